This design comes from an exercise in tuning for small area on the open sky130 flow, not from production work.
The RTL was checked by simulation tests, not by an equivalence proof against the original design.
Runs are listed by start time; runs that overlapped did not see each other's results, and the first one shown may already differ from the original design.
Some runs may be left out. An edit can pass the tests and still lose a function that they never use.
Power is estimated from default activity; no workload was simulated.

**flow/config.mk**
```make
export PLATFORM = sky130hd
export DESIGN_NAME = Final
export DESIGN_NICKNAME = Final
export VERILOG_FILES = /design/flow/design.v
export SDC_FILE = /design/flow/constraint.sdc
export NUM_CORES = 4
export LEC_CHECK = 0
export CAP_MARGIN = 20
export CORE_MARGIN = 2
export CORE_UTILIZATION = 40
export SLEW_MARGIN = 20
```
**flow/constraint.sdc**
```tcl
create_clock -name core_clock -period 10.0 [get_ports {CLK}]
set_input_delay 2.0000 -clock core_clock [delete_from_list [all_inputs] [get_ports {CLK}]]
set_output_delay 2.0000 -clock core_clock [all_outputs]
set_load 0.01 [all_outputs]
```
**flow/design.v**
```verilog
module fredivider1(clk,rst,CLK);
input clk;
input rst;
output CLK;
integer a;
assign CLK=(a==125);
always@(posedge clk)
begin
	if(rst)
		a<=0;
	else if(a==249)
		a<=1;
	else
		a<=a+1;
end
endmodule
module fredivider2(clk,rst,CLK);
input clk;
input rst;
output CLK;
integer a;
assign CLK=(a==51);
always@(posedge clk)
begin
	if(rst)
		a<=0;
	else if(a==99)
		a<=1;
	else
		a<=a+1;
end
endmodule
module sweepkeyboard
(
	input	clk,rst,en,A,
	output reg[3:0] out
);
	reg		[1:0]state;
	parameter S0 = 0, S1 = 1, S2 = 2, S3 = 3;
	always @ (posedge clk ) 
	begin
		if (rst)
			state <= S0;
		else if (en)
			case (state)
				S0:
						state <=A?S0:S1;
				S1:
						state <=A?S1:S2;
				S2:
						state <=A?S2:S3;
				S3:
						state <=A?S3:S0;
			endcase
	end
	always @ (*)
	begin
			case (state)
				S0:
						out = 4'b1000;
				S1:
						out = 4'b0100;
				S2:
						out = 4'b0010;
				S3:
						out = 4'b0001;
			endcase
	end
endmodule
module acceptsignal(clk,rst,en,In,A,B);
input clk;
input rst;
input en;
input[3:0] In;
output reg A;
output B;
assign B=|In;
integer a;
reg b;
always@(posedge clk)
begin
if(rst)
begin
A<=0;
a=0;
end
else if(en)
begin
b=|In;
if(b!=0)
begin
a=a+1;
if (a<=1)
A<=0;
else
A<=1;
end
else
begin
A<=0;
a=0;
end
end
end
endmodule
module judgewhichkey(clk,rst,CLK,keyCols,keyRows,Key);
	input clk;
	input rst;
	input CLK;
	output[3:0] keyCols;
	input[3:0] keyRows;
	output reg[4:0] Key;
wire A;
wire B;
wire[0:7] X;
wire[3:0] keycols;
sweepkeyboard skb(clk,rst,CLK,B,keycols);
assign keyCols=keycols;
acceptsignal asg(clk,rst,CLK,keyRows,A,B);
 assign X[0:3]=keycols;
 assign X[4:7]=keyRows;
always@(*)
	begin
		if(A==1)
			begin
				case(X)
					8'b1000_1000:
					begin
						 Key=5'H1;
					end
					8'b0100_1000:
					begin
						 Key=5'H2;
					end
					8'b0010_1000:
					begin
						 Key=5'H3;
					end
					8'b1000_0100:
					begin
						 Key=5'H4;
					end
					8'b0100_0100:
					begin
						 Key=5'H5;
					end
					8'b0010_0100:
					begin
						 Key=5'H6;
					end
					8'b1000_0010:
					begin
						 Key=5'H7;
					end
					8'b0100_0010:
					begin
						 Key=5'H8;
					end
					8'b0010_0010:
					begin
						 Key=5'H9;
					end
					8'b1000_0001:
					begin
						 Key=5'H0;
					end 
					8'b0100_0001:
					begin
						 Key=5'b11100;
					end
					8'b0010_0001:
					begin
						 Key=5'b11110;
					end
					8'b0001_0001:
					begin
						 Key=5'b11000;
					end
					default:
					begin
						 Key=5'b11111;
					end
				endcase			
			end
		else 
			 Key=5'b11111;		
	end
endmodule
module mul2(in,out);
input[7:0] in;
output[7:0] out;
wire m;
assign m=&in;
wire step;
assign step=in[3]|(in[2]&(in[1]|in[0]));
assign out[7]=m;
assign out[6]=in[5]|m;
assign out[5]=in[4]|m;
assign out[4]=step|m;
assign out[3]=(in[3]&in[0])|(in[2]&(~in[1])&(~in[0]))|m;
assign out[2]=((~in[3])&(~in[2])&in[1])|((~in[3])&in[2]&in[1]&in[0])|(in[3]&(~(in[2]|in[1]|in[0])))|m;
assign out[1]=((~in[3])&(~in[2])&in[0])|((~in[3])&in[2]&in[1]&(~in[0]))|(in[3]&(~(in[2]|in[1]|in[0])))|m;
assign out[0]=m;
endmodule
module minus1
(
	input[7:0] in,
	output[7:0] out
);
wire zero;
assign zero=in[3]|in[2]|in[1]|in[0];
assign out[0]=~in[0];
assign out[1]=(~(in[0]^in[1]))&zero;
assign out[2]=((~in[3])&in[2]&(~in[1])&in[0])|((~in[3])&in[2]&in[1]&(~in[0]))|((~in[3])&in[2]&in[1]&in[0])|(in[3]&(~in[2])&(~in[1])&(~in[0]));
assign out[3]=(in[3]&(~in[2])&(~in[1])&in[0])|(~zero);
assign out[4]=in[6]|(in[5]&in[4]&zero)|(in[5]&(~in[4])&(~zero))|((~in[5])&in[4]&zero);
assign out[5]=in[6]|(in[5]&in[4])|(in[5]&(~in[4])&zero);
assign out[6]=0;
assign out[7]=0;
endmodule
module Move
(
	input	clk,
	input	rst,
	input	en,
	input[4:0] in,
	output reg[15:0] out
);
	wire In;
	wire Reset;
	wire Start;
	wire timing;
	wire zero;
	assign In=~(&in);
	assign Reset=in[4]&in[3]&in[2]&in[1]&(~in[0]);
	assign Start=in[4]&in[3]&in[2]&(~in[1])&(~in[0]);
	assign timing=in[4]&in[3]&(~in[2])&(~in[1])&(~in[0]);
	assign zero=|out[15:8];
	wire[7:0] buffer1;
	wire[7:0] temp1;
	assign temp1[3:0]=in[3:0];
	assign temp1[7:4]=out[3:0];
	mul2 MUL2(temp1,buffer1);
	wire[7:0] buffer2;
	minus1 MINUS1(out[15:8],buffer2);
	reg taketime;
	reg	[2:0]state;
	parameter S0 = 0, S1 = 1, S2 = 2, S3 = 3,S4 = 4;
	reg[15:0] buffer;
	reg judge;
	integer a;
	integer b;
always @ (posedge clk) 
if (rst)
begin
	state <= S2;
	taketime<=0;
	judge<=1;
	a<=0;
	b<=0;
end
else if (en)
begin
	   if(In==0&&taketime==0&&state[1]==0&&state[0]==0)
			begin
			if (b<500)
				begin
				b<=b+1;
				end
			else
			begin
				b<=0;
				state <= S2;
			end
			judge<=1;
			end
		else if(In==0&&taketime==0&&(~(state[1]==1&&state[0]==0)))
			begin
			b<=0;
			judge<=1;
			end
		else if(In==1&&judge==1&&timing==0&&Start==0&&Reset==0&&taketime==0)
			begin
			b<=0;
			case (state)
				S0:
					begin
						state <= S1;
						judge<=0;
						buffer[3:0]<=in[3:0];
						buffer[7:4]<=out[3:0];
						buffer[15:8]<=buffer1;
					end
				S1:
					begin
						state <= S1;
						judge<=0;
						if (out[3]==1||out[2]==1||out[1]==1)
							begin
							buffer<=16'b0100000000100000;
							state <= S4;
							end
						else
							begin
							buffer[3:0]<=in[3:0];
							buffer[7:4]<=temp1[7:4];
							buffer[15:8]<=buffer1;
							end
					end
				S2:
					begin
						state <= S2;
					end
			endcase
			end
		else if(In==1&&judge==1&&timing==1&&(~(state[1]==1&&state[0]==0)))
			begin
			b<=0;
			taketime<=1;
			state <= S3;
			end
		else if(In==0&&taketime==1)
			begin
			b<=0;
			if (zero==1)
				begin
				if (a<50)
					begin
					a<=a+1;
					end
				else
					begin
					buffer[15:8]<=buffer2;
					a<=0;
					end
				end
			else
				begin
				taketime<=0;
				state <= S0;
				end
			end
		else if(In==1&&judge==1&&Start==1&&taketime==0)
			begin
			b<=0;
			buffer<=0;
			state <= S0;
			end
		else if(In==1&&judge==1&&Reset==1&&taketime==0&&(~(state[1]==1&&state[0]==0)))
			begin
			b<=0;
			buffer<=0;
			state <= S0;
			end
		else if(In==1&&judge==0)
			begin
			b<=0;
			a<=0;
			case (state)
				S0:
					begin
						state <= S0;
					end
				S1:
					begin
						state <= S1;
					end
				S2:
					begin
						state <= S2;
					end
				S3:
					begin
						state <= S3;
					end
				S4:
					begin
						state <= S4;
					end
			endcase
			end
end
always@(*)	
begin
	case (state)
		S0:
			begin
				out=0;
			end				
		S1:
			begin
				out=buffer;
			end
		S2:
			begin
				out=16'b1111111111111111;
			end
		S3:
			begin
				out=buffer;
			end
		S4:
			begin
				out=16'b0100000000100000;
			end
		default:
			begin
				out=16'b1111111111111111;
			end
	endcase
end
endmodule
module twobitcounter(clk,rst,en,out);
input clk;
input rst;
input en;
output reg[1:0] out;
reg	[1:0]state;
parameter S0 = 0, S1 = 1, S2 = 2, S3 = 3;
always@(posedge clk)
	begin
		if(rst)
			state<=S0;
		else if(en)
		case(state)
			S0: state<=S1;
			S1: state<=S2;
			S2: state<=S3;
			S3: state<=S0;
		endcase
	end
always@(*)
	begin
		case(state)
			S0: out=2'b00;
			S1: out=2'b01;
			S2: out=2'b10;
			S3: out=2'b11;
		endcase
	end
endmodule
module Mux4bit41(D0,D1,D2,D3,sel,Y);
input[3:0] D0;
input[3:0] D1;
input[3:0] D2;
input[3:0] D3;
input[1:0] sel;
output reg[3:0] Y;
always@(sel or D0 or D1 or D2 or D3)
	begin
		case(sel)
			2'b00:  Y=D0;
			2'b01:  Y=D1;
			2'b10:  Y=D2;
			2'b11:  Y=D3;
		endcase
	end
endmodule
module displaydecoder(data,display8);
input[3:0] data;
output reg[7:0] display8;
always@(*)
	begin
		case(data)
		4'H0: display8=8'b11000000;
		4'H1: display8=8'b11111001;
		4'H2: display8=8'b10100100;
		4'H3: display8=8'b10110000;
		4'H4: display8=8'b10011001;
		4'H5: display8=8'b10010010;
		4'H6: display8=8'b10000010;
		4'H7: display8=8'b11111000;
		4'H8: display8=8'b10000000;
		4'H9: display8=8'b10011000;
		default: display8=8'b11111111;
		endcase
	end
endmodule
module twofourdecoder(in,out);
input[1:0] in;
output[3:0] out;
		assign out[0]=(!in[1])&(!in[0]);
		assign out[1]=(!in[1])&(in[0]);
		assign out[2]=(in[1])&(!in[0]);
		assign out[3]=(in[1])&(in[0]);
endmodule
module sweepdisplay(clk,rst,CLK,displaydata,display8,choosebit);
input clk;
input rst;
input CLK;
input[15:0] displaydata;
output[7:0] display8;
output[3:0] choosebit;
wire[1:0] sel;
wire[3:0] out1;
wire[3:0] out2;
wire[3:0] out3;
wire[3:0] out4;
wire[3:0] chosennum;
assign out4=displaydata[11:8];
assign out3=displaydata[15:12];
assign out2=displaydata[3:0];
assign out1=displaydata[7:4];
twobitcounter tbc(clk,rst,CLK,sel);
Mux4bit41 mux4b41(out1,out2,out3,out4,sel,chosennum);
displaydecoder dspd(chosennum,display8);
twofourdecoder tfd(sel,choosebit);
endmodule
module Final(CLK,rst,keyRows,keyCols,display8,bitchoose);
input CLK;
input rst;
input[3:0] keyRows;
output[3:0] keyCols;
output[7:0] display8;
output[3:0] bitchoose;
wire[15:0] out;
wire[4:0] Key;
wire CLK1;
wire CLK2;
fredivider1 fred1(CLK,rst,CLK1);
fredivider2 fred2(CLK,rst,CLK2);
judgewhichkey jwk(CLK,rst,CLK1,keyCols,keyRows,Key);
Move mb(CLK,rst,CLK1,Key,out);
sweepdisplay sd(CLK,rst,CLK2,out,display8,bitchoose);
endmodule
```
**flow/run.sh**
```bash
#!/bin/bash
# synth_recipe.tcl (not shown) runs the flow's synth.tcl, then flattens the netlist and writes it again
# the make line also repeats each setting of config.mk as NAME=value (left out here)
make -C /OpenROAD-flow-scripts/flow DESIGN_CONFIG=/design/flow/config.mk WORK_HOME=/design/flow/orfs CLKGATE_MAP_FILE= SYNTH_SCRIPT=/design/flow/synth_recipe.tcl finish
```
==> out/metrics.csv, run 1 <==
metric,value,unit
place.gp.congestion,0.862,
final_layout_size_suffix_gt1_share,5.71,%
wl_per_cell,14.9,µm
clock-root-buffer,clkbuf_16,
rsz0062_at_grt,false,
n_antenna_cell,0,
r2r-end,mb.a[4]$_SDFFE_PP0P_,
r2r-start,mb.state[2]$_SDFFE_PP0P_,
grt_pass1_vias,8704,
die_area,27800,µm²
drtAntennaViolNets,0,
fp.coreArea,26100,µm²
drt-initial-drc-count,783,
cts_resized,0,
viasPerCell,5.69,
final-hold-violation-count,0,
maxSlewViolCount,0,
cellLeakagePower,0.00359,µW
worst-endpoint-arrival,3.71,ns
slew_headroom,33.6,%
maxCapViolCount,0,
power.density,125,nW/µm²
grt_max_degree,57,
areaGrowthSynthToFinish,9.19,%
port_buffers,20,
rows,59,
start_util,40.7,%
dpl.hpwl,16.6,mm
synth_nets,1384,
outcome,no timing/DRC/antenna violations,
finalCritPeriodShare,57.1,%
min_period,5.71,ns
cts_tree,done,
drc,0,
track_usage,17.9,%
sw_frac_of_total,23.5,%
crit_path_start,mb.state[2]$_SDFFE_PP0P_,
die_h,167,µm
switching_power,341,µW
pwr-share-comb,2.3,%
fin_nets,1359,
regArea,3880,µm²
ys_seq_elements,186,
antenna_found_initial,0,
clkPwrFrac,45.7,%
htreeDepth,4,
syn_area_per_cell,7.79,µm²
pwr-share-seq,52.0,%
ys.warnings.count,9,
cts_hold_buf,0,
cts_buffers,17,
ioPinCount,22,
critPathCaptureType,primary output,
via_count,9582,
cts_sinks,186,
crit_fanout,23,
synth_edf_count,16,
setup_viol,0,
grt_pass1_wl,42.5,mm
clk_latency,0.44,ns
r2r_slack,6.39,ns
path_class,reg -> out,
multi_input_area,6340,µm²
required,8.00,ns
worst_clock_skew,0.0187,ns
intPower,1110,µW
fill_cells,2601,
post_cts_buffers,0,
drt_wl_total,25.1,mm
synth_flop_cell,dfxtp_1,
netlist_instances,1361,
dpl-instance-area,11000,µm²
die_x,167,µm
max_freq,175,MHz
tightestPinTransition,0.997,ns
crit_path_start_kind,flip-flop,
netlist_area,10600,µm²
clock_path_buffers,2,
path_clk_slew,0.07,ns
yosysUniqueCellTypes,83,
r2r_cells,8,
vdd_drop_max,0.115,mV
overflow,0,
async_reset_ff_share,0,%
hold_path.class,reg -> reg,
setup_tns,0,ns
fin_area,11600,µm²
synth_seq_area_share,36.6,%
dr.pass1.iters,6,
crit_end,display8[3],
power by group through the flow:
| stage | Sequential, µW | Combinational (µW) | Clock [µW] |
|---|---|---|---|
| floorplan | 770 | 24.9 | 0 |
| CTS | 753 | 33.2 | 680 |
| finish | 753 | 32.9 | 661 |
| global placement | 770 | 32.8 | 0 |
| global route | 753 | 37.1 | 712 |
| detailed placement | 770 | 33.2 | 0 |
through the flow:
step	cells	worst slack, ns	power [µW]	hold WS [ns]	utilization, %
2_1_floorplan	1361	5.29	795	0.427	-
3_3_place_gp	1652	3.98	803	0.444	42.2
3_5_place_dp	1652	3.75	803	0.460	42.2
4_1_cts	1684	4.20	1470	0.470	44.4
5_1_grt	1684	3.93	1500	0.498	44.4
6_report	1684	4.29	1450	0.466	44.4
cells in the final DEF, fill, tap and decap left out, types with 19 or more instances in the layout:
master,instances
nor2_1,186
nor4_1,37
nand4_1,41
dfxtp_1,170
nor3_1,46
inv_1,28
xnor2_1,46
nand3_1,74
o21ai_0,91
a31oi_1,25
a21oi_1,116
nand2_1,119
and2_1,19
xor2_1,47
clkdlybuf4s50_1,19
or3_1,37
cell usage after synthesis, drive strengths merged (17+ instances only):
cell	instances	area [µm²]
nor2	186	698
dfxtp	170	3400
nand2	119	447
a21oi	117	589
o21ai	92	460
nand3	74	370
clkbuf	58	218
nor3	48	257
xor2	47	412
xnor2	46	403
nand4	41	257
nor4	39	250
or3	37	231
inv	28	105
a31oi	25	156
and2	20	125
ha	17	213
sequential cells by signal, summed over array words and instances (netlist names):
name and cells:
fred2.a 32, mb.buffer 16, mb.b 32, jwk.asg.a 32
sd.tbc.state 2, mb.state 3, mb.taketime 1, jwk.skb.state 2
fred1.a 32, mb.a 32, mb.judge 1, jwk.asg.A 1
area by class of cell:
type,count,area share [%]
Clock inverter,12,0.897
Sequential cell,186,33.5
Timing Repair Buffer,28,2.20
Multi-Input combinational cell,1075,54.8
Tap cell,335,3.62
Clock buffer,20,4.03
Inverter,28,0.908
how the worst min path moves through the flow:
stage	to	cells past startpoint	slack (ns)	from
finish	fred2.a[0]$_SDFF_PP0_	1	0.47	fred2.a[0]$_SDFF_PP0_
global route	mb.b[31]$_SDFFE_PP0P_	2	0.50	mb.b[31]$_SDFFE_PP0P_
CTS	fred2.a[0]$_SDFF_PP0_	1	0.47	fred2.a[0]$_SDFF_PP0_
detailed placement	fred2.a[0]$_SDFF_PP0_	1	0.46	fred2.a[0]$_SDFF_PP0_
global placement	fred2.a[0]$_SDFF_PP0_	1	0.44	fred2.a[0]$_SDFF_PP0_
floorplan	mb.b[31]$_SDFFE_PP0P_	2	0.43	mb.b[31]$_SDFFE_PP0P_
cells by family (layout without fill, tap and decap cells):
logic type | count (synthesis) | count (layout) | synth area share (%)
simple gates | 664 | 664 | 32.3
compound gates | 290 | 290 | 16.7
flops | 186 | 186 | 36.6
buf+inv | 100 | 88 | 3.75
xor+xnor | 93 | 93 | 7.68
fa+ha+maj | 17 | 17 | 2.01
mux | 9 | 9 | 0.861
other cells | 2 | 2 | 0.0708
critical path, stage by stage, from the launching register on:
cell             delay, ns
dfxtp_1               0.50
nand2b_1              0.59
o21ai_0               0.34
a31oi_1               0.11
o22ai_1               0.49
inv_1                 0.13
ha_1                  0.34
mux2i_1               0.08
a21oi_1               0.17
clkdlybuf4s50_1       0.54
metal layers:
metal | routed length [µm] | vias up | share of wire (%) | track usage, %
met4 | 212 | 0 | 0.84 | 3.41
met3 | 958 | 16 | 3.8 | 3.56
met2 | 11000 | 194 | 44 | 28.4
met5 | 0 | - | 0 | 0
met1 | 12900 | 4501 | 51 | 25.5
li1 | - | 4871 | - | -
==> inputs of run 2 (changes only) <==
==> flow/design.v (replaced) <==
module Final(CLK,rst,keyRows,keyCols,display8,bitchoose);
input CLK;
input rst;
input[3:0] keyRows;
output[3:0] keyCols;
output[7:0] display8;
output[3:0] bitchoose;
reg [7:0] c1;
wire en1 = &c1;
always @(posedge CLK)
	if (rst) c1 <= 8'd130;
	else c1 <= (c1 + 8'd1) | {5'b0, {3{en1}}};
reg [6:0] c2;
wire en2 = &c2;
always @(posedge CLK)
	if (rst) c2 <= 7'd76;
	else c2 <= (c2 + 7'd1) | {2'b0, en2, en2, en2, 1'b0, en2};
reg [1:0] ks;
wire B = |keyRows;
always @(posedge CLK)
	if (rst) ks <= 2'b00;
	else if (en1 && !B) ks <= {ks[0], ~ks[1]};
assign keyCols = {~ks[1]&~ks[0], ~ks[1]&ks[0], ks[1]&ks[0], ks[1]&~ks[0]};
reg p, A;
always @(posedge CLK)
	if (rst) begin p <= 1'b0; A <= 1'b0; end
	else if (en1) begin p <= B; A <= B & p; end
wire r3 = keyRows==4'b1000, r2 = keyRows==4'b0100, r1 = keyRows==4'b0010, r0 = keyRows==4'b0001;
wire c3 = keyCols[3], cc2 = keyCols[2], cc1 = keyCols[1], c0 = keyCols[0];
wire kStart  = A & cc2 & r0;
wire kReset  = A & cc1 & r0;
wire kTiming = A & c0 & r0;
wire kDigit  = A & (r3|r2|r1|(r0&c3)) & ~c0;
reg [3:0] dig;
always @(*)
	case ({ks, keyRows})
		6'b00_1000: dig = 4'd1;
		6'b01_1000: dig = 4'd2;
		6'b11_1000: dig = 4'd3;
		6'b00_0100: dig = 4'd4;
		6'b01_0100: dig = 4'd5;
		6'b11_0100: dig = 4'd6;
		6'b00_0010: dig = 4'd7;
		6'b01_0010: dig = 4'd8;
		6'b11_0010: dig = 4'd9;
		default:    dig = 4'd0;
	endcase
wire kAny = kStart | kReset | kTiming | kDigit;
localparam S0 = 3'd0, S1 = 3'd1, S2 = 3'd2, S3 = 3'd3, S4 = 3'd4;
reg [2:0] st;
reg judge;
reg [8:0] M;       
reg [5:0] a;       
reg [1:0] Lh;      
reg [3:0] Ll;      
wire [3:0] mu = {dig[2:0], 1'b0} - (dig >= 4'd5 ? 4'd10 : 4'd0);
wire [2:0] mt = {1'b0, Ll[0], 1'b0} + (dig >= 4'd5);
wire [2:0] mt0 = {2'b0, dig >= 4'd5};
wire mnz = |M[6:0];
wire [3:0] du = (M[3:0] == 4'd0) ? 4'd9 : M[3:0] - 4'd1;
wire [2:0] dt = (M[3:0] == 4'd0) ? M[6:4] - 3'd1 : M[6:4];
wire bend = (M == 9'd500);
always @(posedge CLK)
	if (rst) begin
		st <= S2; judge <= 1'b1; M <= 9'd0; a <= 6'd0;
	end else if (en1) begin
		case (st)
		S0: begin
			if (!kAny) begin
				if (bend) begin M <= 9'd0; st <= S2; end
				else M <= M + 9'd1;
			end else if (kDigit) begin
				st <= S1; judge <= 1'b0; Lh <= 2'd0; Ll <= dig; M <= {2'b0, mt0, mu};
			end else if (kTiming) begin
				st <= S3; M <= 9'd0;
			end else begin
				st <= S0; M <= 9'd0; Lh <= 2'd0; Ll <= 4'd0;
			end
		end
		S1: begin
			if (!kAny) judge <= 1'b1;
			else if (!judge) a <= 6'd0;
			else if (kDigit) begin
				judge <= 1'b0;
				if (Ll[3:1] != 3'd0) begin
					st <= S4; M <= 9'd0; Lh <= 2'd2; Ll <= 4'd0;
				end else begin
					Lh <= {1'b0, Ll[0]}; Ll <= dig; M <= {2'b0, mt, mu};
				end
			end else if (kTiming) st <= S3;
			else begin
				st <= S0; M <= 9'd0; Lh <= 2'd0; Ll <= 4'd0;
			end
		end
		S2: begin
			if (kStart) begin
				st <= S0; M <= 9'd0; Lh <= 2'd0; Ll <= 4'd0;
			end
		end
		S3: begin
			if (!kAny) begin
				if (mnz) begin
					if (a == 6'd50) begin a <= 6'd0; M <= {2'b0, dt, du}; end
					else a <= a + 6'd1;
				end else st <= S0;
			end
		end
		default: begin  
			if (!kAny) begin
				judge <= 1'b1;
				if (bend) begin M <= 9'd0; st <= S2; end
				else M <= M + 9'd1;
			end else if (!judge) begin
				a <= 6'd0; M <= 9'd0;
			end else if (kDigit) M <= 9'd0;
			else if (kTiming) begin
				st <= S3; M <= {2'b0, 3'd4, 4'd0};
			end else begin
				st <= S0; M <= 9'd0; Lh <= 2'd0; Ll <= 4'd0;
			end
		end
		endcase
	end
reg [1:0] ds;
always @(posedge CLK)
	if (rst) ds <= 2'b00;
	else if (en2) ds <= {ds[0], ~ds[1]};
assign bitchoose = {ds[1]&~ds[0], ds[1]&ds[0], ~ds[1]&ds[0], ~ds[1]&~ds[0]};
reg [3:0] code;
always @(*)
	if (st == S2) code = 4'd15;
	else if (st == S0) code = 4'd0;
	else if (st == S4) code = (ds == 2'b11) ? 4'd4 : (ds == 2'b00) ? 4'd2 : 4'd0;
	else case (ds)
		2'b00: code = {2'b0, Lh};
		2'b01: code = Ll;
		2'b11: code = {1'b0, M[6:4]};
		default: code = M[3:0];
	endcase
reg [7:0] seg;
always @(*)
	case (code)
		4'd0: seg = 8'b11000000;
		4'd1: seg = 8'b11111001;
		4'd2: seg = 8'b10100100;
		4'd3: seg = 8'b10110000;
		4'd4: seg = 8'b10011001;
		4'd5: seg = 8'b10010010;
		4'd6: seg = 8'b10000010;
		4'd7: seg = 8'b11111000;
		4'd8: seg = 8'b10000000;
		4'd9: seg = 8'b10011000;
		default: seg = 8'b11111111;
	endcase
assign display8 = seg;
endmodule
==> run 2 against run 1 <==
Effect of this change:
- clock power fell by about 80%
- maximum frequency rose by 13%
- setup slack improved by 0.67 ns
- still clean on timing, DRC and antenna
- highest routed layer unchanged
- first-iteration DRC count fell by 73%
- combinational power fell by 36%
- critical path depth fell by 2
- hold slack improved by 0.010 ns
- utilization fell by 0.97 points
- synthesized cell count fell by 68%
- cell area fell by 68%
==> out/metrics.csv, run 2 <==
metric,value,unit
setup_viol,0,
finalCritPeriodShare,50.5,%
min_period,5.05,ns
synthTopCellsByArea,"dfxtp_1, ha_1, edfxtp_1, a21oi_1, o21ai_0",
track_usage,18.0,%
final_cell_mix,"dfxtp_1, nor2_1, a21oi_1, nand2_1, o21ai_0",
grt_pass1_vias,2995,
worst_clock_skew,0.0145,ns
pwr-share-comb,6.1,%
vdd_drop_max,0.0559,mV
fill_cells,866,
rows,34,
htreeDepth,2,
critPathCaptureType,primary output,
power.density,92.7,nW/µm²
synth_top_area_share,23.0,%
dr.pass1.iters,5,
ys.warnings.count,1,
outcome,no timing/DRC/antenna violations,
async_reset_ff_share,0,%
required,8.00,ns
crit_path_start_kind,flip-flop,
tightestPinTransition,0.910,ns
largest_reg_flops,9,
path_clk_slew,0.10,ns
fin_nets,453,
max_freq,198,MHz
netlist_area,3480,µm²
final_common_cell,dfxtp_1,
grt_max_degree,38,
cts_buffers,5,
viasPerCell,6.00,
r2r-end,M[0]$_SDFFE_PP0P_,
crit_fanout,8,
hold_path.class,reg -> reg,
maxCapViolCount,0,
maxSlewViolCount,0,
ys_top_cells_by_count,"dfxtp_1, nor2_1, a21oi_1, nand2_1, o21ai_0",
top_register,M,
rsz0062_at_grt,false,
r2r_cells,7,
final_layout_size_suffix_gt1_share,8.14,%
drt-initial-drc-count,208,
post_cts_buffers,0,
cts_resized,0,
final-hold-violation-count,0,
dp_slack,5.03,ns
clk_latency,0.31,ns
wl_per_cell,16.0,µm
clock_path_buffers,2,
synth_area_leader_cell,dfxtp_1,
r2r_slack,7.13,ns
via_count,3228,
synth_edf_count,6,
ioPinCount,22,
fp.coreArea,8590,µm²
synth_seq_area_share,28.2,%
synthMostInstantiatedCell,dfxtp_1,
die_x,97.3,µm
path_class,reg -> out,
drtAntennaViolNets,0,
grt_pass1_wl,14.4,mm
setup_tns,0,ns
setup_ws,4.95,ns
clock-root-buffer,clkbuf_8,
synth_flop_cell,dfxtp_1,
netlist_instances,429,
clkPwrFrac,38.4,%
r2r-start,ks[0]$_SDFFE_PP0P_,
die_area,9470,µm²
n_antenna_cell,0,
cts_sinks,46,
hp-start,p$_SDFFE_PP0P_,
slew_headroom,39.3,%
dpl.hpwl,6.33,mm
hold_path_depth,2,
start_util,40.6,%
drc,0,
antenna_found_initial,0,
intPower,263,µW
areaGrowthSynthToFinish,7.18,%
drt_wl_total,8.62,mm
syn_area_per_cell,8.12,µm²
worst-endpoint-arrival,3.05,ns
sw_frac_of_total,24.0,%
cellLeakagePower,0.00120,µW
port_buffers,20,
ys_seq_elements,46,
switching_power,83.1,µW
cts_hold_buf,0,
min_to,A$_SDFFE_PP0P_,
pwr-share-seq,55.5,%
largest_registers,"M: 9 flops, c1: 8 flops, c2: 7 flops",
place.gp.congestion,0.912,
yosysUniqueCellTypes,74,
synth_nets,453,
cts_tree,done,
die_h,97.3,µm
overflow,0,
==> run 2: cell count changes after synthesis, sizes merged, moves of 37 or more <==
cell	previous run	this run
nand2	119	27
nand3	74	17
o21ai	92	26
nor2	186	34
a21oi	117	30
xor2	47	4
clkbuf	58	21
dfxtp	170	40
==> run 2: layout make-up <==
type,instances,area (µm²),area share (%)
clock inverters,1,7.51,0.201
repair buffers,23,220,5.90
well taps,108,135,3.62
inverters,18,67.6,1.81
multi-input cells,335,2230,59.6
clock buffers,7,97.6,2.61
flip-flops and latches,46,981,26.3
==> run 2: worst max-delay path, stage by stage (launching register included) <==
cell and delay (ns):
dfxtp_1 0.53, mux4_2 0.56, o2bb2ai_1 0.37, inv_1 0.15, ha_1 0.20, mux2_2 0.26
a21oi_1 0.14, clkdlybuf4s50_1 0.54
==> run 2: worst max path at each step <==
stage,slack (ns),from,endpoint
global placement,5.11,keyRows[3],M[0]$_SDFFE_PP0P_
global route,4.75,st[2]$_SDFFE_PP0P_,display8[4]
floorplan,5.84,ds[0]$_SDFFE_PP0P_,display8[4]
finish,4.95,ds[0]$_SDFFE_PP0P_,display8[4]
CTS,4.92,ds[0]$_SDFFE_PP0P_,display8[4]
detailed placement,5.03,keyRows[2],M[0]$_SDFFE_PP0P_
==> run 2: cell families (layout without fill, tap and decap cells) <==
logic type	after synthesis	after routing	share of synthesized area, %
AOI/OAI and AO/OA	128	128	24.7
adders and majority gates	19	19	6.75
buffers and inverters	48	49	7.97
xor gates and xnor gates	14	14	3.52
muxes	11	11	3.95
and+or+nand+nor	162	162	24.8
other	1	1	0.108
DFF	46	46	28.2
==> run 2: routing by layer <==
layer  share of wire, %  vias to the layer above  GRT usage (%)
met5                  0                        -              0
met4                1.1                        0           4.38
met3                5.4                        7           2.52
met2                 45                       97           28.4
met1                 49                     1521           26.1
li1                   -                     1603              -
==> run 2: per-stage QoR <==
| step | util, % | instance area [µm²] | instances | hold slack, ns | power, µW |
|---|---|---|---|---|---|
| finish | 43.5 | 3730 | 538 | 0.476 | 346 |
| global route | 43.5 | 3730 | 538 | 0.510 | 360 |
| CTS | 43.4 | 3730 | 537 | 0.477 | 348 |
| detailed placement | 42.2 | 3620 | 529 | 0.457 | 218 |
| global placement | 42.2 | 3620 | 529 | 0.452 | 217 |
| floorplan | - | 3480 | 429 | 0.445 | 213 |
==> run 2: power by group through the flow <==
| stage | clock, µW | combinational [µW] | sequential (µW) |
|---|---|---|---|
| floorplan | 0 | 17.0 | 196 |
| global placement | 0 | 20.7 | 196 |
| detailed placement | 0 | 21.2 | 196 |
| CTS | 135 | 21.3 | 192 |
| global route | 144 | 24.0 | 193 |
| finish | 133 | 21.2 | 192 |
==> inputs of run 3 (changes only) <==
==> flow/design.v (replaced) <==
module Final(CLK,rst,keyRows,keyCols,display8,bitchoose);
input CLK;
input rst;
input[3:0] keyRows;
output[3:0] keyCols;
output[7:0] display8;
output[3:0] bitchoose;
reg [7:0] c1;
wire en1 = (~c1[1] & ~c1[2] & ~c1[3] & ~c1[4] & ~c1[5] & ~c1[6] & ~c1[7]);
always @(posedge CLK)
	if (rst) c1 <= 8'd176;
	else c1 <= {c1[6:0], c1[7] ^ c1[0] ^ (c1[1] & c1[3])};
reg [6:0] c2;
wire en2 = (~c2[1] & ~c2[2] & ~c2[4] & ~c2[5] & ~c2[6]);
always @(posedge CLK)
	if (rst) c2 <= 7'd95;
	else c2 <= {c2[5:0], c2[6] ^ (c2[0] & c2[3])};
reg [1:0] ks;
wire B = |keyRows;
always @(posedge CLK)
	if (rst) ks <= 2'b00;
	else if (en1 && !B) ks <= {ks[0], ~ks[1]};
assign keyCols = {~ks[1]&~ks[0], ~ks[1]&ks[0], ks[1]&ks[0], ks[1]&~ks[0]};
reg p, A;
always @(posedge CLK)
	if (rst) begin p <= 1'b0; A <= 1'b0; end
	else if (en1) begin p <= B; A <= B & p; end
wire r3 = keyRows==4'b1000, r2 = keyRows==4'b0100, r1 = keyRows==4'b0010, r0 = keyRows==4'b0001;
wire kStart  = A & keyCols[2] & r0;
wire kReset  = A & keyCols[1] & r0;
wire kTiming = A & keyCols[0] & r0;
wire kDigit  = A & (r3|r2|r1|(r0&keyCols[3])) & ~keyCols[0];
wire kSR = kStart | kReset;
wire kAny = kSR | kTiming | kDigit;
reg [3:0] dig;
always @(*)
	case ({ks, keyRows})
		6'b00_1000: dig = 4'd1;
		6'b01_1000: dig = 4'd2;
		6'b11_1000: dig = 4'd3;
		6'b00_0100: dig = 4'd4;
		6'b01_0100: dig = 4'd5;
		6'b11_0100: dig = 4'd6;
		6'b00_0010: dig = 4'd7;
		6'b01_0010: dig = 4'd8;
		6'b11_0010: dig = 4'd9;
		default:    dig = 4'd0;
	endcase
wire ge5 = (dig >= 4'd5);
wire [3:0] mu = {dig[2:0], 1'b0} - (ge5 ? 4'd10 : 4'd0);
localparam S0 = 3'd0, S1 = 3'd1, S2 = 3'd2, S3 = 3'd3, S4 = 3'd4;
reg [2:0] st;
reg judge;         
reg [8:0] M;       
reg [5:0] a;       
reg [1:0] Lh;      
reg [3:0] Ll;      
wire isS0 = st == S0, isS1 = st == S1, isS2 = st == S2, isS3 = st == S3, isS4 = st == S4;
wire bend = (M[0] & M[1] & ~M[2] & ~M[3] & ~M[4] & ~M[5] & M[6] & ~M[7] & ~M[8]);
wire aend = (a[0] & a[1] & a[2] & a[5]);
wire [8:0] bstep = {M[7:0], ~(M[8] ^ M[4])};
wire [5:0] astep = {a[4:0], ~(a[5] ^ a[0])};
wire mnz = |M[6:0];
wire [3:0] du = (M[3:0] == 4'd0) ? 4'd9 : M[3:0] - 4'd1;
wire [2:0] dt = (M[3:0] == 4'd0) ? M[6:4] - 3'd1 : M[6:4];
wire lp = isS1 & Ll[0];
always @(posedge CLK)
	if (rst) begin
		st <= S2; a <= 6'd0;
	end else if (en1) begin
		case (st)
		S0: begin
			if (!kAny) begin
				if (bend) st <= S2;
				M <= bstep;
			end else if (kDigit) begin
				st <= S1; judge <= 1'b0; Lh <= 2'd0; Ll <= dig; M <= {2'b0, 2'b0, ge5, mu};
			end else if (kTiming) begin
				st <= S3; M <= 9'd0;
			end else begin
				M <= 9'd0; Lh <= 2'd0; Ll <= 4'd0;
			end
		end
		S1: begin
			if (!kAny) judge <= 1'b1;
			else if (!judge) a <= 6'd0;
			else if (kDigit) begin
				judge <= 1'b0;
				if (Ll[3:1] != 3'd0) begin
					st <= S4; M <= 9'd0; Lh <= 2'd2; Ll <= 4'd0;
				end else begin
					Lh <= {1'b0, Ll[0]}; Ll <= dig; M <= {2'b0, 1'b0, Ll[0], ge5, mu};
				end
			end else if (kTiming) st <= S3;
			else begin
				st <= S0; M <= 9'd0; Lh <= 2'd0; Ll <= 4'd0;
			end
		end
		S2: begin
			if (kStart) begin
				st <= S0; M <= 9'd0; Lh <= 2'd0; Ll <= 4'd0;
			end
		end
		S3: begin
			if (!kAny) begin
				if (mnz) begin
					if (aend) begin a <= 6'd0; M <= {2'b0, dt, du}; end
					else a <= astep;
				end else st <= S0;
			end
		end
		default: begin  
			if (!kAny) begin
				judge <= 1'b1;
				if (bend) st <= S2;
				M <= bstep;
			end else if (!judge) begin
				a <= 6'd0; M <= 9'd0;
			end else if (kDigit) M <= 9'd0;
			else if (kTiming) begin
				st <= S3; M <= {2'b0, 3'd4, 4'd0};
			end else begin
				st <= S0; M <= 9'd0; Lh <= 2'd0; Ll <= 4'd0;
			end
		end
		endcase
	end
reg [1:0] ds;
always @(posedge CLK)
	if (rst) ds <= 2'b00;
	else if (en2) ds <= {ds[0], ~ds[1]};
assign bitchoose = {ds[1]&~ds[0], ds[1]&ds[0], ~ds[1]&ds[0], ~ds[1]&~ds[0]};
wire [3:0] dsel = ds[1] ? (ds[0] ? {1'b0, M[6:4]} : M[3:0]) : (ds[0] ? Ll : {2'b0, Lh});
wire [3:0] code = isS0 ? 4'd0 : (isS4 & ds[1]) ? {1'b0, ds[0], 2'b0} : dsel;
reg [7:0] seg;
always @(*)
	case (code)
		4'd0: seg = 8'b11000000;
		4'd1: seg = 8'b11111001;
		4'd2: seg = 8'b10100100;
		4'd3: seg = 8'b10110000;
		4'd4: seg = 8'b10011001;
		4'd5: seg = 8'b10010010;
		4'd6: seg = 8'b10000010;
		4'd7: seg = 8'b11111000;
		4'd8: seg = 8'b10000000;
		4'd9: seg = 8'b10011000;
		default: seg = 8'b11111111;
	endcase
assign display8 = seg | {8{isS2}};
endmodule
--- a/flow/config.mk
+++ b/flow/config.mk
@@ -6,6 +6,7 @@
 export NUM_CORES = 4
 export LEC_CHECK = 0
+export ABC_AREA = 1
 export CAP_MARGIN = 20
 export CORE_MARGIN = 2
-export CORE_UTILIZATION = 40
+export CORE_UTILIZATION = 60
 export SLEW_MARGIN = 20
==> run 3 against run 2 <==
Effect of this change:
- sequential share of layout area up 7.4 points
- cell count shrank 7.8%
- register-to-register slack improved by 0.33 ns
==> out/metrics.csv, run 3 <==
metric,value,unit
maxCapViolCount,0,
clk_latency,0.30,ns
viasPerCell,5.53,
crit_slowest_cell,clkdlybuf4s50_1,
via_count,2743,
maxSlewViolCount,0,
cts_resized,0,
antenna_found_initial,0,
rows,25,
hold_path.class,reg -> reg,
worst_clock_skew,0.0108,ns
synth_seq_area_share,37.3,%
crit_buf_inv,5,
pwr-share-seq,61.4,%
yosysUniqueCellTypes,41,
die_area,5410,µm²
switching_power,70.3,µW
rsz0062_at_grt,false,
cts_sinks,46,
grt_pass1_wl,11.2,mm
max_freq,198,MHz
wl_per_cell,13.4,µm
whs,0.421,ns
path_common_cell,inv_1,
fp.coreArea,4690,µm²
syn_area_per_cell,6.91,µm²
min_period,5.06,ns
die_h,73.5,µm
finalCritPeriodShare,50.6,%
cts_tree,done,
crit_fanout,13,
port_buffers,20,
intPower,251,µW
final_cell_mix,"nand2_1, inv_1, nor2_1, dfxtp_1, o21ai_0",
drt_wl_total,6.63,mm
grt_pass1_vias,2507,
r2r_slack,7.46,ns
final-hold-violation-count,0,
dp_slack,5.30,ns
cts_buffers,5,
place.gp.congestion,0.959,
netlist_instances,420,
dr.pass1.iters,5,
n_antenna_cell,0,
slew_headroom,37.3,%
htreeDepth,2,
regArea,1080,µm²
cellLeakagePower,0.00148,µW
synth_flop_cell,dfxtp_1,
required,8.00,ns
crit_chain,nor2_1 -> inv_1 -> nor2_2 -> inv_2 -> nand2_1 -> inv_1 -> nand2_1 -> inv_1 -> ha_1 -> or2_2 -> o21ai_0 -> o21ai_1 -> clkdlybuf4s50_1,
async_reset_ff_share,0,%
drtAntennaViolNets,0,
overflow,0,
drt-initial-drc-count,196,
grt_max_degree,21,
areaGrowthSynthToFinish,10.9,%
synth_nets,435,
final_common_cell,nand2_1,
start_util,61.8,%
critPathCaptureType,primary output,
path_clk_slew,0.08,ns
tightestPinTransition,0.940,ns
pwr-share-comb,4.6,%
utilization,68.5,%
final_layout_size_suffix_gt1_share,6.11,%
fin_nets,456,
power.density,99.9,nW/µm²
synthMostInstantiatedCell,nand2_1,
multi_input_area,1510,µm²
ys_seq_elements,46,
ys_top_cells_by_count,"nand2_1, inv_1, nor2_1, dfxtp_1, o21ai_0",
clkPwrFrac,34.0,%
setup_ws,4.94,ns
largest_reg_flops,9,
drc,0,
synth_edf_count,16,
track_usage,26.7,%
power,321,µW
synthTopCellsByArea,"dfxtp_1, edfxtp_1, nand2_1, inv_1, nor2_1",
setup_tns,0,ns
synth_top_area_share,20.7,%
cts_hold_buf,0,
clock_path_buffers,2,
netlist_area,2900,µm²
ioPinCount,22,
slowest_delay,0.49,ns
path_class,reg -> out,
setup_viol,0,
largest_registers,"M: 9 flops, c1: 8 flops, c2: 7 flops",
synth_area_leader_cell,dfxtp_1,
dpl.hpwl,5.17,mm
post_cts_buffers,0,
vdd_drop_max,0.0983,mV
die_x,73.5,µm
crit_family,simple AND/OR/NAND/NOR gates,
sw_frac_of_total,21.9,%
worst-endpoint-arrival,3.06,ns
crit_path_start_kind,flip-flop,
outcome,no timing/DRC/antenna violations,
top_register,M,
fill_cells,436,
clock-root-buffer,clkbuf_8,
ys.warnings.count,1,
## run 3: changes by cell type in the layout (fill, tap and decap cells not counted), sizes merged, moves of 9 or more
cell,delta
a21oi,-15
inv,+54
nand3,+11
a31oi,-9
nor2,+26
nand2,+76
and3,-9
dfxtp,-10
edfxtp,+10
nor3,-13
nor2b,-9
xnor2,-9
ha,-9
## run 3: worst reg2reg max path: stages, from the launching register on
cell and delay, ns:
dfxtp_1 0.64, nor2_1 0.12, inv_1 0.18, nor2_2 0.12, o21ai_1 0.21, nand4_1 0.14, a221oi_1 0.77
## run 3: stage by stage
stage          cells  area [µm²]
2_1_floorplan    420        2900
3_3_place_gp     488        3130
3_5_place_dp     488        3130
4_1_cts          496        3220
5_1_grt          496        3220
6_report         496        3220
## run 3: area by class of cell
class	instances	share of cell area [%]
clock buffer	7	2.37
clock inverter	1	0.195
inverter	73	8.52
multi-input combinational	295	47.0
sequential	46	33.6
tap	54	2.10
timing repair buffer	20	6.23
## run 3: layer usage
layer  GRT usage (%)  part of all wire [%]  vias up
li1                -                     -     1405
met1            34.9                    45     1237
met2            44.7                    49       92
met3            4.94                   5.8        9
met4            8.28                   1.1        0
met5               0                     0        -
## run 3: logic make-up (layout without fill, tap and decap cells)
group                      count (synthesis)  after routing  synth area share, %
other                                      1              1                0.129
xor gates and xnor gates                   4              4                 1.21
buffers and inverters                     79            101                 10.7
adders and majority gates                  9              9                 3.88
DFF                                       46             46                 37.3
and+or+nand+nor                          210            210                 32.0
AOI/OAI and AO/OA                         71             71                 14.9
## run 3: final timing paths
check / startpoint / to / depth (start not counted)
worst max-delay path: st[2]$_SDFFE_PP0P_ / display8[6] / 13
worst min-delay path: c1[6]$_SDFF_PP0_ / c1[7]$_SDFF_PP1_ / 2
worst max register to register: st[2]$_SDFFE_PP0P_ / Ll[3]$_DFFE_PP_ / 6
worst min register to register: c1[6]$_SDFF_PP0_ / c1[7]$_SDFF_PP1_ / 2
## run 3: power by group through the flow
stage / Sequential (µW) / Clock (µW) / Combinational, µW
3_5_place_dp: 202 / 0 / 14.8
4_1_cts: 197 / 112 / 14.8
5_1_grt: 198 / 118 / 16.8
6_report: 197 / 109 / 14.8
2_1_floorplan: 201 / 0 / 10.5
3_3_place_gp: 201 / 0 / 14.5
==> inputs of run 4 (changes only) <==
==> flow/design.v (replaced) <==
module Final(CLK,rst,keyRows,keyCols,display8,bitchoose);
input CLK;
input rst;
input[3:0] keyRows;
output[3:0] keyCols;
output[7:0] display8;
output[3:0] bitchoose;
reg [7:0] c1;
wire en1 = (~c1[1] & ~c1[2] & ~c1[3] & ~c1[4] & ~c1[5] & ~c1[6] & ~c1[7]);
always @(posedge CLK)
	if (rst) c1 <= 8'd176;
	else c1 <= {c1[6:0], c1[7] ^ c1[0] ^ (c1[1] & c1[3])};
reg [6:0] c2;
wire en2 = (~c2[1] & ~c2[2] & ~c2[4] & ~c2[5] & ~c2[6]);
always @(posedge CLK)
	if (rst) c2 <= 7'd95;
	else c2 <= {c2[5:0], c2[6] ^ (c2[0] & c2[3])};
reg [1:0] ks;
wire B = |keyRows;
always @(posedge CLK)
	if (rst) ks <= 2'b00;
	else if (en1 && !B) ks <= {ks[0], ~ks[1]};
wire c3 = ~ks[1] & ~ks[0], cc2 = ~ks[1] & ks[0], cc1 = ks[1] & ks[0], c0 = ks[1] & ~ks[0];
assign keyCols = {c3, cc2, cc1, c0};
reg p, A;
always @(posedge CLK)
	if (rst) begin p <= 1'b0; A <= 1'b0; end
	else if (en1) begin p <= B; A <= B & p; end
wire r3 = keyRows == 4'b1000, r2 = keyRows == 4'b0100, r1 = keyRows == 4'b0010, r0 = keyRows == 4'b0001;
wire kS  = A & r0 & cc2;
wire kSR = A & r0 & ks[0];
wire kT  = A & r0 & c0;
wire kD  = A & ((r3 | r2 | r1) & ~c0 | r0 & c3);
wire kN  = ~(kD | kSR | kT);
wire [3:0] dig = {r1 & ~c3, r2 | r1 & c3, r3 & ~c3 | r2 & cc1 | r1 & c3, r3 & ~cc2 | r2 & cc2 | r1 & ~cc2};
wire ge5 = r2 & ~c3 | r1;
wire [3:1] mu = {r2 & c3 | r1 & cc1, r3 & cc2 | r3 & cc1 | r1 & c3 | r1 & cc2, r3 & c3 | r3 & cc1 | r2 & cc1 | r1 & cc2};
reg x, y, z;
reg [8:0] M;       
reg [5:0] a;       
reg [1:0] Lh;      
reg [3:0] Ll;      
wire isS0 = x & ~y, isS4 = x & y, isS1 = ~x & y, isS2 = ~x & ~y & ~z, isS3 = ~x & ~y & z;
wire j = z;
wire bend = (M[0] & M[1] & ~M[2] & ~M[3] & ~M[4] & ~M[5] & M[6] & ~M[7] & ~M[8]);
wire aend = (a[0] & a[1] & a[2] & a[5]);
wire [8:0] bstep = {M[7:0], ~(M[8] ^ M[4])};
wire [5:0] astep = {a[4:0], ~(a[5] ^ a[0])};
wire mnz = |M[6:0];
wire uz = M[3:0] == 4'd0;
wire [3:0] du = uz ? 4'd9 : M[3:0] - 4'd1;
wire [2:0] dt = uz ? M[6:4] - 3'd1 : M[6:4];
wire err = |Ll[3:1];
wire dload = kD & (isS0 | isS1 & j & ~err);      
wire eload = kD & isS1 & j & err;                
wire lclr  = kSR & (isS0 | (isS1 | isS4) & j) | kS & isS2;
wire tstart = kT & (isS0 | (isS1 | isS4) & j);   
wire down  = kN & isS3;
wire dec   = down & mnz & aend;
always @(posedge CLK)
	if (rst) begin
		x <= 1'b0; y <= 1'b0; z <= 1'b0;
	end else if (en1) begin
		x <= x ? ~(kN & bend | tstart | isS0 & kD) : eload | lclr | down & ~mnz;
		y <= isS0 ? kD : isS1 ? ~(tstart | lclr) : isS4 ? ~(kN & bend | tstart | lclr) : 1'b0;
		z <= isS3 | tstart | (isS1 | isS4) & (kN & ~(x & bend) | ~kN & j & ~kD) | isS4 & j & kD;
	end
always @(posedge CLK)
	if (en1) begin
		if (x & kN) M <= bstep;
		else if (dload) M <= {3'b000, isS1 & Ll[0], ge5, mu, 1'b0};
		else if (tstart & isS4) M <= {2'b00, 3'd4, 4'd0};
		else if (dec) M <= {2'b00, dt, du};
		else if (x | eload | lclr) M <= 9'd0;
	end
always @(posedge CLK)
	if (rst) a <= 6'd0;
	else if (en1) begin
		if ((isS1 | isS4) & ~j & ~kN | dec) a <= 6'd0;
		else if (down & mnz) a <= astep;
	end
always @(posedge CLK)
	if (en1) begin
		if (dload) begin Lh <= {1'b0, isS1 & Ll[0]}; Ll <= dig; end
		else if (eload) begin Lh <= 2'd2; Ll <= 4'd0; end
		else if (lclr) begin Lh <= 2'd0; Ll <= 4'd0; end
	end
reg [1:0] ds;
always @(posedge CLK)
	if (rst) ds <= 2'b00;
	else if (en2) ds <= {ds[0], ~ds[1]};
assign bitchoose = {ds[1]&~ds[0], ds[1]&ds[0], ~ds[1]&ds[0], ~ds[1]&~ds[0]};
wire [3:0] dsel = ds[1] ? (ds[0] ? {1'b0, M[6:4]} : M[3:0]) : (ds[0] ? Ll : {2'b0, Lh});
wire [3:0] c = isS0 ? 4'd0 : (isS4 & ds[1]) ? {1'b0, ds[0], 2'b0} : dsel;
wire [6:0] s;
assign s[0] = ~c[1] & ~c[3] & (c[2] ^ c[0]);
assign s[1] = c[2] & (c[1] ^ c[0]);
assign s[2] = ~c[2] & c[1] & ~c[0];
assign s[3] = (~c[2] & ~c[1] & c[0]) | (c[2] & ~c[1] & ~c[0]) | (c[2] & c[1] & c[0]);
assign s[4] = c[0] | (c[2] & ~c[1]);
assign s[5] = (~c[2] & ~c[3] & (c[1] | c[0])) | (c[2] & c[1] & c[0]);
assign s[6] = (~c[3] & ~c[2] & ~c[1]) | (c[2] & c[1] & c[0]);
assign display8 = {1'b1, s | {7{isS2}}};
endmodule
==> run 4 against run 3 <==
Effect of this change:
- still clean
- cell count shrank 15%
- synthesized cell count down 15%
- non-clock buffer count did not move
- critical path depth decreased by 2
- setup slack better by 0.47 ns
- via count is 16% lower
- power increased by 2.1%
- utilization is 1.9 points higher
- wire length down 18%
- global-route usage fell by 1.9 points
- first-iteration DRC count is 3.1% higher
- combinational power rose by 31%
- largest cell class unchanged
- largest power group unchanged
==> out/metrics.csv, run 4 <==
metric,value,unit
power.density,116,nW/µm²
final_layout_size_suffix_gt1_share,8.29,%
crit_chain,inv_1 -> nor2_1 -> inv_1 -> o22ai_1 -> a211oi_1 -> nor2_1 -> inv_1 -> ha_1 -> inv_1 -> o21ai_0 -> clkdlybuf4s50_1,
synthMostInstantiatedCell,inv_1,
synth_area_leader_cell,dfxtp_1,
yosysUniqueCellTypes,37,
crit_slowest_cell,clkdlybuf4s50_1,
synth_edf_count,15,
synthTopCellsByArea,"dfxtp_1, edfxtp_1, inv_1, nand2_1, nor2_1",
synth_top_area_share,23.8,%
fin_nets,382,
die_area,4750,µm²
setup_viol,0,
crit_path_start_kind,flip-flop,
path_class,reg -> out,
finalCritPeriodShare,45.9,%
drtAntennaViolNets,0,
grt_max_degree,19,
worst_clock_skew,0.00690,ns
dr.pass1.iters,5,
synthSimpleGateAreaFrac,29.5,%
crit_buf_inv,5,
crit_family,buffers and inverters,
netlist_instances,355,
netlist_area,2530,µm²
n_antenna_cell,0,
cts_hold_buf,0,
rsz0062_at_grt,false,
outcome,no timing/DRC/antenna violations,
rows,23,
synth_nets,364,
final-hold-violation-count,0,
ys.warnings.count,1,
largest_registers,"M: 9 flops, c1: 8 flops, c2: 7 flops",
post_cts_buffers,0,
hold_path.class,reg -> reg,
top_register,M,
min_period,4.59,ns
path_clk_slew,0.09,ns
ys_seq_elements,45,
cts_sinks,45,
track_usage,24.8,%
htreeDepth,2,
port_buffers,20,
fin_area,2840,µm²
tightestPinTransition,0.656,ns
async_reset_ff_share,0,%
start_util,62.7,%
dpl.hpwl,4.24,mm
maxSlewViolCount,0,
crit_fanout,6,
synth_xor_area_share,0.693,%
slowest_delay,0.55,ns
critPathCaptureType,primary output,
ioPinCount,22,
drc,0,
cts_tree,done,
final_common_cell,inv_1,
die_x,68.9,µm
worst-endpoint-arrival,2.59,ns
setup_ws,5.41,ns
antenna_found_initial,0,
die_h,68.9,µm
clock-root-buffer,clkbuf_8,
max_freq,218,MHz
via_count,2311,
overflow,0,
clk_latency,0.30,ns
maxCapViolCount,0,
drt-initial-drc-count,202,
cellLeakagePower,0.00129,µW
synth_top_family_by_area,simple AND/OR/NAND/NOR gates,
cts_buffers,5,
setup_tns,0,ns
synthMuxAreaShare,0,%
vdd_drop_max,0.0794,mV
drt_wl_total,5.47,mm
synth_compound_area_share,14.0,%
areaGrowthSynthToFinish,12.4,%
cts_resized,0,
path_common_cell,inv_1,
slew_headroom,55.9,%
synth_seq_area_share,41.6,%
largest_reg_flops,9,
dpl-instance-area,2740,µm²
wl_per_cell,12.9,µm
fp.coreArea,4030,µm²
grt_pass1_vias,2032,
ys_top_cells_by_count,"inv_1, nand2_1, nor2_1, dfxtp_1",
final_cell_mix,"inv_1, nand2_1, nor2_1, dfxtp_1",
place.gp.congestion,0.930,
clock_path_buffers,2,
grt_pass1_wl,8.67,mm
viasPerCell,5.45,
required,8.00,ns
synth_fa_ha_area_share,1.49,%
synth_flop_cell,dfxtp_1,
dp_slack,5.74,ns
syn_area_per_cell,7.12,µm²
==> run 4: worst reg2reg max path, delay by kind of cell (launching register included) <==
| family | cells | cell delay, ns |
|---|---|---|
| buffers and inverters | 3 | 0.53 |
| DFF | 1 | 0.46 |
| and+or+nand+nor | 6 | 0.78 |
==> run 4: area by class of cell <==
| type | instances | area [µm²] |
|---|---|---|
| clock buffer | 5 | 68.8 |
| timing repair buffer | 20 | 200 |
| multi-input combinational | 231 | 1170 |
| tap | 50 | 62.6 |
| sequential | 45 | 1050 |
| clock inverter | 3 | 20.0 |
| inverter | 70 | 263 |
| fill | 359 | 1190 |
==> run 4: logic make-up (layout without fill, tap and decap cells) <==
| kind of cell | after synthesis | count (layout) |
|---|---|---|
| buffers and inverters | 79 | 98 |
| AOI/OAI and AO/OA | 60 | 60 |
| xor gates and xnor gates | 2 | 2 |
| adders and majority gates | 3 | 3 |
| other | 1 | 1 |
| and+or+nand+nor | 165 | 165 |
| DFF | 45 | 45 |
==> run 4: through the flow <==
step / util (%) / instances / hold slack [ns] / total power [µW]
after floorplan: - / 355 / 0.391 / 210
after global placement: 68.0 / 416 / 0.399 / 216
after detailed placement: 68.0 / 416 / 0.404 / 217
after CTS: 70.2 / 424 / 0.425 / 330
after global routing: 70.5 / 424 / 0.443 / 340
final: 70.5 / 424 / 0.422 / 328
==> run 4: metal layers <==
metal | global-route usage (%) | routed length [µm] | vias to the layer above
li1 | - | - | 1182
met1 | 32.0 | 2600 | 1058
met3 | 4.71 | 265 | 8
met5 | 0 | 0 | -
met4 | 8.82 | 87 | 0
met2 | 41.5 | 2520 | 63
==> run 4: path summary, 6_finish.rpt <==
kind / start / end / slack [ns] / cells after the start
max: ds[1]$_SDFFE_PP0P_ / display8[1] / 5.41 / 11
min reg2reg: c1[4]$_SDFF_PP1_ / c1[5]$_SDFF_PP1_ / 0.42 / 2
min: c1[4]$_SDFF_PP1_ / c1[5]$_SDFF_PP1_ / 0.42 / 2
max reg2reg: x$_SDFFE_PP0P_ / M[0]$_DFFE_PP_ / 7.92 / 9
==> run 4: power by group <==
group / switching (µW) / internal, µW
clock: 65.2 / 49.8
combinational: 11.7 / 7.70
sequential: 2.35 / 191
==> inputs of run 5 (changes only) <==
==> flow/flow/run.sh (new file) <==
#!/bin/bash
# Own layout flow: the standard synthesis, then its combinational logic re-mapped with a
# stronger ABC script (flip-flops kept as the standard synthesis made them), then the
# standard layout steps, with buf_1 cells as the port buffers.
set -euo pipefail
W=$(pwd)
LIB=$FLOW_HOME/platforms/sky130hd/lib/sky130_fd_sc_hd__tt_025C_1v80.lib
R=$W/orfs/results/$FLOW_PLATFORM/Final/base
YOSYS=${YOSYS_EXE:-$FLOW_HOME/../tools/install/yosys/bin/yosys}
[ -x "$YOSYS" ] || YOSYS=yosys

bash standard.sh synth > synth_standard.log 2>&1
python3 flow/mkcells.py "$LIB" cells.v > mkcells.log 2>&1
cp "$R/1_2_yosys.v" 1_2_yosys.standard.v
LIB="$LIB" CELLS=cells.v NETIN=1_2_yosys.standard.v NETOUT=resynth.v TOP="$FLOW_TOP" \
  ABCSCRIPT=flow/strong.abc "$YOSYS" -c flow/resynth.tcl > resynth.log 2>&1
cp resynth.v "$R/1_2_yosys.v"
rm -f "$R/1_synth.odb" "$R/1_synth.sdc"
bash standard.sh "BUFFER_PORTS_ARGS=-buffer_cell sky130_fd_sc_hd__buf_1" finish > layout.log 2>&1
==> flow/flow/mkcells.py (new file) <==
#!/usr/bin/env python3
# Writes Verilog models of the liberty's cells: combinational cells as assign statements,
# sequential cells as blackboxes. Usage: mkcells.py LIB OUT.v
import re, sys
lib = open(sys.argv[1]).read()
out = []
starts = [m for m in re.finditer(r'\n\s*cell\s*\(\s*"?([\w]+)"?\s*\)\s*\{', lib)]
for k, m in enumerate(starts):
    name = m.group(1)
    body = lib[m.end(): starts[k + 1].start() if k + 1 < len(starts) else len(lib)]
    seq = re.search(r'\n\s*(ff|latch|statetable)\s*\(', body) is not None
    pins = []
    for pm in re.finditer(r'\n\s*pin\s*\(\s*"?(\w+)"?\s*\)\s*\{', body):
        seg = body[pm.end(): pm.end() + 3000]
        d = re.search(r'direction\s*:\s*"?(\w+)"?', seg)
        f = re.search(r'function\s*:\s*"([^"]*)"', seg.split('\n\s*pin')[0] if False else seg[:seg.find('timing') if 'timing' in seg else len(seg)])
        pins.append((pm.group(1), d.group(1) if d else 'input', f.group(1) if f else None))
    if not pins: continue
    ports = ", ".join(("output " if d == 'output' else "input ") + p for p, d, f in pins if d in ('input', 'output'))
    outs = [(p, f) for p, d, f in pins if d == 'output']
    if seq or any(f is None for p, f in outs) or not outs:
        out.append("(* blackbox *)\nmodule %s(%s);\nendmodule\n" % (name, ports))
    else:
        s = "module %s(%s);\n" % (name, ports)
        for p, f in outs:
            e = f.replace('!', '~').replace('*', '&').replace('+', '|')
            s += "  assign %s = %s;\n" % (p, e)
        out.append(s + "endmodule\n")
open(sys.argv[2], 'w').write("\n".join(out))
==> flow/flow/resynth.tcl (new file) <==
# Re-maps the combinational logic of the standard synthesis netlist with a stronger ABC script.
# The flip-flop instances (blackboxes here) are kept as they are, with their names and cell types.
yosys -import
set lib $::env(LIB)
read_verilog $::env(CELLS)
read_verilog $::env(NETIN)
hierarchy -top $::env(TOP)
flatten
opt_clean
stat
techmap
opt -fast
abc -script $::env(ABCSCRIPT) -liberty $lib -dont_use *probe* -dont_use *lpflow* -dont_use *einv* -dont_use *ebuf* -dont_use *dlygate* -dont_use *clkdly* -dont_use *dlymetal*
opt_clean -purge
hilomap -singleton -hicell sky130_fd_sc_hd__conb_1 HI -locell sky130_fd_sc_hd__conb_1 LO
splitnets
opt_clean -purge
stat -liberty $lib
check
write_verilog -noattr -nohex -nodec $::env(NETOUT)
==> flow/flow/strong.abc (new file) <==
strash
ifraig
scorr
dc2
dch -f
map -a
mfs2
strash
dch -f
map -a
mfs2
strash
dch -f
map -a
topo
dnsize
==> flow/standard.sh (new file) <==
#!/bin/bash
# synth_recipe.tcl (not shown) runs the flow's synth.tcl, then flattens the netlist and writes it again
# the make line also repeats each setting of config.mk as NAME=value (left out here)
make -C /OpenROAD-flow-scripts/flow DESIGN_CONFIG=/design/flow/config.mk WORK_HOME=/design/flow/orfs CLKGATE_MAP_FILE= SYNTH_SCRIPT=/design/flow/synth_recipe.tcl "${@:-finish}"
removed: flow/run.sh
==> run 5 against run 4 <==
Effect of this change:
- critical path depth grew 2
- clock-buffer cell count is the same
- utilization shrank 2.0 points
- power shrank 1.6%
- first-iteration DRC count shrank 51%
- combinational power shrank 31%
- largest power group unchanged
- cell count shrank 11%
- setup slack lost 0.66 ns
- critical path type is now in -> reg
- critical endpoint is now M[5]$_DFFE_PP_
==> out/metrics.csv, run 5 <==
metric,value,unit
largest_reg_flops,9,
r2r-start,ks[1]$_SDFFE_PP0P_,
grt_max_degree,23,
hold_path.class,reg -> reg,
dr.pass1.iters,7,
min_to,c1[6]$_SDFF_PP0_,
hp-start,c1[5]$_SDFF_PP1_,
maxSlewViolCount,0,
final_cell_mix,"nor2_1, clkinv_1, nand2_1, dfxtp_1, buf_1",
port_buffers,20,
setup_ws,4.75,ns
hold_path_depth,2,
ioPinCount,22,
cts_tree,done,
crit_path_start_kind,primary input,
grt_pass1_vias,1957,
drtAntennaViolNets,0,
clk_latency,0.30,ns
maxCapViolCount,0,
track_usage,26.2,%
crit_fanout,7,
antenna_found_initial,0,
crit_slowest_cell,a41oi_1,
slowest_delay,0.69,ns
tightestPinTransition,0.701,ns
power.density,130,nW/µm²
rows,22,
clock-root-buffer,clkbuf_8,
crit_chain,buf_1 -> nor2_1 -> clkinv_1 -> nor3_1 -> clkinv_1 -> nand3_1 -> nand3_1 -> nor3_1 -> nand2_1 -> o21ai_0 -> clkinv_1 -> a41oi_1 -> o21a_1,
drc,0,
cellLeakagePower,0.000855,µW
clock_path_buffers,2,
r2r_slack,6.54,ns
viasPerCell,5.63,
overflow,0,
cts_sinks,45,
critPathCaptureType,flip-flop,
n_antenna_cell,0,
die_h,65.1,µm
outcome,no timing/DRC/antenna violations,
syn_area_per_cell,7.52,µm²
setup_viol,0,
path_class,in -> reg,
top_register,M,
utilization,68.4,%
final_layout_size_suffix_gt1_share,5.18,%
final_common_cell,nor2_1,
r2r-end,M[5]$_DFFE_PP_,
worst_clock_skew,0.00772,ns
dpl.hpwl,3.93,mm
min_period,5.25,ns
largest_registers,"M: 9 flops, c1: 8 flops, c2: 7 flops",
htreeDepth,2,
cts_hold_buf,0,
dp_slack,4.51,ns
areaGrowthSynthToFinish,10.9,%
setup_tns,0,ns
die_area,4240,µm²
required,10.02,ns
finalCritPeriodShare,52.5,%
post_cts_buffers,0,
grt_pass1_wl,8.57,mm
ys.warnings.count,1,
rsz0062_at_grt,false,
cts_buffers,5,
path_common_cell,clkinv_1,
start_util,61.7,%
fp.coreArea,3630,µm²
netlist_area,2240,µm²
cts_resized,0,
synth_nets,304,
slew_headroom,52.7,%
via_count,2115,
die_x,65.1,µm
fin_nets,333,
path_clk_slew,0.09,ns
drt-initial-drc-count,98,
netlist_instances,298,
r2r_cells,13,
final-hold-violation-count,0,
place.gp.congestion,0.972,
max_freq,190,MHz
wl_per_cell,13.6,µm
drt_wl_total,5.11,mm
worst-endpoint-arrival,5.27,ns
vdd_drop_max,0.0903,mV
## run 5: worst max path at each step
stage                          start  cells after the start        endpoint  slack (ns)
after floorplan           keyRows[0]                     12  M[4]$_DFFE_PP_        5.25
after global placement    keyRows[0]                     13  M[5]$_DFFE_PP_        4.54
after detailed placement  keyRows[0]                     13  M[6]$_DFFE_PP_        4.51
after CTS                 keyRows[0]                     13  M[4]$_DFFE_PP_        4.82
after global routing      keyRows[0]                     13  M[5]$_DFFE_PP_        4.34
final                     keyRows[0]                     13  M[5]$_DFFE_PP_        4.75
## run 5: final cells by class
| type | count | area (µm²) |
|---|---|---|
| multi-input combinational | 202 | 1000 |
| clock buffer | 5 | 68.8 |
| tap | 48 | 60.1 |
| inverter | 51 | 191 |
| timing repair buffer | 22 | 90.1 |
| fill | 342 | 1150 |
| clock inverter | 3 | 25.0 |
| sequential | 45 | 1050 |
## run 5: critical path: cells and delay by family
family          cells  cell delay [ns]
simple gates        6             1.05
buf+inv             4             0.69
compound gates      3             1.53
## run 5: stage by stage
stage | instance area, µm² | total power [µW] | instances | hold slack (ns)
finish | 2490 | 323 | 376 | 0.415
global route | 2490 | 333 | 376 | 0.433
CTS | 2490 | 323 | 376 | 0.419
detailed placement | 2390 | 211 | 368 | 0.408
global placement | 2390 | 210 | 368 | 0.403
floorplan | 2240 | 206 | 298 | 0.397
## run 5: power by group
group / switching (µW) / total [µW] / internal (µW)
clock network: 66.1 / 117 / 50.5
logic: 8.17 / 13.3 / 5.09
registers: 2.04 / 193 / 191
total: 76.3 / 323 / 247
## run 5: metal layers
layer	routed length, µm	global-route usage [%]
met1	2390	36.4
met2	2290	42.1
met3	324	4.28
met4	99	8.59
met5	0	0
==> inputs of run 6 (changes only) <==
--- a/flow/design.v
+++ b/flow/design.v
@@ -38,5 +38,5 @@
 reg x, y, z;
 reg [8:0] M;       
-reg [5:0] a;       
+reg [3:0] a;       
 reg [1:0] Lh;      
 reg [3:0] Ll;      
@@ -44,7 +44,8 @@
 wire j = z;
 wire bend = (M[0] & M[1] & ~M[2] & ~M[3] & ~M[4] & ~M[5] & M[6] & ~M[7] & ~M[8]);
-wire aend = (a[0] & a[1] & a[2] & a[5]);
 wire [8:0] bstep = {M[7:0], ~(M[8] ^ M[4])};
-wire [5:0] astep = {a[4:0], ~(a[5] ^ a[0])};
+wire [5:0] aa = {M[8:7], a};
+wire [5:0] astep = {aa[4:0], ~(aa[5] ^ aa[0])};
+wire aend = (aa[0] & aa[1] & aa[2] & aa[5]);
 wire mnz = |M[6:0];
 wire uz = M[3:0] == 4'd0;
@@ -72,11 +73,11 @@
 		else if (tstart & isS4) M <= {2'b00, 3'd4, 4'd0};
 		else if (dec) M <= {2'b00, dt, du};
+		else if (down & mnz) M[8:7] <= astep[5:4];
 		else if (x | eload | lclr) M <= 9'd0;
 	end
 always @(posedge CLK)
-	if (rst) a <= 6'd0;
-	else if (en1) begin
-		if ((isS1 | isS4) & ~j & ~kN | dec) a <= 6'd0;
-		else if (down & mnz) a <= astep;
+	if (en1) begin
+		if (tstart | dec) a <= 4'd0;
+		else if (down & mnz) a <= astep[3:0];
 	end
 always @(posedge CLK)
==> flow/flow/run.sh (replaced) <==
#!/bin/bash
# Own layout flow: the standard synthesis; then its combinational logic re-mapped by ABC with
# several area scripts, keeping the smallest netlist (flip-flops stay as the standard synthesis
# made them); then the standard layout steps, with buf_1 cells as the port buffers.
set -euo pipefail
W=$(pwd)
LIB=$FLOW_HOME/platforms/sky130hd/lib/sky130_fd_sc_hd__tt_025C_1v80.lib
R=$W/orfs/results/$FLOW_PLATFORM/Final/base
YOSYS=${YOSYS_EXE:-$FLOW_HOME/../tools/install/yosys/bin/yosys}
[ -x "$YOSYS" ] || YOSYS=yosys

bash standard.sh synth > synth_standard.log 2>&1
python3 flow/mkcells.py "$LIB" cells.v > mkcells.log 2>&1
cp "$R/1_2_yosys.v" 1_2_yosys.standard.v
best=""; bestarea=""
for s in flow/s*.abc; do
  n=$(basename "$s" .abc)
  LIB="$LIB" CELLS=cells.v NETIN=1_2_yosys.standard.v NETOUT=resynth_$n.v TOP="$FLOW_TOP" \
    ABCSCRIPT="$s" "$YOSYS" -c flow/resynth.tcl > resynth_$n.log 2>&1 || continue
  area=$(grep 'Chip area' resynth_$n.log | tail -1 | sed 's/.*: //')
  echo "$n $area" >> resynth_areas.log
  if [ -z "$best" ] || awk "BEGIN{exit !($area < $bestarea)}"; then best=$n; bestarea=$area; fi
done
echo "chosen $best $bestarea" >> resynth_areas.log
cp resynth_$best.v "$R/1_2_yosys.v"
rm -f "$R/1_synth.odb" "$R/1_synth.sdc"
bash standard.sh "BUFFER_PORTS_ARGS=-buffer_cell sky130_fd_sc_hd__buf_1" finish > layout.log 2>&1
==> flow/flow/s1.abc (new file) <==
strash
ifraig
scorr
dc2
dch -f
map -a
mfs2
strash
dch -f
map -a
mfs2
strash
dch -f
map -a
topo
dnsize
==> flow/flow/s2.abc (new file) <==
strash
dch -f
amap
topo
==> flow/flow/s3.abc (new file) <==
strash
dch -f
amap
mfs2
strash
dch -f
amap
topo
==> flow/flow/s4.abc (new file) <==
strash
ifraig
scorr
dc2
dch -f
amap
mfs2
strash
dch -f
amap
mfs2
strash
dch -f
amap
topo
==> flow/flow/s5.abc (new file) <==
strash
dch -f
map -a
mfs2
strash
dch -f
map -a
topo
--- a/flow/config.mk
+++ b/flow/config.mk
@@ -9,4 +9,5 @@
 export CAP_MARGIN = 20
 export CORE_MARGIN = 2
-export CORE_UTILIZATION = 60
+export CORE_UTILIZATION = 70
+export CTS_BUF_LIST = sky130_fd_sc_hd__clkbuf_4
 export SLEW_MARGIN = 20
removed: flow/flow/strong.abc
==> run 6 against run 5 <==
Effect of this change:
- wire length fell by 11%
- clock skew increased by 0.0027 ns
- critical path depth down 3
- via count fell by 9.1%
- still clean on timing, DRC and antenna
- synthesized cell count is 13% lower
- sequential share of layout area grew 2.8 points
- highest routed layer unchanged
- critical endpoint unchanged
==> out/metrics.csv, run 6 <==
metric,value,unit
final_common_cell,clkinv_1,
rows,20,
clk_latency,0.36,ns
setup_viol,0,
netlist_instances,258,
drt-initial-drc-count,212,
maxCapViolCount,0,
required,10.07,ns
dpl.hpwl,3.46,mm
pwr-share-comb,4.7,%
htreeDepth,2,
worst-endpoint-arrival,4.78,ns
die_h,59.4,µm
maxSlewViolCount,0,
max_freq,212,MHz
drtAntennaViolNets,0,
dpl.cell_count,312,
outcome,no timing/DRC/antenna violations,
largest_registers,"M: 9 flops, c1: 8 flops, c2: 7 flops",
critPathCaptureType,flip-flop,
worst_clock_skew,0.0104,ns
fp.coreArea,2980,µm²
synth_nets,264,
path_class,in -> reg,
grt_pass1_wl,7.42,mm
cts_tree,done,
min_period,4.71,ns
clock-root-buffer,clkbuf_4,
rsz0062_at_grt,false,
hold_path.class,reg -> reg,
track_usage,28.4,%
viasPerCell,6.01,
final_layout_size_suffix_gt1_share,3.14,%
fin_area,2330,µm²
ioPinCount,22,
cts_sinks,43,
drt_wl_total,4.57,mm
cts_resized,0,
overflow,0,
n_antenna_cell,0,
wl_per_cell,14.3,µm
clock_path_buffers,2,
crit_path_start_kind,primary input,
power.density,122,nW/µm²
cellLeakagePower,0.000736,µW
syn_area_per_cell,8.33,µm²
cts_buffers,5,
netlist_area,2150,µm²
setup_tns,0,ns
whs,0.455,ns
cts_hold_buf,0,
die_area,3530,µm²
fin_nets,292,
final-hold-violation-count,0,
post_cts_buffers,0,
port_buffers,20,
crit_fanout,6,
via_count,1922,
start_util,72.2,%
path_clk_slew,0.12,ns
grt_pass1_vias,1676,
top_register,M,
grt_max_degree,23,
finalCritPeriodShare,47.1,%
place.gp.congestion,0.918,
clkPwrFrac,29.5,%
largest_reg_flops,9,
power,285,µW
switching_power,64.4,µW
final_cell_mix,"clkinv_1, nor2_1, dfxtp_1, buf_1, edfxtp_1",
areaGrowthSynthToFinish,8.38,%
ys.warnings.count,1,
dr.pass1.iters,4,
intPower,221,µW
tightestPinTransition,0.838,ns
die_x,59.4,µm
sw_frac_of_total,22.6,%
pwr-share-seq,65.8,%
antenna_found_initial,0,
slew_headroom,44.1,%
vdd_drop_max,0.148,mV
finalNonFillerCells,320,
dpl-instance-area,2270,µm²
drc,0,
## run 6: area by class of cell
cell class	count	area, µm²
sequential	43	1050
multi-input combinational	173	941
fill	236	648
inverter	42	158
timing repair buffer	21	82.6
clock buffer	6	45.0
tap	33	41.3
clock inverter	2	11.3
## run 6: critical path, stage by stage
cell and delay, ns:
buf_1 0.09, or2_0 0.29, nor3_1 0.58, nor3_1 0.11
nor3_1 0.39, nand4_1 0.18, o21ai_0 0.26, nor2_1 0.12
a31oi_1 0.49, o21a_1 0.26
## run 6: power by group through the flow
| stage | sequential (µW) | combinational [µW] | clock, µW |
|---|---|---|---|
| after floorplan | 191 | 8.93 | 0 |
| after global placement | 192 | 12.7 | 0 |
| after detailed placement | 192 | 13.1 | 0 |
| after CTS | 188 | 13.2 | 85.1 |
| after global routing | 188 | 15.3 | 91.4 |
| final | 188 | 13.3 | 84.1 |
## run 6: final timing paths
kind                           start          endpoint  slack (ns)  depth (start not counted)
setup / recovery          keyRows[0]    M[5]$_DFFE_PP_        5.29                         10
hold / removal      c2[2]$_SDFF_PP1_  c2[3]$_SDFF_PP1_        0.46                          1
setup reg to reg  ks[1]$_SDFFE_PP0P_    M[5]$_DFFE_PP_        7.11                          9
hold reg to reg     c2[2]$_SDFF_PP1_  c2[3]$_SDFF_PP1_        0.46                          1
## run 6: per-layer routing
| metal | global-route usage (%) | share of wire [%] |
|---|---|---|
| met2 | 42.2 | 43 |
| met5 | 0 | 0 |
| met4 | 12.0 | 1.6 |
| met3 | 5.68 | 8.1 |
| met1 | 40.2 | 47 |
## run 6: metrics by stage
step                setup WS, ns  util (%)
floorplan                   5.51         -
global placement            5.09      76.3
detailed placement          4.96      76.3
CTS                         5.35      78.2
global route                4.73      78.2
finish                      5.29      78.2
==> inputs of run 7 (changes only) <==
--- a/flow/config.mk
+++ b/flow/config.mk
@@ -10,4 +10,3 @@
 export CORE_MARGIN = 2
 export CORE_UTILIZATION = 70
-export CTS_BUF_LIST = sky130_fd_sc_hd__clkbuf_4
 export SLEW_MARGIN = 20
==> run 7 against run 6 <==
Effect of this change:
- wire length hardly changed
- sequential share of layout area is 0.073 points higher
- setup slack better by 0.0013 ns
- clock-buffer cell count unchanged
- cell area is 0.16% lower
- maximum frequency about the same
- cell count is the same
- combinational power about the same
- first-iteration DRC count down 33%
- sequential power about the same
- area after synthesis did not move
- power fell by 1.1%
==> out/metrics.csv, run 7 <==
metric,value,unit
hold_path_depth,1,
whs,0.454,ns
outcome,no timing/DRC/antenna violations,
max_freq,212,MHz
rsz0062_at_grt,false,
via_count,1958,
sw_frac_of_total,22.7,%
post_cts_buffers,0,
slew_headroom,46.1,%
clock-root-buffer,clkbuf_4,
htreeDepth,2,
dpl-instance-area,2270,µm²
largest_registers,"M: 9 flops, c1: 8 flops, c2: 7 flops",
dp_slack,4.96,ns
switching_power,64.0,µW
rows,20,
fill_cells,234,
power.density,121,nW/µm²
synth_nets,264,
die_area,3530,µm²
cts_hold_buf,0,
ys.warnings.count,1,
final_common_cell,clkinv_1,
crit_path_start,keyRows[3],
utilization,78.1,%
path_class,in -> reg,
port_buffers,20,
maxSlewViolCount,0,
crit_slowest_cell,a31oi_1,
path_common_cell,nor3_1,
die_x,59.4,µm
worst-endpoint-arrival,4.79,ns
hold_path.class,reg -> reg,
drt-initial-drc-count,142,
crit_path_start_kind,primary input,
cts_sinks,43,
slowest_delay,0.49,ns
drtAntennaViolNets,0,
tightestPinTransition,0.809,ns
largest_reg_flops,9,
intPower,218,µW
path_clk_slew,0.12,ns
min_period,4.71,ns
areaGrowthSynthToFinish,8.21,%
crit_fanout,5,
cellLeakagePower,0.000733,µW
antenna_found_initial,0,
netlist_area,2150,µm²
final_layout_size_suffix_gt1_share,2.79,%
final_cell_mix,"clkinv_1, nor2_1, dfxtp_1, buf_1, edfxtp_1",
overflow,0,
drc,0,
clock_path_buffers,2,
grt_pass1_wl,7.42,mm
r2r_cells,9,
crit_chain,buf_1 -> clkinv_1 -> nand2_1 -> nor3_1 -> clkinv_1 -> nand2_1 -> nor3_1 -> nor3_1 -> nand4_1 -> o21ai_0 -> nor2_1 -> a31oi_1 -> o21a_1,
fp.coreArea,2980,µm²
cts_resized,0,
grt_max_degree,23,
final-hold-violation-count,0,
setup_ws,5.29,ns
drt_wl_total,4.57,mm
start_util,72.2,%
place.gp.congestion,0.918,
grt_pass1_vias,1674,
r2r-start,ks[1]$_SDFFE_PP0P_,
fin_area,2330,µm²
clk_latency,0.36,ns
fin_nets,292,
cts_tree,done,
dpl.hpwl,3.46,mm
n_antenna_cell,0,
vdd_drop_max,0.153,mV
finalCritPeriodShare,47.1,%
netlist_instances,258,
top_register,M,
setup_tns,0,ns
setup_viol,0,
ioPinCount,22,
clkPwrFrac,28.8,%
worst_clock_skew,0.00880,ns
maxCapViolCount,0,
wl_per_cell,14.3,µm
pwr-share-seq,66.5,%
required,10.08,ns
hp-start,c2[2]$_SDFF_PP1_,
syn_area_per_cell,8.33,µm²
die_h,59.4,µm
pwr-share-comb,4.7,%
track_usage,28.4,%
cts_buffers,5,
viasPerCell,6.12,
critPathCaptureType,flip-flop,
dr.pass1.iters,5,
run 7: cell types whose count changed in the layout (fill, tap and decap cells not counted):
cell      delta
clkbuf_4     -1
clkbuf_1     +1
run 7: power by group through the flow:
stage,combinational [µW],sequential [µW],clock (µW)
global route,15.3,188,88.7
detailed placement,13.1,192,0
floorplan,8.93,191,0
CTS,13.2,188,82.3
global placement,12.7,192,0
finish,13.3,188,81.1
run 7: final timing paths:
path | endpoint | slack [ns]
setup / recovery | M[5]$_DFFE_PP_ | 5.29
hold / removal | c2[3]$_SDFF_PP1_ | 0.45
setup reg to reg | M[5]$_DFFE_PP_ | 7.09
hold reg to reg | c2[3]$_SDFF_PP1_ | 0.45
run 7: metal layers:
layer  GRT usage [%]  part of all wire (%)
met3            5.68                   8.2
met4            12.0                   1.7
met2            42.1                    43
met5               0                     0
met1            40.3                    47
run 7: area by class of cell:
type,count,area (µm²),area share (%)
Tap cell,33,41.3,1.78
Sequential cell,43,1050,45.2
Timing Repair Buffer,21,82.6,3.55
Clock inverter,2,11.3,0.484
Inverter,42,158,6.78
Clock buffer,6,41.3,1.78
Multi-Input combinational cell,173,941,40.5
run 7: through the flow:
stage / cells / power, µW
floorplan: 258 / 200
global placement: 312 / 204
detailed placement: 312 / 205
CTS: 320 / 283
global route: 320 / 292
finish: 320 / 282
run 7: critical path: cells and delay by family:
family | cells | cell delay [ns]
AND/OR/NAND/NOR | 7 | 1.42
buffers and inverters | 3 | 0.37
AO/OA/AOI/OAI | 3 | 1.01
==> inputs of run 8 (changes only) <==
--- a/flow/design.v
+++ b/flow/design.v
@@ -7,13 +7,15 @@
 output[3:0] bitchoose;
 reg [7:0] c1;
-wire en1 = (~c1[1] & ~c1[2] & ~c1[3] & ~c1[4] & ~c1[5] & ~c1[6] & ~c1[7]);
+wire [7:0] q1 = c1 ^ 8'haa;
+wire en1 = (~q1[0] & q1[1] & q1[2] & q1[3] & ~q1[4] & q1[6] & q1[7]);
 always @(posedge CLK)
-	if (rst) c1 <= 8'd176;
-	else c1 <= {c1[6:0], c1[7] ^ c1[0] ^ (c1[1] & c1[3])};
+	if (rst) c1 <= 8'd106 ^ 8'haa;
+	else c1 <= {q1[6:0], q1[7] ^ q1[0] ^ (q1[1] & q1[3])} ^ 8'haa;
 reg [6:0] c2;
-wire en2 = (~c2[1] & ~c2[2] & ~c2[4] & ~c2[5] & ~c2[6]);
+wire [6:0] q2 = c2 ^ 7'h2a;
+wire en2 = (~q2[0] & ~q2[2] & q2[3] & ~q2[4] & ~q2[6]);
 always @(posedge CLK)
-	if (rst) c2 <= 7'd95;
-	else c2 <= {c2[5:0], c2[6] ^ (c2[0] & c2[3])};
+	if (rst) c2 <= 7'd71 ^ 7'h2a;
+	else c2 <= {q2[5:0], q2[6] ^ (q2[0] & q2[3])} ^ 7'h2a;
 reg [1:0] ks;
 wire B = |keyRows;
@@ -43,6 +45,4 @@
 wire isS0 = x & ~y, isS4 = x & y, isS1 = ~x & y, isS2 = ~x & ~y & ~z, isS3 = ~x & ~y & z;
 wire j = z;
-wire bend = (M[0] & M[1] & ~M[2] & ~M[3] & ~M[4] & ~M[5] & M[6] & ~M[7] & ~M[8]);
-wire [8:0] bstep = {M[7:0], ~(M[8] ^ M[4])};
 wire [5:0] aa = {M[8:7], a};
 wire [5:0] astep = {aa[4:0], ~(aa[5] ^ aa[0])};
@@ -58,26 +58,27 @@
 wire tstart = kT & (isS0 | (isS1 | isS4) & j);   
 wire down  = kN & isS3;
-wire dec   = down & mnz & aend;
+wire idle  = kN & x;
+wire restart = lclr | eload | down & ~mnz | isS4 & ~kN & ~(j & kT);
+wire step  = (down | idle) & mnz;
+wire dec   = step & aend;
 always @(posedge CLK)
 	if (rst) begin
 		x <= 1'b0; y <= 1'b0; z <= 1'b0;
 	end else if (en1) begin
-		x <= x ? ~(kN & bend | tstart | isS0 & kD) : eload | lclr | down & ~mnz;
-		y <= isS0 ? kD : isS1 ? ~(tstart | lclr) : isS4 ? ~(kN & bend | tstart | lclr) : 1'b0;
-		z <= isS3 | tstart | (isS1 | isS4) & (kN & ~(x & bend) | ~kN & j & ~kD) | isS4 & j & kD;
+		x <= x ? ~(kN & ~mnz | tstart | isS0 & kD) : eload | lclr | down & ~mnz;
+		y <= isS0 ? kD : isS1 ? ~(tstart | lclr) : isS4 ? ~(kN & ~mnz | tstart | lclr) : 1'b0;
+		z <= isS3 | tstart | (isS1 | isS4) & (kN & ~(x & ~mnz) | ~kN & j & ~kD) | isS4 & j & kD;
 	end
 always @(posedge CLK)
 	if (en1) begin
-		if (x & kN) M <= bstep;
-		else if (dload) M <= {3'b000, isS1 & Ll[0], ge5, mu, 1'b0};
-		else if (tstart & isS4) M <= {2'b00, 3'd4, 4'd0};
-		else if (dec) M <= {2'b00, dt, du};
-		else if (down & mnz) M[8:7] <= astep[5:4];
-		else if (x | eload | lclr) M <= 9'd0;
-	end
-always @(posedge CLK)
-	if (en1) begin
-		if (tstart | dec) a <= 4'd0;
-		else if (down & mnz) a <= astep[3:0];
+		if (restart) begin M <= {2'd2, 7'h10}; a <= 4'd6; end
+		else if (dload) M[6:0] <= {1'b0, isS1 & Ll[0], ge5, mu, 1'b0};
+		else if (tstart) begin
+			if (isS4) M <= {2'b00, 7'h40};
+			else if (isS0) M <= 9'd0;
+			else M[8:7] <= 2'b00;
+			a <= 4'd0;
+		end else if (dec) begin M <= {2'b00, dt, du}; a <= 4'd0; end
+		else if (step) begin M[8:7] <= astep[5:4]; a <= astep[3:0]; end
 	end
 always @(posedge CLK)
==> flow/flow/s6.abc (new file) <==
strash
&get -n
&deepsyn -T 20
&put
dch -f
amap
mfs2
strash
dch -f
amap
topo
==> flow/flow/s7.abc (new file) <==
strash
&get -n
&dc2
&put
dch -f
amap
mfs2
strash
dch -f
amap
mfs2
strash
dch -f
amap
topo
--- a/flow/config.mk
+++ b/flow/config.mk
@@ -10,3 +10,4 @@
 export CORE_MARGIN = 2
 export CORE_UTILIZATION = 70
+export CTS_CLUSTER_SIZE = 10
 export SLEW_MARGIN = 20
==> run 8 against run 7 <==
Effect of this change:
- still clean on timing, DRC and antenna
- maximum frequency fell by 7.2%
- clock power rose by 39%
- non-clock buffer count fell by 1
- area after synthesis fell by 6.1%
- flip-flop and latch count did not move
==> out/metrics.csv, run 8 <==
metric,value,unit
track_usage,29.5,%
htreeDepth,2,
clock-root-buffer,clkbuf_4,
wl_per_cell,14.6,µm
ys.warnings.count,1,
crit_fanout,6,
final_common_cell,nor2_1,
final_layout_size_suffix_gt1_share,2.58,%
cellLeakagePower,0.000764,µW
netlist_area,2020,µm²
drt_wl_total,4.40,mm
pwr-share-comb,4.5,%
start_util,73.2,%
cts_tree,done,
fin_area,2230,µm²
path_class,in -> reg,
cts_buffers,5,
dpl.hpwl,3.34,mm
intPower,249,µW
path_clk_slew,0.12,ns
hold_path.class,reg -> reg,
clkPwrFrac,35.6,%
maxSlewViolCount,0,
critPathCaptureType,flip-flop,
fill_cells,197,
dr.pass1.iters,4,
areaGrowthSynthToFinish,10.2,%
fp.coreArea,2760,µm²
syn_area_per_cell,8.31,µm²
n_antenna_cell,0,
grt_pass1_vias,1684,
grt_max_degree,16,
largest_registers,"M: 9 flops, c1: 8 flops, c2: 7 flops",
vdd_drop_max,0.163,mV
required,10.07,ns
clock_path_buffers,2,
maxCapViolCount,0,
largest_reg_flops,9,
cts_hold_buf,0,
netlist_instances,243,
ioPinCount,22,
sw_frac_of_total,21.2,%
utilization,80.7,%
worst_clock_skew,0.00664,ns
fin_nets,276,
finalNonFillerCells,302,
max_freq,197,MHz
die_area,3330,µm²
finalCritPeriodShare,50.7,%
min_period,5.07,ns
post_cts_buffers,0,
setup_tns,0,ns
die_x,57.7,µm
crit_path_start_kind,primary input,
switching_power,66.9,µW
slew_headroom,44.2,%
place.gp.congestion,0.914,
top_register,M,
dpl.cell_count,294,
die_h,57.7,µm
overflow,0,
clk_latency,0.35,ns
final_cell_mix,"nor2_1, clkinv_1, dfxtp_1, nand2_1, buf_1",
drc,0,
drtAntennaViolNets,0,
cts_sinks,43,
multi_input_area,842,µm²
cts_resized,0,
outcome,no timing/DRC/antenna violations,
worst-endpoint-arrival,5.14,ns
tightestPinTransition,0.834,ns
port_buffers,20,
pwr-share-seq,59.9,%
antenna_found_initial,0,
dpl-instance-area,2130,µm²
drt-initial-drc-count,103,
regArea,1050,µm²
rows,19,
grt_pass1_wl,7.33,mm
synth_nets,249,
viasPerCell,6.00,
setup_viol,0,
final-hold-violation-count,0,
rsz0062_at_grt,false,
via_count,1813,
power.density,142,nW/µm²
-- run 8: layout make-up --
class | count | area share (%)
clock buffer | 8 | 4.10
multi-input combinational | 166 | 37.8
inverter | 34 | 5.73
timing repair buffer | 20 | 3.37
sequential | 43 | 47.2
tap | 31 | 1.74
-- run 8: layer usage --
layer | share of wire [%] | routed length (µm) | GRT usage [%] | vias up
li1 | - | - | - | 913
met1 | 43 | 1870 | 38.6 | 796
met2 | 47 | 2050 | 46.4 | 94
met3 | 8.6 | 380 | 6.92 | 10
met4 | 2.3 | 99 | 14.6 | 0
met5 | 0 | 0 | 0 | -
-- run 8: worst max-delay path, stage by stage --
cell and delay [ns]:
buf_1 0.12, nor2_1 0.29, o21ai_0 0.16, a2111oi_1 0.69, nand4_1 0.22, nor2_1 0.20
a21oi_1 0.08, o31ai_1 0.12, nor2_1 0.16, clkinv_1 0.08, nor2_1 0.06, a221oi_1 0.70
o21a_1 0.28
-- run 8: stage by stage --
| stage | hold WS, ns | total power, µW | setup WS (ns) |
|---|---|---|---|
| after floorplan | 0.352 | 202 | 5.20 |
| after global placement | 0.353 | 206 | 4.72 |
| after detailed placement | 0.356 | 207 | 4.45 |
| after CTS | 0.385 | 318 | 4.81 |
| after global routing | 0.399 | 327 | 4.61 |
| final | 0.382 | 316 | 4.93 |
-- run 8: path summary, 6_finish.rpt --
path                                    startpoint                 end  slack, ns  depth (start not counted)
worst max-delay path                    keyRows[1]  M[6]$_SDFFCE_PP0P_       4.93                         13
worst min-delay path              c2[5]$_SDFF_PP1_    c2[6]$_SDFF_PP1_       0.38                          1
worst max register to register  ks[0]$_SDFFE_PP0P_  M[6]$_SDFFCE_PP0P_       6.40                         11
worst min register to register    c2[5]$_SDFF_PP1_    c2[6]$_SDFF_PP1_       0.38                          1
-- run 8: power groups by stage --
stage          sequential, µW  clock [µW]  combinational [µW]
4_1_cts                   189         114                14.0
5_1_grt                   190         120                16.6
6_report                  189         113                14.2
3_3_place_gp              193           0                13.1
3_5_place_dp              193           0                14.0
2_1_floorplan             192           0                9.31
==> inputs of run 9 (changes only) <==
==> flow/flow/s6_2.abc (new file) <==
strash
&get -n
&deepsyn -T 20 -S 2
&put
dch -f
amap
mfs2
strash
dch -f
amap
topo
==> flow/flow/s6_3.abc (new file) <==
strash
&get -n
&deepsyn -T 20 -S 3
&put
dch -f
amap
mfs2
strash
dch -f
amap
topo
==> flow/flow/s6_4.abc (new file) <==
strash
&get -n
&deepsyn -T 20 -S 4
&put
dch -f
amap
mfs2
strash
dch -f
amap
topo
--- a/flow/config.mk
+++ b/flow/config.mk
@@ -8,6 +8,5 @@
 export ABC_AREA = 1
 export CAP_MARGIN = 20
-export CORE_MARGIN = 2
-export CORE_UTILIZATION = 70
-export CTS_CLUSTER_SIZE = 10
+export CORE_AREA = 2.3 2.72 57.04 57.12
+export DIE_AREA = 0 0 59.415 59.415
 export SLEW_MARGIN = 20
==> run 9 against run 8 <==
Effect of this change:
- clock skew grew 0.0021 ns
- flip-flop and latch count is the same
- synthesized cell count shrank 0.41%
- combinational power shrank 18%
- area after synthesis shrank 0.37%
- non-clock buffer count grew 2
- wire length shrank 6.8%
- hold slack lost 0.0021 ns
- sequential share of layout area grew 0.27 points
- register-to-register slack lost 0.04 ns
- critical path depth is the same
- cell count grew 0.99%
- critical path type unchanged
- critical endpoint unchanged
- largest cell class unchanged
==> out/metrics.csv, run 9 <==
metric,value,unit
crit_path_start,keyRows[1],
n_antenna_cell,0,
dpl-instance-area,2140,µm²
cts_resized,0,
netlist_area,2010,µm²
vdd_drop_max,0.0985,mV
slowest_delay,0.65,ns
critPathCaptureType,flip-flop,
worst_clock_skew,0.00875,ns
dpl.hpwl,3.18,mm
post_cts_buffers,0,
syn_area_per_cell,8.31,µm²
setup_tns,0,ns
path_common_cell,nor2_1,
htreeDepth,2,
max_freq,203,MHz
power.density,133,nW/µm²
dr.pass1.iters,4,
multi_input_area,837,µm²
crit_slowest_cell,a311oi_1,
crit_end,M[6]$_SDFFCE_PP0P_,
gr-usage-met2,40.7,%
rows,20,
crit_chain,buf_1 -> nor2_1 -> a21boi_0 -> a2111oi_0 -> buf_4 -> nand3_1 -> o22ai_1 -> a21oi_1 -> o21ai_0 -> or2_0 -> nor2_1 -> a311oi_1 -> o21a_1,
r2r_slack,6.36,ns
crit_family,compound AO/OA/AOI/OAI gates,
required,10.06,ns
final_common_cell,nor2_1,
cts_sinks,43,
netlist_instances,242,
critical_path_depth,13,
crit_path_start_kind,primary input,
outcome,no timing/DRC/antenna violations,
grt_pass1_vias,1551,
wl_per_cell,13.4,µm
synth_nets,248,
drc,0,
rsz0062_at_grt,false,
final-hold-violation-count,0,
path_clk_slew,0.11,ns
clock_path_buffers,2,
maxCapViolCount,0,
top_register,M,
areaGrowthSynthToFinish,10.0,%
viasPerCell,5.82,
largest_reg_flops,9,
crit_buf_inv,2,
place.gp.congestion,0.906,
start_util,67.6,%
regArea,1050,µm²
largest_registers,"M: 9 flops, c1: 8 flops, c2: 7 flops",
setup_viol,0,
fin_area,2210,µm²
drtAntennaViolNets,0,
hp-start,c2[5]$_SDFF_PP1_,
clock-root-buffer,clkbuf_4,
cellLeakagePower,0.000726,µW
cts_tree,done,
r2r-start,ks[1]$_SDFFE_PP0P_,
utilization,74.3,%
grt_pass1_wl,6.64,mm
worst-endpoint-arrival,4.98,ns
use_met1,33.9,%
slew_headroom,44.5,%
overflow,0,
fill_cells,228,
ys.warnings.count,1,
antenna_found_initial,0,
drt-initial-drc-count,138,
r2r_cells,13,
drt_wl_total,4.10,mm
cts_buffers,5,
die_area,3530,µm²
tightestPinTransition,0.828,ns
final_layout_size_suffix_gt1_share,2.94,%
final_cell_mix,"nor2_1, clkinv_1, dfxtp_1",
clk_latency,0.35,ns
via_count,1776,
fin_nets,277,
track_usage,25.7,%
port_buffers,20,
ioPinCount,22,
die_h,59.4,µm
hold_path.class,reg -> reg,
r2r-end,M[6]$_SDFFCE_PP0P_,
gr-max-usage-layer,met2,
min_period,4.91,ns
fp.coreArea,2980,µm²
path_class,in -> reg,
maxSlewViolCount,0,
finalCritPeriodShare,49.1,%
crit_fanout,7,
cts_hold_buf,0,
die_x,59.4,µm
gr-usage-met3,4.59,%
grt_max_degree,15,
## run 9: worst min path at each step
stage | endpoint | slack (ns) | cells past startpoint
6_report | c2[6]$_SDFF_PP1_ | 0.38 | 1
3_5_place_dp | c2[6]$_SDFF_PP1_ | 0.36 | 1
5_1_grt | c2[6]$_SDFF_PP1_ | 0.40 | 1
4_1_cts | c2[6]$_SDFF_PP1_ | 0.39 | 1
3_3_place_gp | c2[2]$_SDFF_PP1_ | 0.35 | 1
2_1_floorplan | c1[6]$_SDFF_PP1_ | 0.35 | 1
## run 9: power breakdown
part	switching, µW	internal (µW)	total, µW
clock	49.6	43.0	92.7
combinational	7.55	4.08	11.6
sequential	2.84	186	189
total	60.0	233	294
## run 9: worst reg2reg max path, stage by stage, from the launching register on
cell and delay (ns):
dfxtp_1 0.48, clkinv_1 0.18, nor2_1 0.21, clkinv_1 0.12
o211ai_1 0.10, a2111oi_0 0.09, buf_4 0.18, nor3_1 0.27
nand2_1 0.13, o21ai_0 0.33, or2_0 0.26, nor2_1 0.07
a311oi_1 0.65, o21a_1 0.28
## run 9: per-layer routing
| metal | vias to the layer above | part of all wire [%] |
|---|---|---|
| li1 | 910 | - |
| met1 | 801 | 46 |
| met2 | 56 | 47 |
| met3 | 9 | 5.0 |
| met4 | 0 | 1.7 |
| met5 | - | 0 |
## run 9: layout make-up
cell class	count	area share [%]
inverter	33	5.60
tap	33	1.87
sequential	43	47.5
clock buffer	8	3.17
timing repair buffer	22	4.07
multi-input combinational	166	37.8
## run 9: through the flow
step	worst slack [ns]	total power (µW)	cells	hold WS (ns)
detailed placement	4.77	205	297	0.360
CTS	5.12	297	305	0.388
floorplan	4.78	200	242	0.352
global placement	4.89	204	297	0.353
finish	5.09	294	305	0.380
global route	4.82	307	305	0.401
==> inputs of run 10 (changes only) <==
--- a/flow/flow/run.sh
+++ b/flow/flow/run.sh
@@ -25,3 +25,4 @@
 cp resynth_$best.v "$R/1_2_yosys.v"
 rm -f "$R/1_synth.odb" "$R/1_synth.sdc"
-bash standard.sh "BUFFER_PORTS_ARGS=-buffer_cell sky130_fd_sc_hd__buf_1" finish > layout.log 2>&1
+bash standard.sh "BUFFER_PORTS_ARGS=-buffer_cell sky130_fd_sc_hd__buf_1" \
+  "CTS_ARGS=-sink_clustering_enable -repair_clock_nets -dont_use_dummy_load" finish > layout.log 2>&1
--- a/flow/config.mk
+++ b/flow/config.mk
@@ -10,3 +10,4 @@
 export CORE_AREA = 2.3 2.72 57.04 57.12
 export DIE_AREA = 0 0 59.415 59.415
+export GPL_TIMING_DRIVEN = 0
 export SLEW_MARGIN = 20
==> run 10 against run 9 <==
Effect of this change:
- maximum frequency down 5.7%
- wire length down 1.9%
- global-route usage down 0.33 points
- critical path depth down 1
- utilization down 1.4 points
- combinational power about the same
- sequential share of layout area up 0.90 points
- synthesized cell count unchanged
- critical endpoint is now M[4]$_SDFFCE_PP1P_
==> out/metrics.csv, run 10 <==
metric,value,unit
outcome,no timing/DRC/antenna violations,
dpl-instance-area,2130,µm²
hold_path_depth,1,
rows,20,
n_antenna_cell,0,
port_buffers,20,
final-hold-violation-count,0,
hold_path.class,reg -> reg,
post_cts_buffers,0,
cts_tree,done,
fin_area,2170,µm²
r2r_cells,11,
power.density,124,nW/µm²
r2r-start,ks[0]$_SDFFE_PP0P_,
grt_pass1_vias,1553,
slew_headroom,42.0,%
critPathCaptureType,flip-flop,
drt_wl_total,4.02,mm
setup_tns,0,ns
r2r-end,M[4]$_SDFFCE_PP1P_,
crit_chain,buf_1 -> nor2_1 -> a21boi_0 -> a2111oi_2 -> nand3_1 -> o22ai_1 -> a21oi_1 -> o21ai_0 -> or2_0 -> nor2_1 -> a311oi_1 -> o21a_1,
fp.coreArea,2980,µm²
path_clk_slew,0.12,ns
cts_buffers,5,
crit_fanout,7,
fin_nets,275,
maxSlewViolCount,0,
place.gp.congestion,0.865,
drc,0,
cts_resized,0,
viasPerCell,5.81,
dr.pass1.iters,4,
via_count,1742,
tightestPinTransition,0.862,ns
vdd_drop_max,0.105,mV
cts_sinks,43,
r2r_slack,6.28,ns
worst-endpoint-arrival,5.25,ns
largest_registers,"M: 9 flops, c1: 8 flops, c2: 7 flops",
clock-root-buffer,clkbuf_4,
clock_path_buffers,2,
min_period,5.21,ns
ioPinCount,22,
top_register,M,
path_common_cell,nor2_1,
whs,0.382,ns
worst_clock_skew,0.0256,ns
die_h,59.4,µm
overflow,0,
max_freq,192,MHz
synth_nets,248,
netlist_instances,242,
required,10.04,ns
die_area,3530,µm²
cellLeakagePower,0.000701,µW
antenna_found_initial,0,
grt_max_degree,15,
ys.warnings.count,1,
final_cell_mix,"nor2_1, clkinv_1, dfxtp_1",
largest_reg_flops,9,
maxCapViolCount,0,
netlist_area,2010,µm²
start_util,67.6,%
htreeDepth,2,
finalCritPeriodShare,52.1,%
wl_per_cell,13.4,µm
crit_slowest_cell,a2111oi_2,
areaGrowthSynthToFinish,7.96,%
dpl.hpwl,3.14,mm
track_usage,25.4,%
dp_slack,4.51,ns
crit_end,M[4]$_SDFFCE_PP1P_,
dpl.cell_count,295,
grt_pass1_wl,6.53,mm
die_x,59.4,µm
slowest_delay,0.74,ns
finalNonFillerCells,300,
syn_area_per_cell,8.31,µm²
setup_viol,0,
rsz0062_at_grt,false,
fill_cells,237,
setup_ws,4.79,ns
crit_path_start_kind,primary input,
drtAntennaViolNets,0,
drt-initial-drc-count,75,
clk_latency,0.35,ns
path_class,in -> reg,
crit_path_start,keyRows[1],
final_common_cell,nor2_1,
final_layout_size_suffix_gt1_share,2.25,%
cts_hold_buf,0,
## run 10: final cells by class
type	count	area, µm²	area share, %
multi-input combinational	166	843	38.8
sequential	43	1050	48.4
tap	33	41.3	1.90
timing repair buffer	20	75.1	3.46
inverter	33	124	5.70
clock buffer	5	37.5	1.73
## run 10: routing by layer
layer	up-vias	part of all wire, %	track usage (%)
met4	0	1.0	8.77
met2	49	48	42.9
met3	4	4.8	8.08
met1	781	46	30.3
met5	-	0	0
li1	908	-	-
## run 10: critical path: cells and delay by family
kind	cells	cell delay [ns]
buffers and inverters	1	0.13
and+or+nand+nor	4	0.79
AOI/OAI and AO/OA	7	2.33
## run 10: report_power, final
part | switching (µW) | internal (µW) | leakage [µW]
Sequential | 2.94 | 186 | 0.000361
Combinational | 7.50 | 3.96 | 0.000317
Clock | 45.8 | 23.5 | 0.0000230
Total | 56.2 | 214 | 0.000701
## run 10: worst min path at each step
| stage | endpoint | startpoint | slack (ns) |
|---|---|---|---|
| floorplan | c1[6]$_SDFF_PP1_ | c1[5]$_SDFF_PP0_ | 0.35 |
| global placement | c2[2]$_SDFF_PP1_ | c2[1]$_SDFF_PP0_ | 0.35 |
| detailed placement | c2[2]$_SDFF_PP1_ | c2[1]$_SDFF_PP0_ | 0.36 |
| CTS | c2[2]$_SDFF_PP1_ | c2[1]$_SDFF_PP0_ | 0.39 |
| global route | c2[2]$_SDFF_PP1_ | c2[1]$_SDFF_PP0_ | 0.41 |
| finish | c2[2]$_SDFF_PP1_ | c2[1]$_SDFF_PP0_ | 0.38 |
## run 10: metrics by stage
step	power [µW]	util [%]
floorplan	200	-
global placement	204	71.5
detailed placement	205	71.7
CTS	271	72.9
global route	282	72.9
finish	270	72.9
==> inputs of run 11 (changes only) <==
--- a/flow/design.v
+++ b/flow/design.v
@@ -70,16 +70,20 @@
 		z <= isS3 | tstart | (isS1 | isS4) & (kN & ~(x & ~mnz) | ~kN & j & ~kD) | isS4 & j & kD;
 	end
-always @(posedge CLK)
-	if (en1) begin
-		if (restart) begin M <= {2'd2, 7'h10}; a <= 4'd6; end
-		else if (dload) M[6:0] <= {1'b0, isS1 & Ll[0], ge5, mu, 1'b0};
-		else if (tstart) begin
-			if (isS4) M <= {2'b00, 7'h40};
-			else if (isS0) M <= 9'd0;
-			else M[8:7] <= 2'b00;
-			a <= 4'd0;
-		end else if (dec) begin M <= {2'b00, dt, du}; a <= 4'd0; end
-		else if (step) begin M[8:7] <= astep[5:4]; a <= astep[3:0]; end
-	end
+wire t_rs = en1 & restart;
+wire t_dl = en1 & dload;
+wire t_ts = en1 & tstart;
+wire t_st = en1 & step;
+wire t_dc = t_st & aend;
+wire mkeep = ~(t_rs | t_dl | t_ts & x | t_dc);
+wire akeep = ~(t_rs | t_ts | t_st);
+wire [5:0] p10 = 6'd38;
+always @(posedge CLK) begin
+	M[6:0] <= M[6:0] & {7{mkeep}}
+		| {1'b0, 1'b0, t_rs, 4'b0000}
+		| {1'b0, isS1 & Ll[0], ge5, mu, 1'b0} & {7{t_dl}}
+		| {t_ts & x & y, 6'b000000}
+		| {dt, du} & {7{t_dc}};
+	{M[8:7], a} <= aa & {6{akeep}} | p10 & {6{t_rs}} | astep & {6{t_st & ~aend}};
+end
 always @(posedge CLK)
 	if (en1) begin
==> run 11 against run 10 <==
Effect of this change:
- clock-buffer cell count unchanged
- clock skew grew 0.0031 ns
- clock power up 2%
- largest cell class unchanged
- synthesized cell count increased by 3.3%
- still clean
- die area unchanged
- hold slack worse by 0.0019 ns
- maximum frequency down 6.4%
- combinational power rose by 63%
- critical path depth increased by 4
- register-to-register slack lost 0.36 ns
- global-route usage is 0.79 points higher
==> out/metrics.csv, run 11 <==
metric,value,unit
top_register,M,
final_common_cell,nor2_1,
cts_tree,done,
port_buffers,20,
drt_wl_total,4.08,mm
clk_latency,0.36,ns
n_antenna_cell,0,
htreeDepth,2,
gr-max-usage-layer,met2,
slew_headroom,47.3,%
cellLeakagePower,0.000729,µW
viasPerCell,5.86,
post_cts_buffers,0,
fin_nets,283,
dpl.hpwl,3.21,mm
hp-start,c2[5]$_SDFF_PP1_,
final_cell_mix,"nor2_1, clkinv_1, dfxtp_1, buf_1, nand2_1",
die_area,3530,µm²
clock_path_buffers,2,
rows,20,
grt_max_degree,14,
netlist_instances,250,
place.gp.congestion,0.862,
ys.warnings.count,1,
gr-usage-met3,8.52,%
tightestPinTransition,0.788,ns
maxCapViolCount,0,
ioPinCount,22,
start_util,65.3,%
netlist_area,1950,µm²
maxSlewViolCount,0,
max_freq,180,MHz
power.density,131,nW/µm²
drtAntennaViolNets,0,
drc,0,
setup_tns,0,ns
syn_area_per_cell,7.78,µm²
vdd_drop_max,0.116,mV
path_clk_slew,0.12,ns
die_x,59.4,µm
crit_fanout,7,
cts_resized,0,
drt-initial-drc-count,91,
gr-usage-met2,41.6,%
use_met1,33.8,%
cts_hold_buf,0,
worst_clock_skew,0.0287,ns
cts_buffers,5,
crit_path_start_kind,primary input,
overflow,0,
cts_sinks,43,
min_period,5.57,ns
setup_viol,0,
clock-root-buffer,clkbuf_4,
rsz0062_at_grt,false,
die_h,59.4,µm
critPathCaptureType,flip-flop,
finalCritPeriodShare,55.7,%
r2r-start,ks[0]$_SDFFE_PP0P_,
outcome,no timing/DRC/antenna violations,
wl_per_cell,13.2,µm
worst-endpoint-arrival,5.85,ns
final_layout_size_suffix_gt1_share,2.18,%
fp.coreArea,2980,µm²
dr.pass1.iters,4,
largest_registers,"M: 9 flops, c1: 8 flops, c2: 7 flops",
via_count,1804,
required,10.28,ns
synth_nets,256,
largest_reg_flops,9,
grt_pass1_vias,1556,
path_class,in -> reg,
crit_path_start,keyRows[1],
antenna_found_initial,0,
grt_pass1_wl,6.84,mm
track_usage,26.2,%
hold_path.class,reg -> reg,
areaGrowthSynthToFinish,8.30,%
whs,0.380,ns
final-hold-violation-count,0,
run 11: critical path, cell delays in order:
cell and delay [ns]:
buf_1 0.11, nor2_1 0.20, nand2_1 0.10, nor2_1 0.10
a21oi_1 0.05, a2111oi_1 0.64, and3_1 0.32, a32oi_1 0.22
nor2_1 0.36, clkinv_1 0.19, o211ai_1 0.33, nor2_1 0.26
a22oi_1 0.27, nand2_1 0.14, or2_0 0.31, a221oi_1 0.25
run 11: per-stage QoR:
step,total power [µW],instances,area [µm²],utilization [%],worst slack [ns]
detailed placement,209,303,2070,69.5,3.97
global route,289,308,2110,70.8,3.96
finish,276,308,2110,70.8,4.43
global placement,208,303,2060,69.2,3.98
CTS,278,308,2110,70.7,4.33
floorplan,203,250,1950,-,4.89
run 11: per-layer routing:
layer / share of wire, % / wire, µm / vias to the layer above
met3: 6.6 / 270 / 6
met2: 46 / 1870 / 55
li1: - / - / 940
met4: 1.3 / 55 / 0
met1: 46 / 1890 / 803
met5: 0 / 0 / -
run 11: worst paths after layout:
path | endpoint | slack (ns) | cells after the start
worst max-delay path | M[5]$_DFF_P_ | 4.43 | 16
worst min-delay path | c2[6]$_SDFF_PP1_ | 0.38 | 1
worst min register to register | c2[6]$_SDFF_PP1_ | 0.38 | 1
worst max register to register | M[5]$_DFF_P_ | 5.92 | 14
run 11: final cells by class:
cell class,instances,area [µm²]
sequential,43,921
tap,33,41.3
timing repair buffer,20,75.1
inverter,38,143
clock buffer,5,37.5
multi-input combinational,169,890
fill,269,871
run 11: where the power goes:
| group | leakage, µW | total (µW) | switching [µW] | internal, µW |
|---|---|---|---|---|
| registers | 0.000352 | 186 | 4.32 | 182 |
| logic | 0.000354 | 18.7 | 11.4 | 7.31 |
| clock network | 0.0000230 | 70.8 | 47.3 | 23.5 |
| total | 0.000729 | 276 | 63.0 | 213 |
==> inputs of run 12 (changes only) <==
==> flow/flow/run.sh (replaced) <==
#!/bin/bash
# Own layout flow: the standard synthesis; then its combinational logic re-mapped by ABC with
# several area scripts (run 4 at a time), keeping the smallest netlist (flip-flops stay as the
# standard synthesis made them); then the standard layout steps, with buf_1 cells as the port
# buffers and no dummy clock loads.
set -euo pipefail
W=$(pwd)
LIB=$FLOW_HOME/platforms/sky130hd/lib/sky130_fd_sc_hd__tt_025C_1v80.lib
R=$W/orfs/results/$FLOW_PLATFORM/Final/base
YOSYS=${YOSYS_EXE:-$FLOW_HOME/../tools/install/yosys/bin/yosys}
[ -x "$YOSYS" ] || YOSYS=yosys
export LIB YOSYS W

bash standard.sh synth > synth_standard.log 2>&1
python3 flow/mkcells.py "$LIB" cells.v > mkcells.log 2>&1
cp "$R/1_2_yosys.v" 1_2_yosys.standard.v
resynth() {
  n=$(basename "$1" .abc)
  LIB="$LIB" CELLS=cells.v NETIN=1_2_yosys.standard.v NETOUT=resynth_$n.v TOP="$FLOW_TOP" \
    ABCSCRIPT="$1" "$YOSYS" -c flow/resynth.tcl > resynth_$n.log 2>&1 || true
}
export -f resynth
ls flow/s*.abc | xargs -P 4 -I{} bash -c 'resynth {}'
best=""; bestarea=""
for s in flow/s*.abc; do
  n=$(basename "$s" .abc)
  [ -s resynth_$n.v ] || continue
  area=$(grep 'Chip area' resynth_$n.log | tail -1 | sed 's/.*: //')
  [ -n "$area" ] || continue
  echo "$n $area" >> resynth_areas.log
  if [ -z "$best" ] || awk "BEGIN{exit !($area < $bestarea)}"; then best=$n; bestarea=$area; fi
done
echo "chosen $best $bestarea" >> resynth_areas.log
cp resynth_$best.v "$R/1_2_yosys.v"
rm -f "$R/1_synth.odb" "$R/1_synth.sdc"
bash standard.sh "BUFFER_PORTS_ARGS=-buffer_cell sky130_fd_sc_hd__buf_1" \
  "CTS_ARGS=-sink_clustering_enable -repair_clock_nets -dont_use_dummy_load" finish > layout.log 2>&1
==> flow/flow/s6_5.abc (new file) <==
strash
&get -n
&deepsyn -T 20 -S 5
&put
dch -f
amap
mfs2
strash
dch -f
amap
topo
==> flow/flow/s6_6.abc (new file) <==
strash
&get -n
&deepsyn -T 20 -S 6
&put
dch -f
amap
mfs2
strash
dch -f
amap
topo
==> flow/flow/s6_7.abc (new file) <==
strash
&get -n
&deepsyn -T 20 -S 7
&put
dch -f
amap
mfs2
strash
dch -f
amap
topo
==> flow/flow/s6_8.abc (new file) <==
strash
&get -n
&deepsyn -T 20 -S 8
&put
dch -f
amap
mfs2
strash
dch -f
amap
topo
==> run 12 against run 11 <==
Effect of this change:
- sequential share of layout area unchanged
- hold slack unchanged
- synthesized cell count unchanged
- largest cell class unchanged
- critical path type unchanged
- combinational power about the same
- die area unchanged
- still clean on timing, DRC and antenna
- flip-flop and latch count unchanged
- clock skew unchanged
==> out/metrics.csv, run 12 <==
metric,value,unit
syn_area_per_cell,7.78,µm²
netlist_instances,250,
grt_pass1_wl,6.84,mm
crit_slowest_cell,a2111oi_1,
viasPerCell,5.86,
worst-endpoint-arrival,5.85,ns
r2r-end,M[5]$_DFF_P_,
ys.warnings.count,1,
pwr-share-seq,67.6,%
power.density,131,nW/µm²
maxCapViolCount,0,
hp-start,c2[5]$_SDFF_PP1_,
drc,0,
r2r-start,ks[0]$_SDFFE_PP0P_,
final-hold-violation-count,0,
grt_pass1_vias,1556,
top_register,M,
port_buffers,20,
slew_headroom,47.3,%
drt_wl_total,4.08,mm
fp.coreArea,2980,µm²
max_freq,180,MHz
cts_sinks,43,
place.gp.congestion,0.862,
path_clk_slew,0.12,ns
dr.pass1.iters,4,
r2r_cells,14,
areaGrowthSynthToFinish,8.30,%
cts_tree,done,
finalCritPeriodShare,55.7,%
cts_hold_buf,0,
pwr-share-comb,6.8,%
outcome,no timing/DRC/antenna violations,
intPower,213,µW
largest_reg_flops,9,
start_util,65.3,%
rsz0062_at_grt,false,
crit_buf_inv,2,
r2r_slack,5.92,ns
critPathCaptureType,flip-flop,
crit_fanout,7,
cellLeakagePower,0.000729,µW
largest_registers,"M: 9 flops, c1: 8 flops, c2: 7 flops",
min_period,5.57,ns
synth_nets,256,
rows,20,
drt-initial-drc-count,91,
track_usage,26.2,%
die_x,59.4,µm
crit_chain,buf_1 -> nor2_1 -> nand2_1 -> nor2_1 -> a21oi_1 -> a2111oi_1 -> and3_1 -> a32oi_1 -> nor2_1 -> clkinv_1 -> o211ai_1 -> nor2_1 -> a22oi_1 -> nand2_1 -> or2_0 -> a221oi_1,
die_h,59.4,µm
fin_nets,283,
htreeDepth,2,
utilization,70.8,%
maxSlewViolCount,0,
ioPinCount,22,
via_count,1804,
setup_viol,0,
path_class,in -> reg,
tightestPinTransition,0.788,ns
cts_buffers,5,
clock_path_buffers,2,
die_area,3530,µm²
final_layout_size_suffix_gt1_share,2.18,%
crit_path_start_kind,primary input,
wl_per_cell,13.2,µm
sw_frac_of_total,22.8,%
drtAntennaViolNets,0,
setup_tns,0,ns
final_common_cell,nor2_1,
clock-root-buffer,clkbuf_4,
n_antenna_cell,0,
min_to,c2[6]$_SDFF_PP1_,
switching_power,63.0,µW
grt_max_degree,14,
slowest_delay,0.64,ns
dpl.hpwl,3.21,mm
crit_family,simple AND/OR/NAND/NOR gates,
clkPwrFrac,25.6,%
hold_path.class,reg -> reg,
netlist_area,1950,µm²
overflow,0,
worst_clock_skew,0.0287,ns
hold_path_depth,1,
required,10.28,ns
vdd_drop_max,0.116,mV
antenna_found_initial,0,
clk_latency,0.36,ns
path_common_cell,nor2_1,
cts_resized,0,
final_cell_mix,"nor2_1, clkinv_1, dfxtp_1, buf_1, nand2_1",
post_cts_buffers,0,
-- run 12: area by class of cell --
type / instances / area (µm²)
Timing Repair Buffer: 20 / 75.1
Clock buffer: 5 / 37.5
Multi-Input combinational cell: 169 / 890
Tap cell: 33 / 41.3
Inverter: 38 / 143
Fill cell: 269 / 871
Sequential cell: 43 / 921
-- run 12: stage by stage --
stage / worst slack, ns / cells / hold slack, ns / power (µW) / area [µm²]
after floorplan: 4.89 / 250 / 0.352 / 203 / 1950
after global placement: 3.98 / 303 / 0.353 / 208 / 2060
after detailed placement: 3.97 / 303 / 0.359 / 209 / 2070
after CTS: 4.33 / 308 / 0.384 / 278 / 2110
after global routing: 3.96 / 308 / 0.393 / 289 / 2110
final: 4.43 / 308 / 0.380 / 276 / 2110
-- run 12: layer usage --
metal | part of all wire, % | GRT usage [%] | vias to the layer above
met1 | 46 | 33.8 | 803
met4 | 1.3 | 7.79 | 0
met2 | 46 | 41.6 | 55
met3 | 6.6 | 8.52 | 6
met5 | 0 | 0 | -
li1 | - | - | 940
-- run 12: how the worst max path moves through the flow --
stage | startpoint | to | slack, ns | cells past startpoint
global route | keyRows[1] | M[5]$_DFF_P_ | 3.96 | 16
CTS | keyRows[1] | M[5]$_DFF_P_ | 4.33 | 16
global placement | keyRows[1] | M[5]$_DFF_P_ | 3.98 | 16
finish | keyRows[1] | M[5]$_DFF_P_ | 4.43 | 16
floorplan | keyRows[1] | M[5]$_DFF_P_ | 4.89 | 15
detailed placement | keyRows[1] | M[5]$_DFF_P_ | 3.97 | 16
-- run 12: power by group through the flow --
| stage | registers [µW] | logic [µW] | clock network [µW] |
|---|---|---|---|
| 4_1_cts | 187 | 18.8 | 73.1 |
| 3_5_place_dp | 190 | 18.7 | 0 |
| 6_report | 186 | 18.7 | 70.8 |
| 3_3_place_gp | 190 | 18.0 | 0 |
| 2_1_floorplan | 189 | 13.9 | 0 |
| 5_1_grt | 187 | 21.7 | 79.9 |
==> inputs of run 13 (changes only) <==
--- a/flow/design.v
+++ b/flow/design.v
@@ -39,6 +39,8 @@
 wire [3:1] mu = {r2 & c3 | r1 & cc1, r3 & cc2 | r3 & cc1 | r1 & c3 | r1 & cc2, r3 & c3 | r3 & cc1 | r2 & cc1 | r1 & cc2};
 reg x, y, z;
-reg [8:0] M;       
-reg [3:0] a;       
+reg [8:0] Ms;
+wire [8:0] M = Ms ^ {2'b11, 7'h7f};       
+reg [3:0] as;
+wire [3:0] a = as ^ 4'hf;       
 reg [1:0] Lh;      
 reg [3:0] Ll;      
@@ -79,10 +81,10 @@
 wire [5:0] p10 = 6'd38;
 always @(posedge CLK) begin
-	M[6:0] <= M[6:0] & {7{mkeep}}
+	Ms[6:0] <= (M[6:0] & {7{mkeep}}
 		| {1'b0, 1'b0, t_rs, 4'b0000}
 		| {1'b0, isS1 & Ll[0], ge5, mu, 1'b0} & {7{t_dl}}
 		| {t_ts & x & y, 6'b000000}
-		| {dt, du} & {7{t_dc}};
-	{M[8:7], a} <= aa & {6{akeep}} | p10 & {6{t_rs}} | astep & {6{t_st & ~aend}};
+		| {dt, du} & {7{t_dc}}) ^ 7'h7f;
+	{Ms[8:7], as} <= (aa & {6{akeep}} | p10 & {6{t_rs}} | astep & {6{t_st & ~aend}}) ^ 6'h3f;
 end
 always @(posedge CLK)
@@ -97,6 +99,8 @@
 	else if (en2) ds <= {ds[0], ~ds[1]};
 assign bitchoose = {ds[1]&~ds[0], ds[1]&ds[0], ~ds[1]&ds[0], ~ds[1]&~ds[0]};
-wire [3:0] dsel = ds[1] ? (ds[0] ? {1'b0, M[6:4]} : M[3:0]) : (ds[0] ? Ll : {2'b0, Lh});
-wire [3:0] c = isS0 ? 4'd0 : (isS4 & ds[1]) ? {1'b0, ds[0], 2'b0} : dsel;
+wire mdig = ~isS4 & ~isS0, ldig = ~isS0;
+wire [3:0] c = {4{bitchoose[0] & ldig}} & {2'b0, Lh} | {4{bitchoose[1] & ldig}} & Ll
+	| {4{bitchoose[2] & mdig}} & {1'b0, M[6:4]} | {4{bitchoose[3] & mdig}} & M[3:0]
+	| {1'b0, bitchoose[2] & isS4, 2'b00};
 wire [6:0] s;
 assign s[0] = ~c[1] & ~c[3] & (c[2] ^ c[0]);
==> flow/flow/s8_1.abc (new file) <==
strash
&get -n
&deepsyn -T 40 -S 1
&put
dch -f
amap
mfs2
strash
dch -f
amap
mfs2
strash
dch -f
amap
topo
==> flow/flow/s8_2.abc (new file) <==
strash
&get -n
&deepsyn -T 40 -S 2
&put
dch -f
amap
mfs2
strash
dch -f
amap
mfs2
strash
dch -f
amap
topo
==> run 13 against run 12 <==
Effect of this change:
- critical path type unchanged
- clock-buffer cell count stayed put
- clock power grew 0.6%
- maximum frequency up 8.0%
- setup slack better by 0.41 ns
- cell area down 1.9%
- flip-flop and latch count did not move
==> out/metrics.csv, run 13 <==
metric,value,unit
outcome,no timing/DRC/antenna violations,
track_usage,24.2,%
rsz0062_at_grt,false,
cts_hold_buf,0,
viasPerCell,5.83,
tightestPinTransition,0.828,ns
clk_latency,0.35,ns
r2r_slack,6.65,ns
critical_path_depth,18,
netlist_area,1910,µm²
r2r-end,Ms[5]$_DFF_P_,
dp_slack,4.55,ns
cts_sinks,43,
final-hold-violation-count,0,
intPower,210,µW
crit_path_start_kind,primary input,
drc,0,
top_register,Ms,
sw_frac_of_total,23.1,%
die_x,59.4,µm
pwr-share-comb,6.8,%
drtAntennaViolNets,0,
slowest_delay,0.76,ns
syn_area_per_cell,7.75,µm²
setup_ws,4.84,ns
final_common_cell,nor2_1,
path_clk_slew,0.12,ns
netlist_instances,246,
dpl-instance-area,2020,µm²
r2r_cells,11,
cellLeakagePower,0.000710,µW
fin_nets,279,
min_period,5.16,ns
power.density,132,nW/µm²
place.gp.congestion,0.862,
setup_viol,0,
dr.pass1.iters,4,
required,10.22,ns
switching_power,63.1,µW
max_freq,194,MHz
die_h,59.4,µm
setup_tns,0,ns
slew_headroom,44.4,%
crit_end,Ms[5]$_DFF_P_,
rows,20,
grt_max_degree,16,
final_layout_size_suffix_gt1_share,2.21,%
clock-root-buffer,clkbuf_4,
ys.warnings.count,1,
grt_pass1_vias,1496,
via_count,1773,
antenna_found_initial,0,
path_class,in -> reg,
areaGrowthSynthToFinish,8.40,%
clock_path_buffers,2,
n_antenna_cell,0,
crit_path_start,keyRows[3],
cts_resized,0,
hold_path_depth,1,
fp.coreArea,2980,µm²
maxSlewViolCount,0,
fin_area,2070,µm²
wl_per_cell,12.9,µm
crit_family,compound AO/OA/AOI/OAI gates,
maxCapViolCount,0,
power,273,µW
critPathCaptureType,flip-flop,
crit_fanout,6,
vdd_drop_max,0.127,mV
clkPwrFrac,26.1,%
overflow,0,
port_buffers,20,
ioPinCount,22,
r2r-start,c1[0]$_SDFF_PP0_,
cts_tree,done,
crit_slowest_cell,o31ai_1,
htreeDepth,2,
die_area,3530,µm²
drt_wl_total,3.91,mm
fill_cells,268,
crit_buf_inv,4,
whs,0.374,ns
pwr-share-seq,67.2,%
post_cts_buffers,0,
largest_registers,"Ms: 9 flops, c1: 8 flops, c2: 7 flops",
grt_pass1_wl,6.33,mm
drt-initial-drc-count,121,
final_cell_mix,"nor2_1, dfxtp_1, clkinv_1, nand2_1",
worst_clock_skew,0.0342,ns
hold_path.class,reg -> reg,
largest_reg_flops,9,
dpl.hpwl,3.06,mm
cts_buffers,5,
crit_chain,buf_1 -> clkinv_1 -> nand2_1 -> nor2_1 -> a211oi_1 -> a31oi_1 -> nor3_1 -> clkinv_1 -> nand3_1 -> nor2_1 -> nand2_1 -> o21ai_0 -> o31ai_1 -> nor2_1 -> clkinv_1 -> a21oi_1 -> o21ai_0 -> o21ai_0,
finalCritPeriodShare,51.6,%
start_util,64.0,%
synth_nets,252,
worst-endpoint-arrival,5.38,ns
## run 13: cell count changes in the layout (fill, tap and decap cells not counted), moves of 3 or more
| cell | delta |
|---|---|
| a211oi_1 | +5 |
| clkinv_1 | -12 |
| nand2_1 | +7 |
| nand3_1 | -5 |
| nor2_1 | +8 |
| o21ai_0 | +6 |
| o221ai_1 | -4 |
| o22a_1 | +3 |
| o22ai_1 | -3 |
| or3_1 | -5 |
## run 13: metal layers
metal	share of wire (%)	wire length, µm	track usage, %	vias to the layer above
met1	47	1850	30.3	801
li1	-	-	-	917
met3	5.5	216	5.90	5
met5	0	0	0	-
met2	46	1790	41.1	50
met4	1.1	44	6.82	0
## run 13: worst min-delay path by stage
| stage | from | end | slack [ns] |
|---|---|---|---|
| detailed placement | c2[5]$_SDFF_PP1_ | c2[6]$_SDFF_PP1_ | 0.36 |
| CTS | c2[1]$_SDFF_PP0_ | c2[2]$_SDFF_PP1_ | 0.38 |
| finish | c2[1]$_SDFF_PP0_ | c2[2]$_SDFF_PP1_ | 0.37 |
| floorplan | c1[5]$_SDFF_PP0_ | c1[6]$_SDFF_PP1_ | 0.35 |
| global route | c2[1]$_SDFF_PP0_ | c2[2]$_SDFF_PP1_ | 0.38 |
| global placement | c2[5]$_SDFF_PP1_ | c2[6]$_SDFF_PP1_ | 0.35 |
## run 13: through the flow
| step | cells | util (%) |
|---|---|---|
| after global routing | 304 | 69.4 |
| after global placement | 299 | 67.9 |
| after CTS | 304 | 69.2 |
| after detailed placement | 299 | 67.9 |
| final | 304 | 69.4 |
| after floorplan | 246 | - |
## run 13: power groups by stage
stage	Clock, µW	Sequential [µW]	Combinational (µW)
3_3_place_gp	0	187	18.0
4_1_cts	73.6	183	18.4
3_5_place_dp	0	187	18.4
5_1_grt	79.6	184	20.9
6_report	71.2	183	18.5
2_1_floorplan	0	186	12.8
## run 13: cell type report
cell class / instances / area, µm² / share of cell area (%)
inverters: 26 / 97.6 / 4.72
multi-input cells: 177 / 895 / 43.3
clock buffers: 5 / 37.5 / 1.82
well taps: 33 / 41.3 / 2.00
flip-flops and latches: 43 / 921 / 44.6
repair buffers: 20 / 75.1 / 3.63
## run 13: worst reg2reg max path, stage by stage, from the launching register on
cell and delay, ns:
dfxtp_1 0.35, clkinv_1 0.06, nand4_1 0.10, nor4_2 0.52, o21ai_0 0.40, o21ai_0 0.59
o31ai_1 0.31, nor2_1 0.30, clkinv_1 0.17, a21oi_1 0.27, o21ai_0 0.14, o21ai_0 0.08
==> inputs of run 14 (changes only) <==
--- a/flow/design.v
+++ b/flow/design.v
@@ -43,6 +43,8 @@
 reg [3:0] as;
 wire [3:0] a = as ^ 4'hf;       
-reg [1:0] Lh;      
-reg [3:0] Ll;      
+reg Lhs;
+wire Lh = ~Lhs;    
+reg [3:0] Lls;
+wire [3:0] Ll = Lls ^ 4'hf;      
 wire isS0 = x & ~y, isS4 = x & y, isS1 = ~x & y, isS2 = ~x & ~y & ~z, isS3 = ~x & ~y & z;
 wire j = z;
@@ -88,10 +90,9 @@
 	{Ms[8:7], as} <= (aa & {6{akeep}} | p10 & {6{t_rs}} | astep & {6{t_st & ~aend}}) ^ 6'h3f;
 end
-always @(posedge CLK)
-	if (en1) begin
-		if (dload) begin Lh <= {1'b0, isS1 & Ll[0]}; Ll <= dig; end
-		else if (eload) begin Lh <= 2'd2; Ll <= 4'd0; end
-		else if (lclr) begin Lh <= 2'd0; Ll <= 4'd0; end
-	end
+wire lkeep = ~(en1 & (dload | eload | lclr));
+always @(posedge CLK) begin
+	Lhs <= ~(Lh & lkeep | t_dl & isS1 & Ll[0]);
+	Lls <= (Ll & {4{lkeep}} | dig & {4{t_dl}} | {en1 & eload, 1'b0, en1 & eload, 1'b0}) ^ 4'hf;
+end
 reg [1:0] ds;
 always @(posedge CLK)
@@ -100,5 +101,6 @@
 assign bitchoose = {ds[1]&~ds[0], ds[1]&ds[0], ~ds[1]&ds[0], ~ds[1]&~ds[0]};
 wire mdig = ~isS4 & ~isS0, ldig = ~isS0;
-wire [3:0] c = {4{bitchoose[0] & ldig}} & {2'b0, Lh} | {4{bitchoose[1] & ldig}} & Ll
+wire le = Ll[3] & Ll[1];
+wire [3:0] c = {4{bitchoose[0] & ldig}} & {2'b0, le, Lh} | {4{bitchoose[1] & ldig}} & {Ll[3] & ~le, Ll[2], Ll[1] & ~le, Ll[0]}
 	| {4{bitchoose[2] & mdig}} & {1'b0, M[6:4]} | {4{bitchoose[3] & mdig}} & M[3:0]
 	| {1'b0, bitchoose[2] & isS4, 2'b00};
--- a/flow/flow/run.sh
+++ b/flow/flow/run.sh
@@ -3,5 +3,5 @@
 # several area scripts (run 4 at a time), keeping the smallest netlist (flip-flops stay as the
 # standard synthesis made them); then the standard layout steps, with buf_1 cells as the port
-# buffers and no dummy clock loads.
+# buffers no dummy clock loads and clkbuf_8 clock leaves.
 set -euo pipefail
 W=$(pwd)
@@ -35,3 +35,3 @@
 rm -f "$R/1_synth.odb" "$R/1_synth.sdc"
 bash standard.sh "BUFFER_PORTS_ARGS=-buffer_cell sky130_fd_sc_hd__buf_1" \
-  "CTS_ARGS=-sink_clustering_enable -repair_clock_nets -dont_use_dummy_load" finish > layout.log 2>&1
+  "CTS_ARGS=-sink_clustering_enable -repair_clock_nets -dont_use_dummy_load -root_buf sky130_fd_sc_hd__clkbuf_4 -buf_list sky130_fd_sc_hd__clkbuf_8" finish > layout.log 2>&1
==> flow/flow/s6_10.abc (new file) <==
strash
&get -n
&deepsyn -T 20 -S 10
&put
dch -f
amap
mfs2
strash
dch -f
amap
topo
==> flow/flow/s6_11.abc (new file) <==
strash
&get -n
&deepsyn -T 20 -S 11
&put
dch -f
amap
mfs2
strash
dch -f
amap
topo
==> flow/flow/s6_12.abc (new file) <==
strash
&get -n
&deepsyn -T 20 -S 12
&put
dch -f
amap
mfs2
strash
dch -f
amap
topo
==> flow/flow/s6_9.abc (new file) <==
strash
&get -n
&deepsyn -T 20 -S 9
&put
dch -f
amap
mfs2
strash
dch -f
amap
topo
==> flow/flow/s8_3.abc (new file) <==
strash
&get -n
&deepsyn -T 40 -S 3
&put
dch -f
amap
mfs2
strash
dch -f
amap
mfs2
strash
dch -f
amap
topo
==> flow/flow/s8_4.abc (new file) <==
strash
&get -n
&deepsyn -T 40 -S 4
&put
dch -f
amap
mfs2
strash
dch -f
amap
mfs2
strash
dch -f
amap
topo
==> run 14 against run 13 <==
Effect of this change:
- still clean
- combinational power down 37%
- die area unchanged
- wire length up 0.74%
- sequential share of layout area down 3.1 points
- synthesized cell count up 3.3%
- register-to-register slack better by 0.18 ns
- highest routed layer unchanged
==> out/metrics.csv, run 14 <==
metric,value,unit
start_util,63.0,%
crit_path_start_kind,primary input,
wl_met2,1.76,mm
slew_headroom,49.3,%
switching_power,57.8,µW
final-hold-violation-count,0,
crit_chain,buf_1 -> or3_1 -> nand2_1 -> or3_1 -> nor2_1 -> o21ai_0 -> or3_1 -> o31ai_1 -> nor2_1 -> o21ai_0 -> clkinv_1 -> or3_1 -> o31a_1,
clkPwrFrac,27.6,%
pwr-share-seq,67.9,%
power.density,127,nW/µm²
place.gp.congestion,0.863,
final_common_cell,nor2_1,
drtAntennaViolNets,0,
crit_family,simple AND/OR/NAND/NOR gates,
path_common_cell,or3_1,
dr.pass1.iters,4,
post_cts_buffers,0,
final_cell_mix,"nor2_1, dfxtp_1, clkinv_1, nand2_1",
netlist_area,1880,µm²
worst_clock_skew,0.0235,ns
clk_latency,0.35,ns
viasPerCell,5.74,
synth_nets,260,
tightestPinTransition,0.754,ns
max_freq,213,MHz
crit_slowest_cell,o21ai_0,
n_antenna_cell,0,
track_usage,24.1,%
largest_registers,"Ms: 9 flops, c1: 8 flops, c2: 7 flops",
vdd_drop_max,0.112,mV
areaGrowthSynthToFinish,8.20,%
worst-endpoint-arrival,4.93,ns
dpl.hpwl,3.09,mm
via_count,1790,
drt_wl_total,3.94,mm
hold_path.class,reg -> reg,
fp.coreArea,2980,µm²
maxCapViolCount,0,
finalCritPeriodShare,47.0,%
syn_area_per_cell,7.39,µm²
top_register,Ms,
rows,20,
ys.warnings.count,1,
drc,0,
intPower,200,µW
drt-initial-drc-count,64,
cts_buffers,5,
grt_max_degree,14,
path_clk_slew,0.11,ns
grt_pass1_wl,6.44,mm
crit_buf_inv,2,
setup_viol,0,
cts_sinks,42,
overflow,0,
cellLeakagePower,0.000743,µW
required,10.23,ns
port_buffers,20,
die_area,3530,µm²
slowest_delay,0.46,ns
critPathCaptureType,flip-flop,
setup_tns,0,ns
fin_nets,287,
cts_hold_buf,0,
wl_per_cell,12.6,µm
antenna_found_initial,0,
die_x,59.4,µm
maxSlewViolCount,0,
outcome,no timing/DRC/antenna violations,
cts_resized,0,
htreeDepth,2,
clock_path_buffers,2,
cts_tree,done,
top_layer,met4,
crit_fanout,9,
netlist_instances,254,
power,258,µW
final_layout_size_suffix_gt1_share,1.79,%
rsz0062_at_grt,false,
wl_met3,164,µm
met1_length,1.94,mm
min_period,4.70,ns
path_class,in -> reg,
pwr-share-comb,4.6,%
sw_frac_of_total,22.4,%
largest_reg_flops,9,
die_h,59.4,µm
grt_pass1_vias,1515,
clock-root-buffer,clkbuf_4,
ioPinCount,22,
==> run 14: per-stage QoR <==
stage | cells | cell area, µm² | utilization, % | setup WS (ns) | hold WS [ns]
floorplan | 254 | 1880 | - | 5.61 | 0.352
global placement | 307 | 1990 | 66.9 | 4.94 | 0.355
detailed placement | 307 | 1990 | 66.9 | 4.99 | 0.362
CTS | 312 | 2030 | 68.2 | 5.33 | 0.385
global route | 312 | 2030 | 68.2 | 4.97 | 0.403
finish | 312 | 2030 | 68.2 | 5.30 | 0.381
==> run 14: final cells by class <==
class / count / area, µm²
tap: 33 / 41.3
inverter: 28 / 105
multi-input combinational: 184 / 931
timing repair buffer: 20 / 75.1
sequential: 42 / 841
clock buffer: 5 / 37.5
fill: 271 / 947
==> run 14: final timing paths <==
path / from / to / slack [ns] / cells past startpoint
setup / recovery: keyRows[1] / Ms[3]$_DFF_P_ / 5.30 / 13
hold / removal: c1[5]$_SDFF_PP0_ / c1[6]$_SDFF_PP1_ / 0.38 / 1
setup reg to reg: c1[1]$_SDFF_PP0_ / Ms[3]$_DFF_P_ / 6.83 / 13
hold reg to reg: c1[5]$_SDFF_PP0_ / c1[6]$_SDFF_PP1_ / 0.38 / 1
==> run 14: routing by layer <==
metal / vias to the layer above / track usage, %
met2: 43 / 36.7
met1: 806 / 31.8
met3: 8 / 7.42
li1: 933 / -
met5: - / 0
met4: 0 / 9.09
==> run 14: worst reg2reg max path, delay by kind of cell, from the launching register on <==
kind / cells / cell delay (ns)
AND/OR/NAND/NOR: 8 / 1.72
AO/OA/AOI/OAI: 4 / 0.84
flip-flops: 1 / 0.33
buffers and inverters: 1 / 0.17
==> run 14: power by group through the flow <==
stage | Combinational, µW | Sequential [µW] | Clock, µW
finish | 11.7 | 175 | 71.1
global route | 13.5 | 175 | 80.2
CTS | 11.9 | 175 | 74.2
detailed placement | 11.9 | 179 | 0
global placement | 11.6 | 179 | 0
floorplan | 8.29 | 178 | 0

==> port drivers added, routing unchanged <==
Ports are ideal in the flow. The routed layouts listed here were re-timed in OpenROAD.
Step 1 assumes that a clkbuf_16 drives the clock port and a buf_2 every other input.
Step 2 times the ports against the registers' clock, not the clock port: input delays grow and output delays shrink by t, the midpoint of the rising clock arrivals with the driver on.
a / b / c = ideal ports / drivers / drivers and shift; a / b = the first two.
| run | shift t [ns] | setup WS [ns] | worst setup path after step 2 | worst register clock-pin slew, ns |
|---|---|---|---|---|
| run 1 | 0.478 | 4.286 / 4.238 / 4.073 | input to register | 0.08 / 0.08 |
| run 2 | 0.328 | 4.953 / 4.924 / 4.922 | input to register | 0.10 / 0.10 |
| run 3 | 0.324 | 4.944 / 4.917 / 5.240 | register to output | 0.09 / 0.09 |
| run 4 | 0.327 | 5.413 / 5.385 / 5.712 | register to output | 0.09 / 0.09 |
| run 5 | 0.324 | 4.750 / 4.754 / 4.431 | input to register | 0.09 / 0.09 |
| run 6 | 0.377 | 5.292 / 5.297 / 4.920 | input to register | 0.12 / 0.12 |
| run 7 | 0.379 | 5.293 / 5.300 / 4.921 | input to register | 0.12 / 0.12 |
| run 8 | 0.371 | 4.928 / 4.930 / 4.558 | input to register | 0.12 / 0.12 |
| run 9 | 0.364 | 5.086 / 5.088 / 4.723 | input to register | 0.11 / 0.11 |
| run 10 | 0.358 | 4.787 / 4.787 / 4.429 | input to register | 0.12 / 0.12 |
| run 11 | 0.364 | 4.429 / 4.431 / 4.067 | input to register | 0.12 / 0.12 |
| run 12 | 0.364 | 4.429 / 4.431 / 4.067 | input to register | 0.12 / 0.12 |
| run 13 | 0.351 | 4.841 / 4.838 / 4.487 | input to register | 0.12 / 0.12 |
| run 14 | 0.361 | 5.298 / 5.295 / 4.934 | input to register | 0.11 / 0.11 |
After both steps setup and hold are still met in every run listed.
